Background: an optimization exercise with open tools, aiming at small area. Do not read the settings as production practice.
Function was checked by simulation only, so behaviour that the tests miss may differ from the original.
Order is by start time. A run may have started before the one above it ended, and the first run may already hold edits.
Some runs may be left out. An edit can pass the tests and still lose a function that they never use.
No driver is modelled on the clock port, so clocking that relies on it looks cheaper here than on a real chip.
No activity file was given, so power comes from the tool's default toggle rates.

File: design.v
module lab4_branch_BranchGShareCtrl
#(
    parameter PHT_size  = 2048
)
(
    input  logic clk,
    input  logic reset,
    input  logic update_en,
    input  logic update_val,
    input logic entry_upper_reached,
    input logic entry_lower_reached,
    output logic update_ghr,
    output logic increment_entry,
    output logic decrement_entry
);
always_comb begin
    if (reset) begin
        update_ghr = 1'b0;
        increment_entry = 1'b0;
        decrement_entry = 1'b0;
    end else if (update_en) begin
        update_ghr = 1'b1;
        increment_entry = update_val && !entry_upper_reached;
        decrement_entry = !update_val && !entry_lower_reached;
    end else begin
        update_ghr = 1'b0;
        increment_entry = 1'b0;
        decrement_entry = 1'b0;
    end
end
endmodule
module lab4_branch_BranchGShareDpath
#(
  parameter PHT_size  = 2048
)
(
  input  logic clk,
  input  logic reset,
  input  logic update_val,
  input  logic[31:0] PC,
  output logic prediction,
  output logic entry_upper_reached,
  output logic entry_lower_reached,
  input logic update_ghr,
  input logic increment_entry,
  input logic decrement_entry
);
localparam ghr_length = $clog2(PHT_size);
logic [PHT_size-1:0][1:0] counts;  
logic [ghr_length-1:0] ghr;
logic [ghr_length-1:0] pc_index;
assign pc_index = PC[ghr_length+1:2];
logic [ghr_length-1:0] pht_index;
assign pht_index = pc_index ^ ghr;
always_ff @(posedge clk) begin
  if (reset) begin
    ghr <= {ghr_length{1'b0}};
    counts <= {PHT_size{2'b0}};
  end
  else if (increment_entry) counts[pht_index] <= counts[pht_index] + 1'b1;  
  else if (decrement_entry) counts[pht_index] <= counts[pht_index] - 1'b1;  
  if (!reset && update_ghr) ghr <= ((ghr << 1) | {{(ghr_length-1){1'b0}}, update_val});  
end
assign entry_upper_reached = counts[pht_index] == 2'b11;
assign entry_lower_reached = counts[pht_index] == 2'b00;
assign prediction = counts[pht_index][1];  
endmodule
module lab4_branch_BranchGShare
#(
  parameter PHT_size  = 2048
)
(
  input  logic clk,
  input  logic reset,
  input  logic update_en,
  input  logic update_val,
  input  logic [31:0] PC,
  output logic prediction
);
logic entry_upper_reached;
logic entry_lower_reached;
logic update_ghr;
logic increment_entry;
logic decrement_entry;
lab4_branch_BranchGShareCtrl
#(
  .PHT_size(PHT_size)
)
ctrl
(
  .*
);
lab4_branch_BranchGShareDpath
#(
  .PHT_size(PHT_size)
)
dpath
(
  .*
);
endmodule
File: run.sh
#!/bin/bash
# synth_recipe.tcl (not shown) runs the flow's synth.tcl, then flattens the netlist and writes it again
# the make line also repeats each setting of config.mk as NAME=value (left out here)
make -C /OpenROAD-flow-scripts/flow DESIGN_CONFIG=/design/flow/config.mk WORK_HOME=/design/flow/orfs CLKGATE_MAP_FILE= SYNTH_SCRIPT=/design/flow/synth_recipe.tcl finish
File: config.mk
export PLATFORM = sky130hd
export DESIGN_NAME = lab4_branch_BranchGShare
export DESIGN_NICKNAME = lab4_branch_BranchGShare
export VERILOG_FILES = /design/flow/design.v
export SDC_FILE = /design/flow/constraint.sdc
export NUM_CORES = 8
export LEC_CHECK = 0
export CAP_MARGIN = 20
export CORE_MARGIN = 2
export CORE_UTILIZATION = 40
export SLEW_MARGIN = 20
File: constraint.sdc
create_clock -name core_clock -period 12.0 [get_ports {clk}]
set_input_delay 2.4000 -clock core_clock [delete_from_list [all_inputs] [get_ports {clk}]]
set_output_delay 2.4000 -clock core_clock [all_outputs]
set_load 0.01 [all_outputs]
==> results.py, run 1 <==
metrics = {
    "run_status": {
        "status": "timing/DRC/antenna clean",
    },
    "critical_path": {
        "critPathKind": "in2out",
        "worstPathRequired_ps": 9600,
        "worst-path-max-fanout": 73,
        "crit_family": "buffers and inverters",
        "path_depth": 14,
        "critPathMostFrequentCell": "clkdlybuf4s50_1",
        "cp.buffers_inverters": 5,
        "crit_arrival_ps": 8760,
        "timing.rr.end": "dpath.counts[2106]",
        "cp_cell_sequence": "clkdlybuf4s50_1, xor2_4, buf_4, buf_12, mux4_2, a22oi_1, a21oi_1, nor4_1, a2111oi_0, a41oi_1, o2111ai_1, o32ai_4, inv_2, clkdlybuf4s50_1",
        "regToRegSetupSlack_ps": 3410,
        "endpoint_kind": "output port",
        "cp-endpoint": "prediction",
        "slowest_stage": "nor4_1",
        "crit_path_start": "PC[3]",
        "critPathMaxStageDelay_ps": 1210,
        "timing.rr.start": "dpath.ghr[2]",
        "start_kind": "input port",
        "ff2ff_path_depth": 16,
    },
    "sta": {
        "worst_slew_pin_slew_ps": 1390,
        "relSlewSlack_pct": 6.60,
        "fmax_mhz": 89.6,
        "final-hold-violation-count": 0,
        "rsz0062_at_grt": "false",
        "fin_ws_ps": 841,
        "setup_viol": 0,
        "drv_slew": 0,
        "period_share_pct": 93.0,
        "finClkSkew_ps": 79.1,
        "finalSetupTns_ps": 0,
        "fin_crit_ps": 11160,
    },
    "cells_and_area": {
        "drive_gt1_share_pct": 13.1,
        "final_util_pct": 44.3,
        "multi_input_area_um2": 94600,
        "area_growth_pct": 10.4,
        "seqCellArea_um2": 82300,
        "num-nets-final": 18600,
        "num-fill-cells": 45400,
    },
    "clocking": {
        "clk_latency_ps": 1100,
        "postCtsSetupRepairBufs": 0,
        "cts_tree": "yes",
        "clockBufferDepth": 4,
        "ctsHoldBuffers": 0,
        "numCtsBuffers": 437,
        "clockRootBuffer": "clkbuf_16",
        "clock-sinks": 4107,
        "clkTransAtPathRegs_ps": 60,
        "htree_levels": 5,
        "cts-resized-gates": 0,
    },
    "die": {
        "dieHeight_um": 699,
        "num_rows": 255,
        "top_level_ports": 37,
        "start_util_pct": 40.1,
        "core_um2": 481000,
        "die_w_um": 699,
        "dieArea_um2": 488000,
    },
    "synth": {
        "synth_nets": 19600,
        "synth.distinct_cells": 76,
        "ys.flop_type": "dfxtp_1",
        "netlist_area_um2": 193000,
        "synth_top_area_share_pct": 42.5,
        "synth_common_cells": "dfxtp_1 (4096), nand2_1 (3002), mux2i_1 (2127)",
        "synth_edf_count": 11,
        "synth_most_common_cell": "dfxtp_1",
        "yosys-top-cells-area": "dfxtp_1 (42%), mux4_2 (11%), mux2i_1 (11%), o32ai_1 (9.2%), nor4_1 (6.2%)",
        "syn_inst": 19600,
        "synth.avg_cell_area_um2": 9.86,
        "ys_ff_latch": 4107,
        "synthArstFlopShare_pct": 0,
        "yosys.area.top_type": "dfxtp_1",
        "ys_warn_count": 2,
        "yosysSeqAreaShare_pct": 42.6,
    },
    "power": {
        "p_leak_uw": 0.0603,
        "irDropWorstVdd_uv": 128,
        "powerDensity_nw_per_um2": 154,
    },
    "global_routing": {
        "grt_max_degree": 209,
        "grt.total_usage_pct": 30.1,
        "grt-ovfl-total": 0,
        "grt_pass1_wl_um": 1110000,
        "antenna_found_initial": 62,
        "grt_pass1_vias": 154000,
    },
    "run": {
        "drv_cap": 0,
    },
    "hold_path": {
        "hp-class": "reg2reg",
    },
    "route": {
        "vias_per_cell": 6.50,
        "drt_iter0_drc": 21600,
        "drtAntennaViolNets": 0,
        "wirelength_um": 769000,
        "vias": 165000,
        "drt_pass1_iterations": 8,
        "routedWlPerCell_um": 30.3,
        "drcViolationCount": 0,
    },
    "placement": {
        "gp_congestion": 1.02,
        "hpwl_um": 477000,
        "place.port_buffers": 15,
        "preCtsSetupSlack_ps": 1250,
    },
}
metal layers:
| metal | track usage [%] | routed length, um |
|---|---|---|
| met5 | 0 | 163 |
| met4 | 17.9 | 52900 |
| met3 | 9.15 | 89800 |
| met2 | 43.0 | 321000 |
| met1 | 39.9 | 305000 |
worst reg2reg max path, delay by kind of cell, from the launching register on:
| family | cells | cell delay, ps |
|---|---|---|
| AO/OA/AOI/OAI | 4 | 2330 |
| XOR/XNOR | 1 | 900 |
| buffers and inverters | 5 | 1880 |
| flip-flops | 1 | 540 |
| multiplexers | 3 | 1560 |
| AND/OR/NAND/NOR | 3 | 1280 |
metrics by stage:
stage	hold WS, ps	total power (uW)	cell area (um2)	instances
2_1_floorplan	431	16900	193000	19600
3_3_place_gp	438	19100	199000	24500
3_5_place_dp	443	19100	199000	24600
4_1_cts	454	32700	213000	25300
5_1_grt	463	33500	213000	25300
6_report	452	32900	213000	25400
worst min-delay path by stage:
stage | cells after the start | slack, ps | end | from
4_1_cts | 2 | 450 | dpath.counts[3640] | dpath.counts[3640]
6_report | 2 | 450 | dpath.counts[3640] | dpath.counts[3640]
3_3_place_gp | 2 | 440 | dpath.counts[3062] | dpath.counts[3062]
3_5_place_dp | 2 | 440 | dpath.counts[1794] | dpath.counts[1794]
2_1_floorplan | 2 | 430 | dpath.counts[2858] | dpath.counts[2858]
5_1_grt | 2 | 460 | dpath.counts[60] | dpath.counts[60]
power breakdown:
group          switching (uW)  internal, uW
registers                6.49         13600
logic                    4350          1040
clock network            5990          7850
total                   10300         22500
cell type report:
| cell class | instances | share of cell area (%) |
|---|---|---|
| antenna | 78 | 0.0915 |
| clock buffer | 662 | 6.01 |
| clock inverter | 114 | 0.722 |
| inverter | 2029 | 3.58 |
| multi-input combinational | 11400 | 44.4 |
| sequential | 4107 | 38.6 |
| tap | 6425 | 3.77 |
| timing repair buffer | 568 | 2.86 |
cells in the final DEF, fill, tap and decap left out, types with 112 or more instances in the layout:
cell	netlist	routed
buf_4	193	411
clkbuf_1	1086	124
dfxtp_1	4096	4096
clkbuf_16	0	439
o32ai_1	2028	2028
inv_1	2025	2025
nor4_1	1912	1906
nand2_1	3002	2987
o22ai_1	131	131
mux4_2	986	986
nand3_1	113	112
mux2i_1	2127	2126
nor4_2	132	138
buf_12	1	136
kinds of logic after synthesis:
kind of cell               after synthesis  share of synthesized area (%)
DFF                                   4107                           42.6
and+or+nand+nor                       5534                           14.1
adders and majority gates                2                         0.0130
AOI/OAI and AO/OA                     2744                           11.7
buffers and inverters                 4064                           8.86
muxes                                 3115                           22.5
xor gates and xnor gates                29                          0.139
state kept, by name, summed over array words and instances (netlist names):
name,count
dpath.ghr,11
dpath.counts,4096
==> run 2: changes to the inputs <==
==> design.v (replaced) <==
module lab4_branch_BranchGShareCtrl
(
    input  logic       update_en,
    input  logic       update_val,
    input  logic [1:0] cur_cnt,
    output logic [1:0] next_cnt
);
always_comb begin
    if (update_en && update_val && cur_cnt != 2'b11)
        next_cnt = cur_cnt + 2'b01;
    else if (update_en && !update_val && cur_cnt != 2'b00)
        next_cnt = cur_cnt - 2'b01;
    else
        next_cnt = cur_cnt;
end
endmodule
module lab4_branch_BranchGShareBit
(
  input  logic clk,
  input  logic sel,
  input  logic rowb,
  input  logic colc,
  output logic q
);
always_ff @(posedge clk)
  q <= ~((q | sel) & (rowb | colc));
endmodule
module lab4_branch_BranchGShareRead8
(
  input  logic [7:0] sel,
  input  logic [7:0] s,
  output logic       rd
);
assign rd = |(sel & s);
endmodule
module lab4_branch_BranchGShareRow
#(
  parameter COLS = 32
)
(
  input  logic            clk,
  input  logic            row_n,     
  input  logic            rowb,
  input  logic [COLS-1:0] col_n,     
  input  logic [COLS-1:0] colc0,
  input  logic [COLS-1:0] colc1,
  output logic            rd0,       
  output logic            rd1
);
logic [COLS-1:0] sel;
logic [COLS-1:0] s0;
logic [COLS-1:0] s1;
assign sel = ~(col_n | {COLS{row_n}});
genvar k;
generate
  for (k = 0; k < COLS; k++) begin : g_ent
    lab4_branch_BranchGShareBit b0
    (
      .clk  (clk),
      .sel  (sel[k]),
      .rowb (rowb),
      .colc (colc0[k]),
      .q    (s0[k])
    );
    lab4_branch_BranchGShareBit b1
    (
      .clk  (clk),
      .sel  (sel[k]),
      .rowb (rowb),
      .colc (colc1[k]),
      .q    (s1[k])
    );
  end
endgenerate
logic [COLS/8-1:0] rd0_p, rd1_p;
generate
  for (k = 0; k < COLS/8; k++) begin : g_rd
    lab4_branch_BranchGShareRead8 r0
    (
      .sel (sel[8*k+7:8*k]),
      .s   (s0[8*k+7:8*k]),
      .rd  (rd0_p[k])
    );
    lab4_branch_BranchGShareRead8 r1
    (
      .sel (sel[8*k+7:8*k]),
      .s   (s1[8*k+7:8*k]),
      .rd  (rd1_p[k])
    );
  end
endgenerate
assign rd0 = |rd0_p;
assign rd1 = |rd1_p;
endmodule
module lab4_branch_BranchGShareDpath
#(
  parameter PHT_size  = 2048
)
(
  input  logic       clk,
  input  logic       reset,
  input  logic       update_en,
  input  logic       update_val,
  input  logic[31:0] PC,
  input  logic [1:0] next_cnt,
  output logic [1:0] cur_cnt,
  output logic       prediction
);
localparam IW   = $clog2(PHT_size);
localparam CW   = 5;
localparam RW   = IW - CW;
localparam COLS = 1 << CW;
localparam ROWS = 1 << RW;
logic [IW-1:0] ghr;
logic          phase;
logic [IW-1:0] idx;
assign idx = PC[IW+1:2] ^ ghr;
logic [RW-1:0] ridx;
logic [CW-1:0] cidx;
assign ridx = idx[IW-1:CW];
assign cidx = idx[CW-1:0];
logic [ROWS-1:0] rsel;
logic [COLS-1:0] csel;
genvar j, k;
generate
  for (j = 0; j < ROWS; j++) begin : g_rsel
    assign rsel[j] = (ridx == j);
  end
  for (k = 0; k < COLS; k++) begin : g_csel
    assign csel[k] = (cidx == k);
  end
endgenerate
logic [ROWS-1:0] rowb;
logic [COLS-1:0] colc0, colc1;
logic            w0, w1;    
assign w0 = next_cnt[0] ^ phase;
assign w1 = next_cnt[1] ^ phase;
assign rowb  = reset ? {ROWS{1'b0}} : ~rsel;
assign colc0 = reset ? {COLS{1'b0}} : (~csel | {COLS{w0}});
assign colc1 = reset ? {COLS{1'b0}} : (~csel | {COLS{w1}});
logic [ROWS-1:0] rd0, rd1;
generate
  for (j = 0; j < ROWS; j++) begin : g_row
    lab4_branch_BranchGShareRow #(.COLS(COLS)) row
    (
      .clk   (clk),
      .row_n (~rsel[j]),
      .rowb  (rowb[j]),
      .col_n (~csel),
      .colc0 (colc0),
      .colc1 (colc1),
      .rd0   (rd0[j]),
      .rd1   (rd1[j])
    );
  end
endgenerate
logic s0, s1;    
assign s0 = |rd0;
assign s1 = |rd1;
assign cur_cnt    = {s1 ^ phase, s0 ^ phase};
assign prediction = s1 ^ phase;
always_ff @(posedge clk) begin
  phase <= reset | ~phase;
  if (reset)          ghr <= {IW{1'b0}};
  else if (update_en) ghr <= {ghr[IW-2:0], update_val};
end
endmodule
module lab4_branch_BranchGShare
#(
  parameter PHT_size  = 2048
)
(
  input  logic clk,
  input  logic reset,
  input  logic update_en,
  input  logic update_val,
  input  logic [31:0] PC,
  output logic prediction
);
logic [1:0] cur_cnt;
logic [1:0] next_cnt;
lab4_branch_BranchGShareCtrl ctrl
(
  .update_en  (update_en),
  .update_val (update_val),
  .cur_cnt    (cur_cnt),
  .next_cnt   (next_cnt)
);
lab4_branch_BranchGShareDpath
#(
  .PHT_size(PHT_size)
)
dpath
(
  .clk        (clk),
  .reset      (reset),
  .update_en  (update_en),
  .update_val (update_val),
  .PC         (PC),
  .next_cnt   (next_cnt),
  .cur_cnt    (cur_cnt),
  .prediction (prediction)
);
endmodule
--- a/config.mk
+++ b/config.mk
@@ -7,5 +7,6 @@
 export LEC_CHECK = 0
 export CAP_MARGIN = 20
 export CORE_MARGIN = 2
-export CORE_UTILIZATION = 40
+export CORE_UTILIZATION = 60
 export SLEW_MARGIN = 20
+export SYNTH_HIERARCHICAL = 1
==> run 2 against run 1 <==
  * Worst hold slack lost 9.1 ps
  * Die area is 52% lower
  * Combinational power fell by 37%
  * Sequential power rose by 23%
  * Still clean on timing, DRC and antenna
  * Non-clock buffer count decreased by 17
  * Utilization increased by 27 points
  * Maximum frequency down 4.4%
  * Clock skew down 5.5 ps
  * Final cell count down 30%
  * Total power is 1.4% higher
  * Flip-flop and latch count is 1 higher
  * Setup slack lost 520 ps
  * Critical endpoint unchanged
==> results.py, run 2 <==
metrics = {
    "clocking": {
        "clockRootBuffer": "clkbuf_16",
        "clockBufferDepth": 4,
        "clock-sinks": 4108,
        "htree_levels": 5,
        "numCtsBuffers": 408,
        "clkTransAtPathRegs_ps": 60,
        "ctsHoldBuffers": 0,
        "cts-resized-gates": 0,
        "postCtsSetupRepairBufs": 0,
        "clk_latency_ps": 1000,
        "cts_tree": "yes",
    },
    "route": {
        "wirelength_um": 592000,
        "drcViolationCount": 0,
        "drt_pass1_iterations": 9,
        "drtAntennaViolNets": 0,
        "vias": 136000,
        "drt_iter0_drc": 20100,
        "routedWlPerCell_um": 33.5,
        "vias_per_cell": 7.70,
    },
    "global_routing": {
        "grtUsageMet1_pct": 59.9,
        "grt_pass1_wl_um": 840000,
        "grtUsageMet2_pct": 68.3,
        "grt.total_usage_pct": 48.0,
        "antenna_found_initial": 34,
        "use_met3_pct": 16.4,
        "grt_max_degree": 65,
        "grt.busiest_layer": "met2",
        "grt_pass1_vias": 127000,
        "grt-ovfl-total": 0,
    },
    "critical_path": {
        "start_kind": "input port",
        "ff2ff_path_depth": 26,
        "critPathKind": "in2out",
        "timing.rr.start": "dpath.ghr[1]",
        "worst-path-max-fanout": 28,
        "regToRegSetupSlack_ps": 3090,
        "endpoint_kind": "output port",
        "timing.rr.end": "dpath.g_row[1].row.g_ent[28].b0.q",
        "worstPathRequired_ps": 9600,
        "crit_arrival_ps": 9280,
    },
    "synth": {
        "yosys.area.top_type": "dfxtp_1",
        "netlist_area_um2": 138000,
        "ys_ff_latch": 4108,
        "synth_top_area_share_pct": 59.5,
        "ys_warn_count": 9,
        "synth_common_cells": "dfxtp_1 (4108), o22ai_1 (4096), nor2_1 (2113)",
        "synth.distinct_cells": 23,
        "yosysSeqAreaShare_pct": 59.5,
        "synthArstFlopShare_pct": 0,
        "synth_nets": 13600,
        "yosys-top-cells-area": "dfxtp_1 (59%), o22ai_1 (19%), a22oi_1 (11%), nor2_1 (5.7%), nand4_1 (2.4%)",
        "syn_inst": 13600,
        "ys.flop_type": "dfxtp_1",
        "synth_most_common_cell": "dfxtp_1",
        "synth.avg_cell_area_um2": 10.2,
        "synth_edf_count": 0,
    },
    "sta": {
        "relSlewSlack_pct": 12.7,
        "setup_viol": 0,
        "final-hold-violation-count": 0,
        "period_share_pct": 97.3,
        "rsz0062_at_grt": "false",
        "finClkSkew_ps": 73.7,
        "finalSetupTns_ps": 0,
        "drv_slew": 0,
        "fmax_mhz": 85.6,
        "fin_crit_ps": 11680,
        "worst_slew_pin_slew_ps": 1300,
    },
    "power": {
        "powerDensity_nw_per_um2": 204,
        "p_leak_uw": 0.0565,
        "irDropWorstVdd_uv": 170,
    },
    "hold_path": {
        "hp-class": "reg2reg",
        "hold-path-cell-count": 1,
        "min_to": "dpath.g_row[45].row.g_ent[31].b0.q",
        "hp-start": "dpath.g_row[45].row.g_ent[31].b0.q",
    },
    "cells_and_area": {
        "drive_gt1_share_pct": 9.40,
        "design_area_um2": 163000,
        "num-nets-final": 14300,
        "layout_common_cells": "dfxtp_1 (4108), o22ai_1 (4096), nor2_1 (2101), a22oi_1 (2048), nand4_1 (520)",
        "final_util_pct": 71.1,
        "layout_commonest_cell": "dfxtp_1",
        "reg_top3": "dpath.g_row.row.g_ent.b0.q: 2048 flops, dpath.g_row.row.g_ent.b1.q: 2048 flops, dpath.ghr: 11 flops",
        "area_growth_pct": 18.0,
    },
    "die": {
        "top_level_ports": 37,
        "dieArea_um2": 234000,
        "core_um2": 229000,
        "num_rows": 176,
        "start_util_pct": 60.2,
        "die_w_um": 484,
        "dieHeight_um": 484,
    },
    "run_status": {
        "status": "timing/DRC/antenna clean",
    },
    "placement": {
        "place.port_buffers": 15,
        "gp_congestion": 0.916,
        "place_area_um2": 149000,
        "hpwl_um": 359000,
    },
    "run": {
        "drv_cap": 0,
    },
}
run 2: changes by cell type after synthesis, moves of 986 or more:
| cell | change |
|---|---|
| nor2_1 | +1912 |
| mux4_2 | -986 |
| inv_1 | -1992 |
| o32ai_1 | -2028 |
| clkbuf_1 | -1060 |
| nor4_1 | -1878 |
| nand2_1 | -2925 |
| o22ai_1 | +3965 |
| a22oi_1 | +1976 |
| mux2i_1 | -2115 |
run 2: cell type report:
cell class | count | area, um2
Clock buffer | 598 | 12100
Timing Repair Buffer | 551 | 6620
Antenna cell | 24 | 60.1
Fill cell | 16500 | 66400
Clock inverter | 120 | 1650
Inverter | 34 | 288
Sequential cell | 4108 | 82200
Multi-Input combinational cell | 9199 | 56400
Tap cell | 3026 | 3790
run 2: cell families (layout without fill, tap and decap cells):
kind of cell	after synthesis	in the layout	share of synthesized area, %
xor gates and xnor gates	27	27	0.171
and+or+nand+nor	2883	2883	9.19
DFF	4108	4108	59.5
buffers and inverters	263	1303	0.900
muxes	12	12	0.0869
other	0	24	0
adders and majority gates	2	2	0.0181
AOI/OAI and AO/OA	6275	6275	30.1
run 2: per-module statistics from Yosys (local to each module, per instance), excerpt:
module | area (um2) | cells | flip-flops and latches | copies in the design
lab4_branch_BranchGShareBit | 26.3 | 2 | 1 | 4096
lab4_branch_BranchGShareCtrl | 103 | 14 | 0 | 1
lab4_branch_BranchGShareRead8 | 36.3 | 5 | 0 | 512
run 2: worst max path at each step:
stage,start,endpoint
after floorplan,PC[3],dpath.g_row[0].row.g_ent[0].b1.q
after global placement,PC[12],prediction
after detailed placement,PC[11],prediction
after CTS,PC[11],prediction
after global routing,PC[12],prediction
final,PC[12],prediction
run 2: where the power goes:
group          internal [uW]  switching (uW)
Combinational           1260            2120
Sequential             15700            1140
Clock                   7750            5350
run 2: worst max-delay path, cell delays in order:
cell	delay, ps
clkdlybuf4s50_1	670
xnor2_1	530
nor2_4	240
buf_4	300
nand2_1	270
buf_4	410
nor2_1	170
a22oi_1	240
nand4_1	460
or4_1	650
nor4_1	550
buf_4	250
nand4_1	400
nor4_1	670
buf_4	210
xnor2_1	120
buf_4	180
clkdlybuf4s50_1	540
run 2: metal layers:
layer  part of all wire (%)  up-vias
met5                  0.050        -
met3                     15     3030
met2                     41    10600
met4                    9.2       26
met1                     35    65200
li1                       -    57100
run 2: through the flow:
stage                     instances  total power (uW)  hold WS (ps)  worst slack, ps
after floorplan               13600             18600           422             2210
after global placement        16900             20000           429              710
after detailed placement      16900             20300           437              709
after CTS                     17600             33100           445              689
after global routing          17600             34100           453              446
final                         17700             33300           443              322
==> run 3: changes to the inputs <==
--- a/config.mk
+++ b/config.mk
@@ -5,8 +5,11 @@
 export SDC_FILE = /design/flow/constraint.sdc
 export NUM_CORES = 8
 export LEC_CHECK = 0
-export CAP_MARGIN = 20
+export CAP_MARGIN = 0
 export CORE_MARGIN = 2
-export CORE_UTILIZATION = 60
-export SLEW_MARGIN = 20
+export CORE_UTILIZATION = 70
+export CTS_CLUSTER_DIAMETER = 80
+export CTS_CLUSTER_SIZE = 40
+export GPL_TIMING_DRIVEN = 0
+export SLEW_MARGIN = 0
 export SYNTH_HIERARCHICAL = 1
==> run 3 against run 2 <==
  * The run now fails in global routing (5_1_grt)
  * Synthesized cell count did not move
  * Area after synthesis did not move
==> results.py, run 3 <==
metrics = {
    "clocking": {
        "clock-sinks": 4108,
        "clockBufferDepth": 3,
        "numCtsBuffers": 144,
        "postCtsSetupRepairBufs": 0,
        "ctsHoldBuffers": 0,
        "clockRootBuffer": "clkbuf_16",
        "cts-resized-gates": 6,
        "htree_levels": 4,
    },
    "synth": {
        "synth_top_area_share_pct": 59.5,
        "yosysSeqAreaShare_pct": 59.5,
        "synth.distinct_cells": 23,
        "synth.avg_cell_area_um2": 10.2,
        "synth_most_common_cell": "dfxtp_1",
        "yosys.area.top_type": "dfxtp_1",
        "syn_inst": 13600,
        "yosys-top-cells-area": "dfxtp_1 (59%), o22ai_1 (19%), a22oi_1 (11%), nor2_1 (5.7%), nand4_1 (2.4%)",
        "ys.flop_type": "dfxtp_1",
        "netlist_area_um2": 138000,
        "synth_edf_count": 0,
        "synth_nets": 13600,
        "ys_warn_count": 9,
        "synth_common_cells": "dfxtp_1 (4108), o22ai_1 (4096), nor2_1 (2113)",
        "ys_ff_latch": 4108,
        "synthArstFlopShare_pct": 0,
    },
    "run_status": {
        "stop_error": "[ERROR GRT-0232] Routing congestion too high. Check the congestion heatmap in the GUI.",
        "failing_step": "global routing (5_1_grt)",
        "status": "aborted with a tool error",
    },
    "global_routing": {
        "grt_max_degree": 52,
        "grt-ovfl-total": 56,
        "grt.total_usage_pct": 70.0,
    },
    "placement": {
        "dp_cells": 16700,
        "place_area_um2": 153000,
        "hpwl_um": 417000,
        "gp_congestion": 0.890,
        "place.port_buffers": 14,
    },
    "die": {
        "num_rows": 163,
        "top_level_ports": 37,
        "start_util_pct": 70.2,
        "die_w_um": 448,
        "dieHeight_um": 448,
    },
}
==> run 3: kinds of logic after synthesis <==
logic type	Yosys count	share of synthesized area (%)
simple gates	2883	9.19
xor+xnor	27	0.171
buf+inv	263	0.900
mux	12	0.0869
fa+ha+maj	2	0.0181
flops	4108	59.5
compound gates	6275	30.1
==> run 3: how the worst max path moves through the flow <==
stage,startpoint,end,slack (ps),depth (start not counted)
after CTS,PC[12],prediction,130,15
after global placement,PC[3],dpath.g_row[6].row.g_ent[12].b0.q,-13740,22
after floorplan,PC[3],dpath.g_row[0].row.g_ent[0].b1.q,2210,22
after detailed placement,PC[12],dpath.g_row[32].row.g_ent[12].b0.q,-1340,28
==> run 3: per-module statistics from Yosys (local to each module, per instance), excerpt <==
module / area, um2 / times used
lab4_branch_BranchGShareCtrl: 103 / 1
lab4_branch_BranchGShareBit: 26.3 / 4096
lab4_branch_BranchGShareRead8: 36.3 / 512
==> run 3: power groups by stage <==
stage          registers (uW)  clock network, uW  logic, uW
3_5_place_dp            17100                  0       3510
2_1_floorplan           16800                  0       1770
4_1_cts                 16900               7000       3550
3_3_place_gp            17000                  0       2830
==> run 3: metal layers <==
metal,GRT overflow,GRT usage (%)
met2,32,86.0
met4,21,65.3
met5,0,32.8
met1,2,73.3
met3,1,51.9
==> run 3: metrics by stage <==
stage / utilization (%) / hold WS (ps) / power [uW] / TNS [ps] / worst slack, ps
after floorplan: - / 422 / 18600 / 0 / 2210
after global placement: 72.0 / 429 / 19800 / - / -13740
after detailed placement: 77.9 / 437 / 20600 / -2735870 / -1340
after CTS: 80.4 / 453 / 27400 / 0 / 128
==> run 4: changes to the inputs <==
==> design.v (replaced) <==
module lab4_branch_BranchGShareCtrl
(
    input  logic       update_en,
    input  logic       update_val,
    input  logic [1:0] cur_cnt,
    output logic [1:0] next_cnt
);
always_comb begin
    if (update_en && update_val && cur_cnt != 2'b11)
        next_cnt = cur_cnt + 2'b01;
    else if (update_en && !update_val && cur_cnt != 2'b00)
        next_cnt = cur_cnt - 2'b01;
    else
        next_cnt = cur_cnt;
end
endmodule
module lab4_branch_BranchGShareBit
(
  input  logic clk,
  input  logic wr,
  input  logic wr_n,
  input  logic c,
  output logic s
);
always_ff @(posedge clk)
  s <= ~((s | wr) & (wr_n | c));
endmodule
module lab4_branch_BranchGShareRead8
(
  input  logic [7:0] s,
  input  logic [7:0] wr_n,
  output logic       rd
);
assign rd = |(~s & ~wr_n);
endmodule
module lab4_branch_BranchGShareCol
#(
  parameter ROWS = 64
)
(
  input  logic            clk,
  input  logic [ROWS-1:0] wr,
  input  logic [ROWS-1:0] wr_n,
  input  logic            c0,
  input  logic            c1,
  output logic            rd0_n,     
  output logic            rd1_n      
);
logic [ROWS-1:0] s0;
logic [ROWS-1:0] s1;
genvar j;
generate
  for (j = 0; j < ROWS; j++) begin : g_ent
    lab4_branch_BranchGShareBit b0
    (
      .clk  (clk),
      .wr   (wr[j]),
      .wr_n (wr_n[j]),
      .c    (c0),
      .s    (s0[j])
    );
    lab4_branch_BranchGShareBit b1
    (
      .clk  (clk),
      .wr   (wr[j]),
      .wr_n (wr_n[j]),
      .c    (c1),
      .s    (s1[j])
    );
  end
endgenerate
logic [ROWS/8-1:0] rd0_p, rd1_p;
generate
  for (j = 0; j < ROWS/8; j++) begin : g_rd
    lab4_branch_BranchGShareRead8 r0
    (
      .s    (s0[8*j+7:8*j]),
      .wr_n (wr_n[8*j+7:8*j]),
      .rd   (rd0_p[j])
    );
    lab4_branch_BranchGShareRead8 r1
    (
      .s    (s1[8*j+7:8*j]),
      .wr_n (wr_n[8*j+7:8*j]),
      .rd   (rd1_p[j])
    );
  end
endgenerate
assign rd0_n = |rd0_p;
assign rd1_n = |rd1_p;
endmodule
module lab4_branch_BranchGShareDpath
#(
  parameter PHT_size  = 2048
)
(
  input  logic       clk,
  input  logic       reset,
  input  logic       update_en,
  input  logic       update_val,
  input  logic[31:0] PC,
  input  logic [1:0] next_cnt,
  output logic [1:0] cur_cnt,
  output logic       prediction
);
localparam IW   = $clog2(PHT_size);
localparam CW   = 5;
localparam RW   = IW - CW;
localparam COLS = 1 << CW;
localparam ROWS = 1 << RW;
logic [IW-1:0] ghr;
logic          phase;
logic [IW-1:0] idx;
assign idx = PC[IW+1:2] ^ ghr;
logic [RW-1:0] ridx;
logic [CW-1:0] cidx;
assign ridx = idx[IW-1:CW];
assign cidx = idx[CW-1:0];
logic [ROWS-1:0] rsel;
logic [ROWS-1:0] wr, wr_n;
genvar j, k;
generate
  for (j = 0; j < ROWS; j++) begin : g_rsel
    assign rsel[j] = (ridx == j);
  end
endgenerate
assign wr   = rsel | {ROWS{reset}};
assign wr_n = ~rsel;
logic [COLS-1:0] c0, c1;
logic [COLS-1:0] rd0_n, rd1_n;
generate
  for (k = 0; k < COLS; k++) begin : g_col
    lab4_branch_BranchGShareCol #(.ROWS(ROWS)) col
    (
      .clk   (clk),
      .wr    (wr),
      .wr_n  (wr_n),
      .c0    (c0[k]),
      .c1    (c1[k]),
      .rd0_n (rd0_n[k]),
      .rd1_n (rd1_n[k])
    );
  end
endgenerate
logic s0, s1;    
assign s0 = ~rd0_n[cidx];
assign s1 = ~rd1_n[cidx];
assign cur_cnt    = {s1 ^ phase, s0 ^ phase};
assign prediction = s1 ^ phase;
logic w0, w1;    
assign w0 = next_cnt[0] ^ phase;
assign w1 = next_cnt[1] ^ phase;
generate
  for (k = 0; k < COLS; k++) begin : g_cl
    assign c0[k] = reset | ((cidx == k) ? w0 : ~rd0_n[k]);
    assign c1[k] = reset | ((cidx == k) ? w1 : ~rd1_n[k]);
  end
endgenerate
always_ff @(posedge clk) begin
  phase <= ~reset & ~phase;
  if (reset)          ghr <= {IW{1'b0}};
  else if (update_en) ghr <= {ghr[IW-2:0], update_val};
end
endmodule
module lab4_branch_BranchGShare
#(
  parameter PHT_size  = 2048
)
(
  input  logic clk,
  input  logic reset,
  input  logic update_en,
  input  logic update_val,
  input  logic [31:0] PC,
  output logic prediction
);
logic [1:0] cur_cnt;
logic [1:0] next_cnt;
lab4_branch_BranchGShareCtrl ctrl
(
  .update_en  (update_en),
  .update_val (update_val),
  .cur_cnt    (cur_cnt),
  .next_cnt   (next_cnt)
);
lab4_branch_BranchGShareDpath
#(
  .PHT_size(PHT_size)
)
dpath
(
  .clk        (clk),
  .reset      (reset),
  .update_en  (update_en),
  .update_val (update_val),
  .PC         (PC),
  .next_cnt   (next_cnt),
  .cur_cnt    (cur_cnt),
  .prediction (prediction)
);
endmodule
--- a/config.mk
+++ b/config.mk
@@ -7,9 +7,9 @@
 export LEC_CHECK = 0
 export CAP_MARGIN = 0
 export CORE_MARGIN = 2
-export CORE_UTILIZATION = 70
-export CTS_CLUSTER_DIAMETER = 80
-export CTS_CLUSTER_SIZE = 40
-export GPL_TIMING_DRIVEN = 0
+export CORE_UTILIZATION = 62
+export CTS_BUF_LIST = sky130_fd_sc_hd__clkbuf_16
+export CTS_CLUSTER_DIAMETER = 60
+export CTS_CLUSTER_SIZE = 30
 export SLEW_MARGIN = 0
 export SYNTH_HIERARCHICAL = 1
==> run 4 against run 3 <==
  * The run now finishes clean
  * Synthesized cell count down 15%
  * Area after synthesis down 6.8%
==> results.py, run 4 <==
metrics = {
    "route": {
        "vias_per_cell": 7.90,
        "drt_pass1_iterations": 8,
        "drtAntennaViolNets": 0,
        "wirelength_um": 483000,
        "drt_iter0_drc": 16000,
        "vias": 119000,
        "routedWlPerCell_um": 32.2,
        "drcViolationCount": 0,
    },
    "die": {
        "die_w_um": 460,
        "num_rows": 167,
        "dieArea_um2": 211000,
        "core_um2": 207000,
        "dieHeight_um": 460,
        "start_util_pct": 62.3,
        "top_level_ports": 37,
    },
    "cells_and_area": {
        "final_cells": 15000,
        "layout_common_cells": "o22ai_1 (6151), dfxtp_1 (4108), or4_1 (512), buf_4 (362), clkbuf_16 (203)",
        "seqCellArea_um2": 82200,
        "drive_gt1_share_pct": 8.58,
        "design_area_um2": 145000,
        "multi_input_area_um2": 47600,
        "area_growth_pct": 12.9,
        "reg_top3": "dpath.g_col.col.g_ent.b0.s: 2048 flops, dpath.g_col.col.g_ent.b1.s: 2048 flops, dpath.ghr: 11 flops",
        "final_util_pct": 70.3,
        "num-fill-cells": 15300,
        "layout_commonest_cell": "o22ai_1",
        "num-nets-final": 12200,
    },
    "synth": {
        "ys_warn_count": 9,
        "synth.avg_cell_area_um2": 11.2,
        "synth_top_area_share_pct": 63.9,
        "yosysSeqAreaShare_pct": 63.9,
        "synthArstFlopShare_pct": 0,
        "synth_nets": 11500,
        "synth_common_cells": "o22ai_1 (6151), dfxtp_1 (4108), or4_1 (512)",
        "yosys-top-cells-area": "dfxtp_1 (64%), o22ai_1 (30%), or4_1 (3.0%), nand2_1 (0.63%), nor4_1 (0.62%)",
        "netlist_area_um2": 129000,
        "ys_ff_latch": 4108,
        "syn_inst": 11500,
        "synth_most_common_cell": "o22ai_1",
        "ys.flop_type": "dfxtp_1",
        "yosys.area.top_type": "dfxtp_1",
        "synth_edf_count": 0,
        "synth.distinct_cells": 37,
    },
    "sta": {
        "period_share_pct": 92.9,
        "final-hold-violation-count": 0,
        "fin_crit_ps": 11150,
        "relSlewSlack_pct": 10.6,
        "fmax_mhz": 89.7,
        "rsz0062_at_grt": "false",
        "drv_slew": 0,
        "finalSetupTns_ps": 0,
        "finClkSkew_ps": 43.8,
        "setup_viol": 0,
        "worst_slew_pin_slew_ps": 1340,
    },
    "critical_path": {
        "slowest_stage": "nor4_1",
        "worst-path-max-fanout": 30,
        "endpoint_kind": "output port",
        "ff2ff_path_depth": 23,
        "crit_arrival_ps": 8750,
        "start_kind": "input port",
        "worstPathRequired_ps": 9600,
        "crit_family": "simple AND/OR/NAND/NOR gates",
        "critPathMaxStageDelay_ps": 960,
        "cp.buffers_inverters": 3,
        "critPathKind": "in2out",
        "path_depth": 15,
        "cp_cell_sequence": "clkdlybuf4s50_1, xnor2_1, nor2_4, nand2_4, buf_4, o22ai_1, or4_1, nor4_1, nand2_1, mux2_2, o22ai_1, a32oi_1, a31oi_1, xor2_1, clkdlybuf4s50_1",
        "regToRegSetupSlack_ps": 3280,
    },
    "clocking": {
        "clock-sinks": 4108,
        "postCtsSetupRepairBufs": 0,
        "clkTransAtPathRegs_ps": 90,
        "ctsHoldBuffers": 0,
        "numCtsBuffers": 196,
        "cts-resized-gates": 0,
        "cts_tree": "yes",
        "clockRootBuffer": "clkbuf_16",
        "htree_levels": 4,
        "clk_latency_ps": 900,
        "clockBufferDepth": 3,
    },
    "global_routing": {
        "grt_pass1_wl_um": 700000,
        "antenna_found_initial": 18,
        "grt_max_degree": 125,
        "grt_pass1_vias": 109000,
        "grt.total_usage_pct": 43.7,
        "grt-ovfl-total": 0,
    },
    "placement": {
        "place_area_um2": 139000,
        "gp_congestion": 0.964,
        "hpwl_um": 284000,
        "place.port_buffers": 15,
        "dp_cells": 14700,
    },
    "hold_path": {
        "hold-path-cell-count": 1,
        "hp-class": "reg2reg",
    },
    "power": {
        "p_leak_uw": 0.0552,
        "irDropWorstVdd_uv": 176,
        "powerDensity_nw_per_um2": 186,
    },
    "run": {
        "drv_cap": 0,
    },
    "run_status": {
        "status": "timing/DRC/antenna clean",
    },
}
-- run 4: per-module statistics from Yosys (local to each module, per instance), excerpt --
module                         flops+latches  area, um2
lab4_branch_BranchGShareBit                1       26.3
lab4_branch_BranchGShareCtrl               0        103
lab4_branch_BranchGShareRead8              0       32.5
-- run 4: path summary, 6_finish.rpt --
kind | start | end
worst max-delay path | PC[11] | prediction
worst min-delay path | dpath.g_col[13].col.g_ent[41].b1.s | dpath.g_col[13].col.g_ent[41].b1.s
worst max register to register | dpath.ghr[9] | dpath.g_col[24].col.g_ent[6].b0.s
worst min register to register | dpath.g_col[13].col.g_ent[41].b1.s | dpath.g_col[13].col.g_ent[41].b1.s
-- run 4: metal layers --
layer / global-route usage [%] / up-vias / part of all wire (%)
met5: 0 / - / 0.064
li1: - / 50700 / -
met3: 11.9 / 1565 / 13
met2: 63.8 / 8009 / 42
met1: 59.2 / 58400 / 39
met4: 23.2 / 18 / 6.3
-- run 4: report_power, final --
group	switching [uW]	internal, uW
Combinational	2240	1160
Clock	4780	3460
Sequential	593	14800
Total	7610	19400
-- run 4: area by class of cell --
cell class              count  share of cell area [%]
flip-flops and latches   4108                    56.6
multi-input cells        7350                    32.7
repair buffers            501                    3.69
clock buffers             203                    3.49
well taps                2704                    2.33
clock inverters           143                    1.17
diodes                      7                  0.0121
inverters                   2                 0.00516
-- run 4: cells by family after synthesis --
logic type	count (synthesis)	synth area share (%)
fa+ha+maj	2	0.0194
mux	36	0.413
simple gates	1001	4.80
buf+inv	43	0.170
flops	4108	63.9
compound gates	6284	30.5
xor+xnor	27	0.198
-- run 4: stage by stage --
step | hold WS, ps | total power, uW | worst slack [ps]
finish | 447 | 27000 | 852
global route | 457 | 27700 | 941
CTS | 449 | 26800 | 1210
detailed placement | 437 | 18900 | 917
global placement | 429 | 18700 | 981
floorplan | 422 | 17400 | 2030
==> run 5: changes to the inputs <==
--- a/config.mk
+++ b/config.mk
@@ -8,8 +8,8 @@
 export CAP_MARGIN = 0
 export CORE_MARGIN = 2
 export CORE_UTILIZATION = 62
-export CTS_BUF_LIST = sky130_fd_sc_hd__clkbuf_16
-export CTS_CLUSTER_DIAMETER = 60
-export CTS_CLUSTER_SIZE = 30
+export CTS_BUF_LIST = sky130_fd_sc_hd__clkbuf_8
+export CTS_CLUSTER_DIAMETER = 40
+export CTS_CLUSTER_SIZE = 14
 export SLEW_MARGIN = 0
 export SYNTH_HIERARCHICAL = 1
==> run 5 against run 4 <==
  * Still clean on timing, DRC and antenna
  * Synthesized cell count is the same
  * Setup slack worse by 75 ps
  * Routed wire length rose by 1.2%
  * Register-to-register slack is essentially flat
  * Final cell count up 3.5%
  * Sequential power barely moved
  * Count of clock-buffer cells in the layout rose by 317
  * Maximum frequency is 0.67% lower
  * Sequential share of layout area fell by 1.7 points
==> results.py, run 5 <==
metrics = {
    "run_status": {
        "status": "timing/DRC/antenna clean",
    },
    "clocking": {
        "cts-resized-gates": 0,
        "ctsHoldBuffers": 0,
        "clock-sinks": 4108,
        "clockBufferDepth": 4,
        "clk_latency_ps": 1190,
        "postCtsSetupRepairBufs": 0,
        "clockRootBuffer": "clkbuf_8",
        "numCtsBuffers": 480,
        "clkTransAtPathRegs_ps": 70,
        "cts_tree": "yes",
        "htree_levels": 5,
    },
    "power": {
        "power_frac_clock_pct": 37.3,
        "p_leak_uw": 0.0575,
        "p_int_uw": 21600,
        "switching_power_uw": 8330,
        "comb_power_share_pct": 11.4,
        "irDropWorstVdd_uv": 159,
        "p_sw_share_pct": 27.9,
        "totalPowerFinal_uw": 29900,
        "powerDensity_nw_per_um2": 200,
        "p_seq_share_pct": 51.3,
    },
    "cells_and_area": {
        "final_util_pct": 72.4,
        "layout_commonest_cell": "o22ai_1",
        "layout_common_cells": "o22ai_1 (6151), dfxtp_1 (4108), clkbuf_8 (520), or4_1 (512), buf_4 (362)",
        "num-nets-final": 12500,
        "area_growth_pct": 16.4,
        "drive_gt1_share_pct": 12.2,
        "design_area_um2": 150000,
        "reg_top3": "dpath.g_col.col.g_ent.b0.s: 2048 flops, dpath.g_col.col.g_ent.b1.s: 2048 flops, dpath.ghr: 11 flops",
        "num-fill-cells": 14800,
    },
    "route": {
        "routedWlPerCell_um": 31.5,
        "drcViolationCount": 0,
        "drtAntennaViolNets": 0,
        "wirelength_um": 489000,
        "drt_iter0_drc": 16400,
        "vias": 121000,
        "drt_pass1_iterations": 8,
        "vias_per_cell": 7.77,
    },
    "critical_path": {
        "regToRegSetupSlack_ps": 3290,
        "crit_arrival_ps": 8820,
        "worstPathRequired_ps": 9600,
        "start_kind": "input port",
        "endpoint_kind": "output port",
        "critPathKind": "in2out",
        "timing.rr.end": "dpath.g_col[24].col.g_ent[40].b0.s",
        "worst-path-max-fanout": 68,
        "timing.rr.start": "dpath.ghr[9]",
        "ff2ff_path_depth": 23,
    },
    "global_routing": {
        "grt.total_usage_pct": 44.3,
        "grt_pass1_wl_um": 710000,
        "grt-ovfl-total": 0,
        "antenna_found_initial": 17,
        "grt_max_degree": 125,
        "grt_pass1_vias": 111000,
    },
    "sta": {
        "period_share_pct": 93.5,
        "fmax_mhz": 89.1,
        "drv_slew": 0,
        "finClkSkew_ps": 70.7,
        "final-hold-violation-count": 0,
        "setup_viol": 0,
        "finalSetupTns_ps": 0,
        "fin_crit_ps": 11220,
        "worst_slew_pin_slew_ps": 1380,
        "relSlewSlack_pct": 8.28,
        "rsz0062_at_grt": "false",
    },
    "die": {
        "dieArea_um2": 211000,
        "die_w_um": 460,
        "dieHeight_um": 460,
        "top_level_ports": 37,
        "num_rows": 167,
        "core_um2": 207000,
        "start_util_pct": 62.3,
    },
    "synth": {
        "synthArstFlopShare_pct": 0,
        "synth_nets": 11500,
        "ys_ff_latch": 4108,
        "synth_common_cells": "o22ai_1 (6151), dfxtp_1 (4108), or4_1 (512)",
        "ys_warn_count": 9,
        "yosysSeqAreaShare_pct": 63.9,
        "ys.flop_type": "dfxtp_1",
        "synth_top_area_share_pct": 63.9,
        "netlist_area_um2": 129000,
        "yosys.area.top_type": "dfxtp_1",
        "synth_edf_count": 0,
        "synth.distinct_cells": 37,
        "synth.avg_cell_area_um2": 11.2,
        "syn_inst": 11500,
        "yosys-top-cells-area": "dfxtp_1 (64%), o22ai_1 (30%), or4_1 (3.0%), nand2_1 (0.63%), nor4_1 (0.62%)",
        "synth_most_common_cell": "o22ai_1",
    },
    "placement": {
        "place.port_buffers": 15,
        "hpwl_um": 284000,
        "place_area_um2": 139000,
        "gp_congestion": 0.964,
    },
    "hold_path": {
        "hp-start": "dpath.g_col[17].col.g_ent[25].b0.s",
        "hold-path-cell-count": 1,
        "hp-class": "reg2reg",
        "min_to": "dpath.g_col[17].col.g_ent[25].b0.s",
    },
    "run": {
        "drv_cap": 0,
    },
}
run 5: changes by cell type in the layout (fill, tap and decap cells not counted), sizes merged:
cell      change
bufinv       +60
clkinvlp     +56
diode         +5
clkbuf      +317
clkinv       +69
inv          +19
run 5: worst max-delay path, cell delays in order:
cell and delay, ps:
clkdlybuf4s50_1 730, xnor2_1 590, nor2_4 290, nand2_4 270, buf_12 380, o22ai_1 150
or4_1 680, nor4_1 1020, nand2_1 240, mux2_2 330, o22ai_1 120, o21ai_0 170
a31oi_1 270, xor2_1 290, clkdlybuf4s50_1 850
run 5: how the worst max path moves through the flow:
stage | startpoint | endpoint | slack (ps) | cells past startpoint
finish | PC[11] | prediction | 780 | 15
global route | PC[11] | prediction | 870 | 15
CTS | PC[12] | prediction | 1240 | 16
detailed placement | PC[11] | dpath.g_col[24].col.g_ent[8].b1.s | 920 | 24
global placement | PC[12] | dpath.g_col[24].col.g_ent[44].b0.s | 980 | 24
floorplan | PC[12] | dpath.g_col[0].col.g_ent[23].b1.s | 2030 | 24
run 5: modules after synthesis (local to each module, per instance), excerpt:
module / flops+latches / copies in the design
lab4_branch_BranchGShareRead8: 0 / 512
lab4_branch_BranchGShareCtrl: 0 / 1
lab4_branch_BranchGShareBit: 1 / 4096
run 5: layout make-up:
class                   count  area [um2]  area share (%)
multi-input cells        7350       47600            31.7
inverters                   2        7.51         0.00501
flip-flops and latches   4108       82200            54.9
clock inverters           347        4130            2.75
well taps                2704        3380            2.26
diodes                     12        30.0          0.0200
repair buffers            501        5360            3.58
clock buffers             520        7160            4.78
run 5: layer usage:
layer  global-route usage [%]  routed length, um
met2                     64.2             204000
met3                     12.0              63400
met1                     59.5             190000
met4                     25.2              31500
met5                        0                327
run 5: cell families (layout without fill, tap and decap cells):
kind of cell,Yosys count,count (layout),synth area share (%)
compound gates,6284,6284,30.5
flops,4108,4108,63.9
simple gates,1001,1001,4.80
fa+ha+maj,2,2,0.0194
xor+xnor,27,27,0.198
buf+inv,43,1370,0.170
mux,36,36,0.413
other cells,0,12,0
run 5: through the flow:
step / cells / hold slack [ps] / setup slack [ps]
3_5_place_dp: 14700 / 437 / 917
4_1_cts: 15500 / 447 / 1240
5_1_grt: 15500 / 453 / 872
2_1_floorplan: 11500 / 422 / 2030
6_report: 15500 / 445 / 777
3_3_place_gp: 14700 / 429 / 981
run 5: power groups by stage:
stage | Sequential [uW] | Clock (uW) | Combinational (uW)
6_report | 15400 | 11200 | 3410
3_5_place_dp | 15600 | 0 | 3240
5_1_grt | 15500 | 11700 | 3480
4_1_cts | 15300 | 11100 | 3240
2_1_floorplan | 15500 | 0 | 1870
3_3_place_gp | 15600 | 0 | 3130
==> run 6: changes to the inputs <==
==> flow/run.sh (new file) <==
#!/bin/bash
# Own layout flow: the standard synthesis unchanged, then the standard ORFS
# steps with a few settings changed. Each step's output goes to its own log.
set -euo pipefail
bash standard.sh synth > synth.log 2>&1
bash standard.sh GPL_TIMING_DRIVEN=0 \
  "BUFFER_PORTS_ARGS=-buffer_cell sky130_fd_sc_hd__buf_2" \
  finish > layout.log 2>&1
==> standard.sh (new file) <==
#!/bin/bash
# synth_recipe.tcl (not shown) runs the flow's synth.tcl, then flattens the netlist and writes it again
# the make line also repeats each setting of config.mk as NAME=value (left out here)
make -C /OpenROAD-flow-scripts/flow DESIGN_CONFIG=/design/flow/config.mk WORK_HOME=/design/flow/orfs CLKGATE_MAP_FILE= SYNTH_SCRIPT=/design/flow/synth_recipe.tcl "${@:-finish}"
--- a/config.mk
+++ b/config.mk
@@ -8,8 +8,8 @@
 export CAP_MARGIN = 0
 export CORE_MARGIN = 2
 export CORE_UTILIZATION = 62
-export CTS_BUF_LIST = sky130_fd_sc_hd__clkbuf_8
-export CTS_CLUSTER_DIAMETER = 40
-export CTS_CLUSTER_SIZE = 14
+export CTS_BUF_LIST = sky130_fd_sc_hd__clkbuf_16
+export CTS_CLUSTER_DIAMETER = 60
+export CTS_CLUSTER_SIZE = 30
 export SLEW_MARGIN = 0
 export SYNTH_HIERARCHICAL = 1
removed: run.sh
==> run 6 against run 5 <==
  * Now fails the layout checks on max-capacitance violations, max-slew violations
  * First-iteration DRC count is 0.20% higher
  * Count of clock-buffer cells in the layout is 313 lower
  * Clock power fell by 25%
  * Utilization shrank 1.5 points
  * Clock skew shrank 19 ps
  * Via count fell by 1.1%
  * Critical path type is now in2reg
  * Largest power group unchanged
  * Highest routed layer unchanged
==> results.py, run 6 <==
metrics = {
    "critical_path": {
        "ff2ff_path_depth": 26,
        "slowest_stage": "nor4_1",
        "worst-path-max-fanout": 50,
        "start_kind": "input port",
        "critPathMaxStageDelay_ps": 1390,
        "critPathMostFrequentCell": "nand2_1",
        "endpoint_kind": "flop",
        "regToRegSetupSlack_ps": 1970,
        "timing.rr.start": "dpath.ghr[9]",
        "worstPathRequired_ps": 12780,
        "crit_path_start": "PC[12]",
        "cp-endpoint": "dpath.g_col[28].col.g_ent[54].b0.s",
        "timing.rr.end": "dpath.g_col[28].col.g_ent[54].b0.s",
        "crit_arrival_ps": 11990,
        "critPathKind": "in2reg",
    },
    "placement": {
        "place.port_buffers": 14,
        "hpwl_um": 287000,
        "gp_congestion": 0.931,
    },
    "synth": {
        "synth_most_common_cell": "o22ai_1",
        "syn_inst": 11500,
        "synth_nets": 11500,
        "synth_top_area_share_pct": 63.9,
        "ys.flop_type": "dfxtp_1",
        "synth_edf_count": 0,
        "netlist_area_um2": 129000,
        "yosys-top-cells-area": "dfxtp_1 (64%), o22ai_1 (30%), or4_1 (3.0%), nand2_1 (0.63%), nor4_1 (0.62%)",
        "synth_common_cells": "o22ai_1 (6151), dfxtp_1 (4108), or4_1 (512)",
        "synth.avg_cell_area_um2": 11.2,
        "yosysSeqAreaShare_pct": 63.9,
        "synthArstFlopShare_pct": 0,
        "ys_ff_latch": 4108,
        "ys_warn_count": 9,
        "synth.distinct_cells": 37,
        "yosys.area.top_type": "dfxtp_1",
    },
    "clocking": {
        "clkTransAtPathRegs_ps": 100,
        "clockRootBuffer": "clkbuf_16",
        "clockBufferDepth": 3,
        "cts-resized-gates": 0,
        "cts_tree": "yes",
        "postCtsSetupRepairBufs": 0,
        "clk_latency_ps": 910,
        "ctsHoldBuffers": 0,
        "numCtsBuffers": 197,
        "clock-sinks": 4108,
        "htree_levels": 4,
    },
    "sta": {
        "relSlewSlack_pct": -15.1,
        "final-hold-violation-count": 0,
        "setup_viol": 0,
        "worst_slew_pin_slew_ps": 1710,
        "period_share_pct": 93.4,
        "finalSetupTns_ps": 0,
        "whs_ps": 448,
        "finClkSkew_ps": 51.2,
        "drv_slew": 12,
        "rsz0062_at_grt": "false",
        "fin_crit_ps": 11210,
        "fmax_mhz": 89.2,
    },
    "hold_path": {
        "hp-start": "dpath.g_col[31].col.g_ent[58].b1.s",
        "hp-class": "reg2reg",
    },
    "die": {
        "dieHeight_um": 460,
        "die_w_um": 460,
        "num_rows": 167,
        "start_util_pct": 62.3,
        "dieArea_um2": 211000,
        "core_um2": 207000,
        "top_level_ports": 37,
    },
    "route": {
        "drtAntennaViolNets": 0,
        "routedWlPerCell_um": 32.9,
        "drt_pass1_iterations": 8,
        "drcViolationCount": 0,
        "wirelength_um": 488000,
        "vias": 119000,
        "drt_iter0_drc": 16400,
        "vias_per_cell": 8.05,
    },
    "power": {
        "powerDensity_nw_per_um2": 185,
        "totalPowerFinal_uw": 27100,
        "p_leak_uw": 0.0555,
        "irDropWorstVdd_uv": 169,
    },
    "global_routing": {
        "grt_pass1_wl_um": 709000,
        "grt_max_degree": 72,
        "grt.total_usage_pct": 44.1,
        "grt-ovfl-total": 0,
        "antenna_found_initial": 22,
        "grt_pass1_vias": 110000,
    },
    "run_status": {
        "failed_checks": "max-capacitance violations, max-slew violations",
        "status": "finished with violations",
    },
    "run": {
        "drv_cap": 8,
    },
    "cells_and_area": {
        "layout_common_cells": "o22ai_1 (6151), dfxtp_1 (4108), or4_1 (512), clkbuf_16 (207), buf_16 (177)",
        "num-nets-final": 12000,
        "layout_commonest_cell": "o22ai_1",
        "area_growth_pct": 13.9,
        "reg_top3": "dpath.g_col.col.g_ent.b0.s: 2048 flops, dpath.g_col.col.g_ent.b1.s: 2048 flops, dpath.ghr: 11 flops",
        "drive_gt1_share_pct": 7.03,
    },
}
[run 6: cell types whose count changed in the layout (fill, tap and decap cells not counted), sizes merged, moves of 14 or more]
cell / before / now
clkbuf: 520 / 247
buf: 487 / 268
clkinv: 117 / 52
bufinv: 67 / 6
clkinvlp: 66 / 11
inv: 99 / 77
clkdlybuf4s50: 14 / 0
[run 6: area by class of cell]
type | instances | area (um2)
repair buffers | 267 | 6300
well taps | 2704 | 3380
flip-flops and latches | 4108 | 82200
clock inverters | 144 | 1760
multi-input cells | 7350 | 47600
diodes | 11 | 27.5
plain buffers | 41 | 211
fillers | 14900 | 60200
inverters | 2 | 7.51
clock buffers | 207 | 5180
[run 6: logic make-up after synthesis]
logic type	after synthesis	share of synthesized area, %
AO/OA/AOI/OAI	6284	30.5
adder cells (fa/ha/maj)	2	0.0194
multiplexers	36	0.413
XOR/XNOR	27	0.198
buffers and inverters	43	0.170
flip-flops	4108	63.9
AND/OR/NAND/NOR	1001	4.80
[run 6: power breakdown]
group,switching (uW),total [uW],internal [uW]
Clock,4830,8350,3520
Combinational,2170,3350,1180
Sequential,594,15400,14800
[run 6: metal layers]
metal / GRT usage (%) / wire (um)
met1: 58.2 / 185000
met2: 65.8 / 206000
met3: 11.8 / 64600
met4: 24.4 / 31800
met5: 0 / 69
[run 6: critical path, delay by kind of cell]
kind | cells | cell delay, ps
AND/OR/NAND/NOR | 8 | 3670
adder cells (fa/ha/maj) | 1 | 220
buffers and inverters | 7 | 2230
multiplexers | 2 | 720
XOR/XNOR | 4 | 1290
AO/OA/AOI/OAI | 5 | 1220
[run 6: worst min-delay path by stage]
| stage | to | slack, ps | depth (start not counted) |
|---|---|---|---|
| after global routing | dpath.g_col[25].col.g_ent[30].b0.s | 460 | 1 |
| after global placement | dpath.g_col[31].col.g_ent[5].b0.s | 430 | 1 |
| after CTS | dpath.g_col[29].col.g_ent[49].b0.s | 450 | 1 |
| after detailed placement | dpath.g_col[1].col.g_ent[45].b1.s | 440 | 1 |
| after floorplan | dpath.g_col[0].col.g_ent[0].b0.s | 420 | 1 |
| final | dpath.g_col[31].col.g_ent[58].b1.s | 450 | 1 |
[run 6: stage by stage]
stage               utilization (%)  instances  instance area, um2  setup WS [ps]
finish                         70.9      14800              147000            794
global route                   70.9      14800              147000            953
CTS                            70.8      14800              146000           1310
detailed placement             67.5      14500              140000            443
global placement               63.9      14200              132000          -3410
floorplan                         -      11500              129000           2030
[run 6: Yosys stat by module, one instance, submodules excluded, excerpt]
module / area (um2) / flip-flops and latches / cells
lab4_branch_BranchGShareRead8: 32.5 / 0 / 5
lab4_branch_BranchGShareCtrl: 103 / 0 / 14
lab4_branch_BranchGShareBit: 26.3 / 1 / 2
==> run 7: changes to the inputs <==
==> flow/run.sh (replaced) <==
#!/bin/bash
# Own layout flow: the standard synthesis unchanged, then the standard ORFS
# steps with smaller buffers for the resizer, and a leaner clock tree.
# Each part's output goes to its own log in this folder.
set -euo pipefail
H=$(pwd)/flow/dont_use.tcl
bash standard.sh synth > synth.log 2>&1
export PRE_GLOBAL_PLACE_TCL=$H PRE_RESIZE_TCL=$H PRE_CTS_TCL=$H PRE_GLOBAL_ROUTE_TCL=$H
export BUFFER_PORTS_ARGS="-buffer_cell sky130_fd_sc_hd__buf_2"
export CTS_ARGS="-sink_clustering_enable -repair_clock_nets -buf_list sky130_fd_sc_hd__clkbuf_16 -sink_clustering_size 30 -sink_clustering_max_diameter 60 -dont_use_dummy_load"
bash standard.sh \
  PRE_GLOBAL_PLACE_TCL=$H PRE_RESIZE_TCL=$H PRE_CTS_TCL=$H PRE_GLOBAL_ROUTE_TCL=$H \
  "BUFFER_PORTS_ARGS=$BUFFER_PORTS_ARGS" "CTS_ARGS=$CTS_ARGS" \
  finish > layout.log 2>&1
==> flow/dont_use.tcl (new file) <==
# Keep the resizer to small buffers: it otherwise drives the long row and
# column lines of the PHT array with buf_12/buf_16 cells.
set_dont_use {sky130_fd_sc_hd__buf_6 sky130_fd_sc_hd__buf_8 sky130_fd_sc_hd__buf_12
  sky130_fd_sc_hd__buf_16 sky130_fd_sc_hd__bufinv_8 sky130_fd_sc_hd__bufinv_16
  sky130_fd_sc_hd__bufbuf_8 sky130_fd_sc_hd__bufbuf_16}
==> run 7 against run 6 <==
  * Still fails the layout checks on max-capacitance violations, max-slew violations
  * Via count shrank 0.97%
  * Count of clock-buffer cells in the layout down 10
  * Combinational power decreased by 2%
  * Utilization fell by 2.3 points
  * Synthesized cell count unchanged
  * Final cell count increased by 1.5%
  * First-iteration DRC count increased by 1.4%
  * Sequential share of layout area increased by 1.9 points
  * Total power down 5.0%
  * Flip-flop and latch count unchanged
  * Critical endpoint is now prediction
==> results.py, run 7 <==
metrics = {
    "sta": {
        "whs_ps": 445,
        "finalSetupTns_ps": 0,
        "final-hold-violation-count": 0,
        "relSlewSlack_pct": -5.54,
        "fin_ws_ps": 1120,
        "setup_viol": 0,
        "finClkSkew_ps": 94.2,
        "period_share_pct": 90.6,
        "fmax_mhz": 91.9,
        "drv_slew": 3,
        "fin_crit_ps": 10880,
        "worst_slew_pin_slew_ps": 1570,
        "rsz0062_at_grt": "false",
    },
    "clocking": {
        "cts-resized-gates": 0,
        "postCtsSetupRepairBufs": 0,
        "cts_tree": "yes",
        "clock-sinks": 4108,
        "clkTransAtPathRegs_ps": 70,
        "numCtsBuffers": 197,
        "clk_latency_ps": 910,
        "ctsHoldBuffers": 0,
    },
    "route": {
        "drtAntennaViolNets": 0,
        "drt_pass1_iterations": 8,
        "wirelength_um": 478000,
        "vias": 118000,
        "vias_per_cell": 7.85,
        "drcViolationCount": 0,
        "routedWlPerCell_um": 31.7,
        "drt_iter0_drc": 16600,
    },
    "die": {
        "dieHeight_um": 460,
        "start_util_pct": 62.3,
        "die_w_um": 460,
        "top_level_ports": 37,
        "num_rows": 167,
        "dieArea_um2": 211000,
        "core_um2": 207000,
    },
    "power": {
        "irDropWorstVdd_uv": 171,
        "p_leak_uw": 0.0532,
        "powerDensity_nw_per_um2": 181,
    },
    "global_routing": {
        "grt_pass1_wl_um": 695000,
        "grt.total_usage_pct": 43.3,
        "grt_max_degree": 67,
        "antenna_found_initial": 26,
        "grt-ovfl-total": 0,
        "grt_pass1_vias": 109000,
    },
    "placement": {
        "place.port_buffers": 15,
        "dp_cells": 14900,
        "preCtsSetupSlack_ps": 1220,
        "hpwl_um": 294000,
        "gp_congestion": 0.977,
    },
    "synth": {
        "synth_top_area_share_pct": 63.9,
        "synth_most_common_cell": "o22ai_1",
        "yosysSeqAreaShare_pct": 63.9,
        "synth_edf_count": 0,
        "netlist_area_um2": 129000,
        "synth_common_cells": "o22ai_1 (6151), dfxtp_1 (4108), or4_1 (512)",
        "synth.distinct_cells": 37,
        "ys_ff_latch": 4108,
        "yosys.area.top_type": "dfxtp_1",
        "syn_inst": 11500,
        "ys.flop_type": "dfxtp_1",
        "ys_warn_count": 9,
        "synthArstFlopShare_pct": 0,
        "synth_nets": 11500,
        "synth.avg_cell_area_um2": 11.2,
        "yosys-top-cells-area": "dfxtp_1 (64%), o22ai_1 (30%), or4_1 (3.0%), nand2_1 (0.63%), nor4_1 (0.62%)",
    },
    "cells_and_area": {
        "layout_commonest_cell": "o22ai_1",
        "drive_gt1_share_pct": 7.30,
        "reg_top3": "dpath.g_col.col.g_ent.b0.s: 2048 flops, dpath.g_col.col.g_ent.b1.s: 2048 flops, dpath.ghr: 11 flops",
        "layout_common_cells": "o22ai_1 (6151), dfxtp_1 (4108), or4_1 (512), buf_2 (242), buf_4 (232)",
        "num-fill-cells": 15800,
        "num-nets-final": 12400,
        "area_growth_pct": 10.2,
        "final_cells": 15100,
    },
    "critical_path": {
        "start_kind": "input port",
        "endpoint_kind": "output port",
        "cp_cell_sequence": "buf_2, xnor2_1, nor2_4, nand2_4, buf_4, o22ai_1, or4_1, nor4_2, nand2_1, mux4_1, o22ai_1, a211oi_2, a31oi_1, xor2_1, buf_2",
        "ff2ff_path_depth": 24,
        "crit_family": "simple AND/OR/NAND/NOR gates",
        "cp.buffers_inverters": 3,
        "critPathKind": "in2out",
        "critPathMaxStageDelay_ps": 1190,
        "crit_arrival_ps": 8480,
        "path_depth": 15,
        "worst-path-max-fanout": 35,
        "worstPathRequired_ps": 9600,
        "slowest_stage": "nor4_2",
    },
    "run": {
        "drv_cap": 3,
    },
    "hold_path": {
        "hp-class": "reg2reg",
        "hold-path-cell-count": 1,
    },
    "run_status": {
        "failed_checks": "max-capacitance violations, max-slew violations",
        "status": "finished with violations",
    },
}
[run 7: cell counts after synthesis]
No cell type changed its count.
[run 7: path summary, 6_finish.rpt]
check        slack [ps]                                end                         startpoint
max                1120                         prediction                             PC[12]
min                 440  dpath.g_col[5].col.g_ent[44].b0.s  dpath.g_col[5].col.g_ent[44].b0.s
min reg2reg         440  dpath.g_col[5].col.g_ent[44].b0.s  dpath.g_col[5].col.g_ent[44].b0.s
max reg2reg        2920  dpath.g_col[9].col.g_ent[26].b1.s                       dpath.ghr[9]
[run 7: cells by family after synthesis]
kind of cell | share of synthesized area, %
XOR/XNOR | 0.198
AND/OR/NAND/NOR | 4.80
buffers and inverters | 0.170
flip-flops | 63.9
adder cells (fa/ha/maj) | 0.0194
AO/OA/AOI/OAI | 30.5
multiplexers | 0.413
[run 7: cell type report]
type / instances / area (um2) / share of cell area, %
Inverter: 2 / 7.51 / 0.00529
Sequential cell: 4108 / 82200 / 58.0
Multi-Input combinational cell: 7350 / 47500 / 33.5
Clock buffer: 197 / 4930 / 3.47
Antenna cell: 10 / 25.0 / 0.0176
Timing Repair Buffer: 690 / 3760 / 2.65
Tap cell: 2704 / 3380 / 2.38
[run 7: stage by stage]
step / cell area (um2) / power [uW] / utilization [%]
after global routing: 142000 / 26400 / 68.6
after global placement: 137000 / 18600 / 66.2
final: 142000 / 25700 / 68.6
after floorplan: 129000 / 17400 / -
after CTS: 142000 / 25500 / 68.6
after detailed placement: 137000 / 18800 / 66.2
[run 7: routing by layer]
layer	part of all wire [%]	vias up	track usage, %
met5	0.012	-	0
met4	6.7	8	25.7
met3	12	1339	9.73
met2	42	7496	63.1
met1	39	58500	59.1
li1	-	50900	-
[run 7: Yosys stat by module (local to each module, per instance), excerpt]
module                         times used  cell area, um2  flops+latches  cells inside
lab4_branch_BranchGShareRead8         512            32.5              0             5
lab4_branch_BranchGShareBit          4096            26.3              1             2
lab4_branch_BranchGShareCtrl            1             103              0            14
[run 7: power by group]
group          total [uW]  internal (uW)  switching (uW)
clock                7070           2920            4150
combinational        3280           1040            2230
sequential          15400          14800             595
total               25700          18700            6980
==> run 8: changes to the inputs <==
==> flow/run.sh (replaced) <==
#!/bin/bash
# Own layout flow: the standard synthesis unchanged, then the standard ORFS
# steps with smaller buffers for the resizer, and a leaner clock tree.
# Each part's output goes to its own log in this folder.
set -euo pipefail
H=$(pwd)/flow/dont_use.tcl
G=$(pwd)/flow/grt_hook.tcl
bash standard.sh synth > synth.log 2>&1
export PRE_GLOBAL_PLACE_TCL=$H PRE_RESIZE_TCL=$H PRE_CTS_TCL=$H PRE_GLOBAL_ROUTE_TCL=$G
export BUFFER_PORTS_ARGS="-buffer_cell sky130_fd_sc_hd__buf_2"
export CTS_ARGS="-sink_clustering_enable -repair_clock_nets -buf_list sky130_fd_sc_hd__clkbuf_16 -sink_clustering_size 30 -sink_clustering_max_diameter 60 -dont_use_dummy_load"
bash standard.sh \
  PRE_GLOBAL_PLACE_TCL=$H PRE_RESIZE_TCL=$H PRE_CTS_TCL=$H PRE_GLOBAL_ROUTE_TCL=$G \
  "BUFFER_PORTS_ARGS=$BUFFER_PORTS_ARGS" "CTS_ARGS=$CTS_ARGS" \
  finish > layout.log 2>&1
==> flow/grt_hook.tcl (new file) <==
source [file join [file dirname [info script]] dont_use.tcl]
set ::env(CAP_MARGIN) 45
set ::env(SLEW_MARGIN) 45
==> config.mk (replaced) <==
export PLATFORM = sky130hd
export DESIGN_NAME = lab4_branch_BranchGShare
export DESIGN_NICKNAME = lab4_branch_BranchGShare
export VERILOG_FILES = /design/flow/design.v
export SDC_FILE = /design/flow/constraint.sdc
export NUM_CORES = 8
export LEC_CHECK = 0
export CAP_MARGIN = 20
export CORE_MARGIN = 2
export CORE_UTILIZATION = 66
export SLEW_MARGIN = 20
export SYNTH_HIERARCHICAL = 1
==> run 8 against run 7 <==
  * The run now finishes clean
  * Area after synthesis unchanged
  * Sequential share of layout area decreased by 0.80 points
  * First-iteration DRC count increased by 2.6%
  * Routed wire length decreased by 1.4%
  * Final cell count decreased by 0.72%
  * Utilization increased by 5.4 points
  * Global-route usage increased by 1.7 points
  * Worst hold slack got worse by 2.1 ps
  * Largest cell class unchanged
  * Clock skew decreased by 12 ps
  * Synthesized cell count unchanged
  * Critical endpoint unchanged
  * Combinational power about the same
  * Register-to-register slack improved by 150 ps
==> results.py, run 8 <==
metrics = {
    "route": {
        "drcViolationCount": 0,
        "vias": 119000,
        "routedWlPerCell_um": 31.5,
        "drt_iter0_drc": 17100,
        "vias_per_cell": 7.94,
        "drt_pass1_iterations": 9,
        "wirelength_um": 471000,
        "drtAntennaViolNets": 0,
    },
    "critical_path": {
        "critPathMaxStageDelay_ps": 720,
        "start_kind": "input port",
        "endpoint_kind": "output port",
        "cp_cell_sequence": "buf_2, xnor2_1, nor2_4, clkbuf_8, buf_4, nand2_4, buf_4, o22ai_1, or4_1, nor4_1, buf_1, nand2_1, mux4_1, o22ai_1, a211oi_2, a31oi_1, xor2_1, buf_2",
        "crit_arrival_ps": 8300,
        "worst-path-max-fanout": 39,
        "critPathKind": "in2out",
        "slowest_stage": "nor4_1",
        "worstPathRequired_ps": 9600,
    },
    "clocking": {
        "clkTransAtPathRegs_ps": 30,
        "postCtsSetupRepairBufs": 0,
        "clock-sinks": 4108,
        "clk_latency_ps": 910,
        "cts_tree": "yes",
        "cts-resized-gates": 0,
        "ctsHoldBuffers": 0,
        "numCtsBuffers": 194,
    },
    "sta": {
        "final-hold-violation-count": 0,
        "period_share_pct": 89.2,
        "fin_crit_ps": 10700,
        "fmax_mhz": 93.4,
        "drv_slew": 0,
        "relSlewSlack_pct": 35.8,
        "finalSetupTns_ps": 0,
        "worst_slew_pin_slew_ps": 955,
        "whs_ps": 443,
        "setup_viol": 0,
        "finClkSkew_ps": 82.4,
        "rsz0062_at_grt": "false",
    },
    "synth": {
        "yosysSeqAreaShare_pct": 63.9,
        "synth_top_family_by_area": "compound AO/OA/AOI/OAI gates",
        "synth_nets": 11500,
        "yosys.area.top_type": "dfxtp_1",
        "synth_most_common_cell": "o22ai_1",
        "syn_inst": 11500,
        "synth_simple_gate_area_share_pct": 4.80,
        "synth_mux_area_share_pct": 0.413,
        "synthArstFlopShare_pct": 0,
        "synth_top_area_share_pct": 63.9,
        "synth_common_cells": "o22ai_1 (6151), dfxtp_1 (4108), or4_1 (512)",
        "synth-xor-area-share_pct": 0.198,
        "synth_fa_ha_area_share_pct": 0.0194,
        "synth_edf_count": 0,
        "synth.distinct_cells": 37,
        "ys_ff_latch": 4108,
        "synth_compound_area_share_pct": 30.5,
        "ys.flop_type": "dfxtp_1",
        "synth.avg_cell_area_um2": 11.2,
        "netlist_area_um2": 129000,
        "ys_warn_count": 9,
        "yosys-top-cells-area": "dfxtp_1 (64%), o22ai_1 (30%), or4_1 (3.0%), nand2_1 (0.63%), nor4_1 (0.62%)",
    },
    "run": {
        "drv_cap": 0,
    },
    "power": {
        "p_leak_uw": 0.0540,
        "powerDensity_nw_per_um2": 179,
        "irDropWorstVdd_uv": 164,
        "totalPowerFinal_uw": 25700,
    },
    "global_routing": {
        "grt.total_usage_pct": 45.1,
        "grt-ovfl-total": 0,
        "antenna_found_initial": 27,
        "grt_max_degree": 75,
        "grt_pass1_vias": 110000,
        "grt_pass1_wl_um": 684000,
    },
    "die": {
        "num_rows": 162,
        "core_um2": 194000,
        "dieArea_um2": 199000,
        "dieHeight_um": 446,
        "die_w_um": 446,
        "top_level_ports": 37,
        "start_util_pct": 66.3,
    },
    "cells_and_area": {
        "layout_commonest_cell": "o22ai_1",
        "design_area_um2": 144000,
        "drive_gt1_share_pct": 8.22,
        "area_growth_pct": 11.7,
        "layout_common_cells": "o22ai_1 (6151), dfxtp_1 (4108), or4_1 (512), clkbuf_16 (266), buf_2 (228)",
        "reg_top3": "dpath.g_col.col.g_ent.b0.s: 2048 flops, dpath.g_col.col.g_ent.b1.s: 2048 flops, dpath.ghr: 11 flops",
        "final_util_pct": 74.0,
        "num-nets-final": 12400,
    },
    "placement": {
        "place_area_um2": 136000,
        "place.port_buffers": 15,
        "hpwl_um": 286000,
        "gp_congestion": 0.967,
    },
    "run_status": {
        "status": "timing/DRC/antenna clean",
    },
    "hold_path": {
        "hp-class": "reg2reg",
    },
}
==> run 8: changes by cell type in the layout (fill, tap and decap cells not counted), moves of 15 or more <==
cell and change:
nor2_2 +15, buf_4 -23, clkbuf_16 +69, clkbuf_8 +24
nor2_1 -16, clkbuf_2 +29, nand2_8 +17, buf_1 -42
nand2_4 -17, nor4_1 -15
==> run 8: cell type report <==
| type | instances | area, um2 |
|---|---|---|
| Sequential cell | 4108 | 82200 |
| Tap cell | 2542 | 3180 |
| Antenna cell | 19 | 47.5 |
| Inverter | 2 | 7.51 |
| Multi-Input combinational cell | 7350 | 47900 |
| Clock buffer | 194 | 4850 |
| Timing Repair Buffer | 737 | 5650 |
| Fill cell | 13600 | 50500 |
==> run 8: cell families (layout without fill, tap and decap cells) <==
family                     Yosys count  count (layout)
other                                0              19
adders and majority gates            2               2
muxes                               36              36
buffers and inverters               43             933
and+or+nand+nor                   1001            1001
xor gates and xnor gates            27              27
AOI/OAI and AO/OA                 6284            6284
DFF                               4108            4108
==> run 8: stage by stage <==
step	setup WS, ps	instances
after CTS	1730	14800
after detailed placement	1250	14700
after floorplan	2030	11500
final	1300	15000
after global routing	1350	14900
after global placement	1370	14700
==> run 8: path summary, 6_finish.rpt <==
check,start,to,slack [ps],cells after the start
max reg2reg,dpath.ghr[9],dpath.g_col[30].col.g_ent[14].b1.s,3070,27
max,PC[11],prediction,1300,18
min,dpath.g_col[27].col.g_ent[57].b0.s,dpath.g_col[27].col.g_ent[57].b0.s,440,1
min reg2reg,dpath.g_col[27].col.g_ent[57].b0.s,dpath.g_col[27].col.g_ent[57].b0.s,440,1
==> run 8: report_power, final <==
group	switching, uW	total (uW)	internal (uW)	leakage (uW)
combinational	2180	3300	1120	0.0172
sequential	605	15400	14800	0.0345
clock	4130	7010	2880	0.00239
==> run 8: worst max-delay path, delay by kind of cell <==
family | cells | cell delay (ps)
simple gates | 5 | 2180
buf+inv | 6 | 1600
xor+xnor | 2 | 890
compound gates | 4 | 620
mux | 1 | 600
==> run 8: routing by layer <==
metal	up-vias	global-route usage [%]	wire [um]
met4	8	26.7	28600
met2	8142	66.7	203000
li1	51000	-	-
met5	-	0	231
met3	1354	12.1	62000
met1	58300	59.3	178000
==> run 8: modules after synthesis, one instance, submodules excluded, excerpt <==
| module | cells inside | times used |
|---|---|---|
| lab4_branch_BranchGShareCtrl | 14 | 1 |
| lab4_branch_BranchGShareBit | 2 | 4096 |
| lab4_branch_BranchGShareRead8 | 5 | 512 |
==> run 9: changes to the inputs <==
--- a/config.mk
+++ b/config.mk
@@ -7,6 +7,6 @@
 export LEC_CHECK = 0
 export CAP_MARGIN = 20
 export CORE_MARGIN = 2
-export CORE_UTILIZATION = 66
+export CORE_UTILIZATION = 62
 export SLEW_MARGIN = 20
 export SYNTH_HIERARCHICAL = 1
==> run 9 against run 8 <==
  * Still clean on timing, DRC and antenna
  * Clock power grew 1%
  * Sequential share of layout area is 0.26 points lower
  * Register-to-register slack improved by 90 ps
  * Total power increased by 0.64%
  * Critical endpoint unchanged
  * Largest cell class unchanged
  * Largest power group unchanged
==> results.py, run 9 <==
metrics = {
    "synth": {
        "synth_mux_area_share_pct": 0.413,
        "synth_top_area_share_pct": 63.9,
        "synth.avg_cell_area_um2": 11.2,
        "synth_edf_count": 0,
        "synth-xor-area-share_pct": 0.198,
        "syn_inst": 11500,
        "ys.flop_type": "dfxtp_1",
        "yosysSeqAreaShare_pct": 63.9,
        "synth_fa_ha_area_share_pct": 0.0194,
        "synth_compound_area_share_pct": 30.5,
        "synth.distinct_cells": 37,
        "netlist_area_um2": 129000,
        "ys_ff_latch": 4108,
        "synth_top_family_by_area": "compound AO/OA/AOI/OAI gates",
        "yosys-top-cells-area": "dfxtp_1 (64%), o22ai_1 (30%), or4_1 (3.0%), nand2_1 (0.63%), nor4_1 (0.62%)",
        "synth_simple_gate_area_share_pct": 4.80,
        "synth_most_common_cell": "o22ai_1",
        "synthArstFlopShare_pct": 0,
        "ys_warn_count": 9,
        "yosys.area.top_type": "dfxtp_1",
        "synth_common_cells": "o22ai_1 (6151), dfxtp_1 (4108), or4_1 (512)",
        "synth_nets": 11500,
    },
    "global_routing": {
        "grt-ovfl-total": 0,
        "grt_pass1_wl_um": 695000,
        "grt_pass1_vias": 109000,
        "grt_max_degree": 67,
        "antenna_found_initial": 22,
        "grt.total_usage_pct": 43.3,
    },
    "route": {
        "drcViolationCount": 0,
        "routedWlPerCell_um": 31.6,
        "vias": 118000,
        "wirelength_um": 479000,
        "drtAntennaViolNets": 0,
        "drt_iter0_drc": 17200,
        "drt_pass1_iterations": 7,
        "vias_per_cell": 7.81,
    },
    "die": {
        "dieArea_um2": 211000,
        "core_um2": 207000,
        "die_w_um": 460,
        "top_level_ports": 37,
        "dieHeight_um": 460,
        "start_util_pct": 62.3,
        "num_rows": 167,
    },
    "cells_and_area": {
        "design_area_um2": 145000,
        "layout_commonest_cell": "o22ai_1",
        "reg_top3": "dpath.g_col.col.g_ent.b0.s: 2048 flops, dpath.g_col.col.g_ent.b1.s: 2048 flops, dpath.ghr: 11 flops",
        "layout_common_cells": "o22ai_1 (6151), dfxtp_1 (4108), or4_1 (512), clkbuf_16 (270), buf_2 (234)",
        "drive_gt1_share_pct": 8.61,
        "final_cells": 15200,
        "final_util_pct": 69.9,
        "area_growth_pct": 12.2,
        "num-nets-final": 12500,
    },
    "clocking": {
        "cts_tree": "yes",
        "cts-resized-gates": 0,
        "clkTransAtPathRegs_ps": 70,
        "ctsHoldBuffers": 0,
        "numCtsBuffers": 197,
        "clk_latency_ps": 910,
        "postCtsSetupRepairBufs": 0,
        "clock-sinks": 4108,
    },
    "critical_path": {
        "cp_cell_sequence": "buf_2, xnor2_1, nor2_4, clkbuf_8, clkbuf_4, nand2_4, buf_4, o22ai_1, or4_1, nor4_4, nand2_1, mux4_1, o22ai_1, a211oi_2, a31oi_1, xor2_1, buf_2",
        "ff2ff_path_depth": 26,
        "timing.rr.start": "dpath.ghr[10]",
        "crit_arrival_ps": 8350,
        "worst-path-max-fanout": 29,
        "endpoint_kind": "output port",
        "crit_family": "simple AND/OR/NAND/NOR gates",
        "critPathMaxStageDelay_ps": 740,
        "critPathKind": "in2out",
        "start_kind": "input port",
        "cp.buffers_inverters": 5,
        "worstPathRequired_ps": 9600,
        "timing.rr.end": "dpath.g_col[30].col.g_ent[27].b1.s",
        "regToRegSetupSlack_ps": 3160,
        "slowest_stage": "nor4_4",
    },
    "sta": {
        "relSlewSlack_pct": 38.0,
        "finalSetupTns_ps": 0,
        "finClkSkew_ps": 92.5,
        "rsz0062_at_grt": "false",
        "final-hold-violation-count": 0,
        "fmax_mhz": 93.0,
        "setup_viol": 0,
        "drv_slew": 0,
        "period_share_pct": 89.6,
        "worst_slew_pin_slew_ps": 923,
        "fin_crit_ps": 10750,
    },
    "placement": {
        "place.port_buffers": 15,
        "gp_congestion": 0.977,
        "hpwl_um": 294000,
        "place_area_um2": 137000,
        "dp_cells": 14900,
    },
    "power": {
        "powerDensity_nw_per_um2": 179,
        "p_leak_uw": 0.0543,
        "irDropWorstVdd_uv": 167,
        "totalPowerFinal_uw": 25900,
    },
    "run_status": {
        "status": "timing/DRC/antenna clean",
    },
    "hold_path": {
        "hp-start": "dpath.g_col[20].col.g_ent[36].b1.s",
        "hp-class": "reg2reg",
        "min_to": "dpath.g_col[20].col.g_ent[36].b1.s",
        "hold-path-cell-count": 1,
    },
    "run": {
        "drv_cap": 0,
    },
}
run 9: cell count changes in the layout (fill, tap and decap cells not counted), sizes merged:
cell    previous run  this run
buf              611       647
clkbuf           320       330
diode             19        10
run 9: per-module statistics from Yosys, one instance, submodules excluded, a selection:
module	times used	cells inside	area (um2)
lab4_branch_BranchGShareRead8	512	5	32.5
lab4_branch_BranchGShareBit	4096	2	26.3
lab4_branch_BranchGShareCtrl	1	14	103
run 9: per-layer routing:
layer,vias to the layer above,routed length (um),GRT usage [%]
li1,51100,-,-
met3,1245,59600,9.73
met5,-,48,0
met4,8,29000,25.7
met2,7491,204000,63.1
met1,58500,187000,59.1
run 9: final cells by class:
class	instances	area, um2
fill	15500	62300
sequential	4108	82200
tap	2704	3380
clock buffer	197	4930
inverter	2	7.51
multi-input combinational	7350	48000
timing repair buffer	780	5940
antenna	10	25.0
run 9: where the power goes:
group          leakage, uW  total (uW)  switching, uW  internal [uW]
logic               0.0174        3410           2260           1140
registers           0.0345       15400            596          14800
clock network      0.00243        7080           4160           2920
total               0.0543       25900           7020          18800
run 9: cell families (layout without fill, tap and decap cells):
family,Yosys count,in the layout
compound gates,6284,6284
flops,4108,4108
simple gates,1001,1001
buf+inv,43,979
mux,36,36
xor+xnor,27,27
fa+ha+maj,2,2
other cells,0,10
run 9: worst max path at each step:
stage           start                                 end  slack [ps]  depth (start not counted)
5_1_grt        PC[11]                          prediction        1280                         18
3_3_place_gp   PC[12]   dpath.g_col[9].col.g_ent[30].b1.s        1330                         26
4_1_cts        PC[12]                          prediction        1590                         16
3_5_place_dp   PC[12]  dpath.g_col[30].col.g_ent[27].b1.s        1220                         26
2_1_floorplan  PC[12]   dpath.g_col[0].col.g_ent[23].b1.s        2030                         24
6_report       PC[12]                          prediction        1250                         17
run 9: metrics by stage:
stage          hold WS [ps]  setup WS [ps]
2_1_floorplan           422           2030
3_3_place_gp            429           1330
3_5_place_dp            437           1220
4_1_cts                 446           1590
5_1_grt                 453           1280
6_report                444           1250
==> run 10: changes to the inputs <==
==> flow/grt_hook.tcl (replaced) <==
# Global routing step: small buffers only, and before the resizer's repair,
# upsize the drivers of lightly loaded nets whose slew is well up.
set hook_dir [file dirname [info script]]
source [file join $hook_dir dont_use.tcl]
source [file join $hook_dir weak.tcl]
if {[info procs orig_repair_design_helper] eq ""} {
  rename repair_design_helper orig_repair_design_helper
  proc repair_design_helper {} {
    weak_upsize 0.55 4
    orig_repair_design_helper
  }
}
==> flow/weak.tcl (new file) <==
proc weak_upsize {ratio maxfo} {
  set n 0
  set added 0.0
  foreach net [get_nets *] {
    set drv [get_pins -of_objects $net -filter "direction==output"]
    if {[llength $drv] != 1} continue
    set loads [get_pins -of_objects $net -filter "direction==input"]
    if {[llength $loads] > $maxfo || [llength $loads] == 0} continue
    set slew [get_property $drv slew_max]
    if {$slew <= $ratio * 1.5} continue
    set cell [get_cells -of_objects $drv]
    set ref [get_property $cell ref_name]
    if {![regexp {^(sky130_fd_sc_hd__[a-z0-9]+)_([0-9]+)$} $ref -> base size]} continue
    foreach s {2 4 8} {
      if {$s <= $size} continue
      set new [get_lib_cells -quiet */${base}_$s]
      if {[llength $new]} {
        replace_cell $cell $new
        incr n
        break
      }
    }
  }
  puts "weak_upsize: resized $n drivers"
}
==> run 10 against run 9 <==
  * The run now fails in global routing (5_1_grt)
  * Synthesized cell count is the same
  * Area after synthesis unchanged
==> results.py, run 10 <==
metrics = {
    "synth": {
        "netlist_area_um2": 129000,
        "yosys.area.top_type": "dfxtp_1",
        "synth_edf_count": 0,
        "ys_warn_count": 9,
        "synth_top_area_share_pct": 63.9,
        "synth_fa_ha_area_share_pct": 0.0194,
        "synth_most_common_cell": "o22ai_1",
        "ys_ff_latch": 4108,
        "synth_simple_gate_area_share_pct": 4.80,
        "synthArstFlopShare_pct": 0,
        "synth_mux_area_share_pct": 0.413,
        "yosys-top-cells-area": "dfxtp_1 (64%), o22ai_1 (30%), or4_1 (3.0%), nand2_1 (0.63%), nor4_1 (0.62%)",
        "synth_nets": 11500,
        "ys.flop_type": "dfxtp_1",
        "yosysSeqAreaShare_pct": 63.9,
        "synth.avg_cell_area_um2": 11.2,
        "syn_inst": 11500,
        "synth.distinct_cells": 37,
        "synth_compound_area_share_pct": 30.5,
        "synth_top_family_by_area": "compound AO/OA/AOI/OAI gates",
        "synth_common_cells": "o22ai_1 (6151), dfxtp_1 (4108), or4_1 (512)",
        "synth-xor-area-share_pct": 0.198,
    },
    "run_status": {
        "status": "aborted with a tool error",
        "failing_step": "global routing (5_1_grt)",
        "stop_error": "[ERROR EST-0104] inconsistent parasitics state",
    },
    "clocking": {
        "ctsHoldBuffers": 0,
        "postCtsSetupRepairBufs": 0,
        "cts-resized-gates": 0,
        "numCtsBuffers": 197,
        "clock-sinks": 4108,
    },
    "die": {
        "dieHeight_um": 460,
        "num_rows": 167,
        "die_w_um": 460,
        "start_util_pct": 62.3,
        "top_level_ports": 37,
    },
    "placement": {
        "gp_congestion": 0.977,
        "dp_cells": 14900,
        "hpwl_um": 294000,
        "place.port_buffers": 15,
        "preCtsSetupSlack_ps": 1220,
    },
    "global_routing": {
        "grt_max_degree": 67,
    },
}
## run 10: cell counts after synthesis
No cell type changed its count.
## run 10: how the worst max path moves through the flow
stage	start	endpoint	slack, ps	cells past startpoint
after detailed placement	PC[12]	dpath.g_col[30].col.g_ent[27].b1.s	1220	26
after global placement	PC[12]	dpath.g_col[9].col.g_ent[30].b1.s	1330	26
after floorplan	PC[12]	dpath.g_col[0].col.g_ent[23].b1.s	2030	24
after CTS	PC[12]	prediction	1590	16
## run 10: power groups by stage
stage               clock network, uW  logic (uW)  registers [uW]
floorplan                           0        1870           15500
global placement                    0        3020           15600
detailed placement                  0        3120           15600
CTS                              7070        3120           15300
## run 10: per-module statistics from Yosys, one instance, submodules excluded, excerpt
module / cells / times used / area [um2]
lab4_branch_BranchGShareRead8: 5 / 512 / 32.5
lab4_branch_BranchGShareBit: 2 / 4096 / 26.3
lab4_branch_BranchGShareCtrl: 14 / 1 / 103
## run 10: cells by family after synthesis
logic type / after synthesis
AOI/OAI and AO/OA: 6284
DFF: 4108
and+or+nand+nor: 1001
buffers and inverters: 43
muxes: 36
xor gates and xnor gates: 27
adders and majority gates: 2
## run 10: stage by stage
stage | total power (uW) | area, um2
4_1_cts | 25500 | 142000
2_1_floorplan | 17400 | 129000
3_5_place_dp | 18800 | 137000
3_3_place_gp | 18600 | 137000
==> run 11: changes to the inputs <==
--- a/flow/grt_hook.tcl
+++ b/flow/grt_hook.tcl
@@ -7,6 +7,7 @@
   rename repair_design_helper orig_repair_design_helper
   proc repair_design_helper {} {
     weak_upsize 0.55 4
+    estimate_parasitics -global_routing
     orig_repair_design_helper
   }
 }
==> run 11 against run 10 <==
  * The run again fails in global routing (5_1_grt)
  * Area after synthesis is the same
  * Synthesized cell count is the same
==> results.py, run 11 <==
metrics = {
    "synth": {
        "ys.flop_type": "dfxtp_1",
        "synth_most_common_cell": "o22ai_1",
        "ys_warn_count": 9,
        "yosysSeqAreaShare_pct": 63.9,
        "ys_ff_latch": 4108,
        "synth.avg_cell_area_um2": 11.2,
        "yosys-top-cells-area": "dfxtp_1 (64%), o22ai_1 (30%), or4_1 (3.0%), nand2_1 (0.63%), nor4_1 (0.62%)",
        "yosys.area.top_type": "dfxtp_1",
        "synth_nets": 11500,
        "netlist_area_um2": 129000,
        "syn_inst": 11500,
        "synth.distinct_cells": 37,
        "synthArstFlopShare_pct": 0,
        "synth_common_cells": "o22ai_1 (6151), dfxtp_1 (4108), or4_1 (512)",
        "synth_top_area_share_pct": 63.9,
        "synth_edf_count": 0,
    },
    "placement": {
        "gp_congestion": 0.977,
        "hpwl_um": 294000,
        "place.port_buffers": 15,
        "place_area_um2": 137000,
    },
    "global_routing": {
        "grt_max_degree": 67,
    },
    "die": {
        "top_level_ports": 37,
        "dieHeight_um": 460,
        "die_w_um": 460,
        "num_rows": 167,
        "start_util_pct": 62.3,
    },
    "clocking": {
        "cts-resized-gates": 0,
        "postCtsSetupRepairBufs": 0,
        "ctsHoldBuffers": 0,
        "numCtsBuffers": 197,
        "clock-sinks": 4108,
    },
    "run_status": {
        "stop_error": "[ERROR EST-0104] inconsistent parasitics state",
        "status": "aborted with a tool error",
        "failing_step": "global routing (5_1_grt)",
    },
}
[run 11: cell counts after synthesis]
Identical to the previous run, type by type.
[run 11: cell families after synthesis]
logic type	synth area share, %
buf+inv	0.170
mux	0.413
flops	63.9
compound gates	30.5
simple gates	4.80
xor+xnor	0.198
fa+ha+maj	0.0194
[run 11: through the flow]
step                      utilization, %  std cells  hold slack [ps]  power, uW  worst slack [ps]
after CTS                           68.6      15100              446      25500              1590
after detailed placement            66.2      14900              437      18800              1220
after global placement              66.2      14900              429      18600              1330
after floorplan                        -      11500              422      17400              2030
[run 11: how the worst min path moves through the flow]
stage,startpoint,endpoint,slack [ps],cells after the start
after CTS,dpath.g_col[28].col.g_ent[4].b1.s,dpath.g_col[28].col.g_ent[4].b1.s,450,1
after detailed placement,dpath.g_col[23].col.g_ent[53].b1.s,dpath.g_col[23].col.g_ent[53].b1.s,440,1
after global placement,dpath.g_col[6].col.g_ent[61].b1.s,dpath.g_col[6].col.g_ent[61].b1.s,430,1
after floorplan,dpath.g_col[0].col.g_ent[0].b0.s,dpath.g_col[0].col.g_ent[0].b0.s,420,1
[run 11: per-module statistics from Yosys (local to each module, per instance), excerpt]
| module | copies in the design | cells inside | cell area (um2) | flops+latches |
|---|---|---|---|---|
| lab4_branch_BranchGShareCtrl | 1 | 14 | 103 | 0 |
| lab4_branch_BranchGShareBit | 4096 | 2 | 26.3 | 1 |
| lab4_branch_BranchGShareRead8 | 512 | 5 | 32.5 | 0 |
[run 11: power by group through the flow]
stage / Clock [uW] / Sequential [uW] / Combinational (uW)
global placement: 0 / 15600 / 3020
CTS: 7070 / 15300 / 3120
detailed placement: 0 / 15600 / 3120
floorplan: 0 / 15500 / 1870
==> run 12: changes to the inputs <==
--- a/design.v
+++ b/design.v
@@ -89,6 +89,39 @@
 assign rd0_n = |rd0_p;
 assign rd1_n = |rd1_p;
 endmodule
+module lab4_branch_BranchGShareRowDrv
+(
+  input  logic hi,        
+  input  logic lo,        
+  input  logic hir_n,     
+  input  logic lor_n,     
+  output logic wr,
+  output logic wr_n
+);
+assign wr_n = ~(hi & lo);
+assign wr   = ~(hir_n | lor_n);
+endmodule
+module lab4_branch_BranchGShareColLine
+(
+  input  logic sel,
+  input  logic sel_n,
+  input  logic rd_n,      
+  input  logic wn,        
+  input  logic reset_n,
+  output logic c
+);
+assign c = ~((sel_n & rd_n & reset_n) | (sel & wn));
+endmodule
+module lab4_branch_BranchGShareColSel2
+(
+  input  logic sel_a_n,
+  input  logic rd_a_n,
+  input  logic sel_b_n,
+  input  logic rd_b_n,
+  output logic rd
+);
+assign rd = ~((sel_a_n | rd_a_n) & (sel_b_n | rd_b_n));
+endmodule
 module lab4_branch_BranchGShareDpath
 #(
   parameter PHT_size  = 2048
@@ -108,6 +141,8 @@
 localparam RW   = IW - CW;
 localparam COLS = 1 << CW;
 localparam ROWS = 1 << RW;
+localparam RH   = RW / 2;           
+localparam RL   = RW - RH;
 logic [IW-1:0] ghr;
 logic          phase;
 logic [IW-1:0] idx;
@@ -116,16 +151,33 @@
 logic [CW-1:0] cidx;
 assign ridx = idx[IW-1:CW];
 assign cidx = idx[CW-1:0];
-logic [ROWS-1:0] rsel;
+logic [(1<<RH)-1:0] hi, hir_n;
+logic [(1<<RL)-1:0] lo, lor_n;
+genvar j, k;
+generate
+  for (j = 0; j < (1 << RH); j++) begin : g_hi
+    assign hi[j]    = (ridx[RW-1:RL] == j);
+    assign hir_n[j] = ~(hi[j] | reset);
+  end
+  for (j = 0; j < (1 << RL); j++) begin : g_lo
+    assign lo[j]    = (ridx[RL-1:0] == j);
+    assign lor_n[j] = ~(lo[j] | reset);
+  end
+endgenerate
 logic [ROWS-1:0] wr, wr_n;
-genvar j, k;
-generate
-  for (j = 0; j < ROWS; j++) begin : g_rsel
-    assign rsel[j] = (ridx == j);
-  end
-endgenerate
-assign wr   = rsel | {ROWS{reset}};
-assign wr_n = ~rsel;
+generate
+  for (j = 0; j < ROWS; j++) begin : g_rdrv
+    lab4_branch_BranchGShareRowDrv rdrv
+    (
+      .hi    (hi[j >> RL]),
+      .lo    (lo[j % (1 << RL)]),
+      .hir_n (hir_n[j >> RL]),
+      .lor_n (lor_n[j % (1 << RL)]),
+      .wr    (wr[j]),
+      .wr_n  (wr_n[j])
+    );
+  end
+endgenerate
 logic [COLS-1:0] c0, c1;
 logic [COLS-1:0] rd0_n, rd1_n;
 generate
@@ -142,9 +194,51 @@
     );
   end
 endgenerate
+localparam CH = CW / 2;
+localparam CL = CW - CH;
+logic [(1<<CH)-1:0] chi, chi_n;
+logic [(1<<CL)-1:0] clo, clo_n;
+generate
+  for (k = 0; k < (1 << CH); k++) begin : g_chi
+    assign chi[k]   = (cidx[CW-1:CL] == k);
+    assign chi_n[k] = ~chi[k];
+  end
+  for (k = 0; k < (1 << CL); k++) begin : g_clo
+    assign clo[k]   = (cidx[CL-1:0] == k);
+    assign clo_n[k] = ~clo[k];
+  end
+endgenerate
+logic [COLS-1:0] csel, csel_n;
+generate
+  for (k = 0; k < COLS; k++) begin : g_csel
+    assign csel[k]   = ~(chi_n[k >> CL] | clo_n[k % (1 << CL)]);
+    assign csel_n[k] = ~(chi[k >> CL] & clo[k % (1 << CL)]);
+  end
+endgenerate
+logic [COLS/2-1:0] rs0, rs1;
+generate
+  for (k = 0; k < COLS/2; k++) begin : g_cmux
+    lab4_branch_BranchGShareColSel2 m0
+    (
+      .sel_a_n (csel_n[2*k]),
+      .rd_a_n  (rd0_n[2*k]),
+      .sel_b_n (csel_n[2*k+1]),
+      .rd_b_n  (rd0_n[2*k+1]),
+      .rd      (rs0[k])
+    );
+    lab4_branch_BranchGShareColSel2 m1
+    (
+      .sel_a_n (csel_n[2*k]),
+      .rd_a_n  (rd1_n[2*k]),
+      .sel_b_n (csel_n[2*k+1]),
+      .rd_b_n  (rd1_n[2*k+1]),
+      .rd      (rs1[k])
+    );
+  end
+endgenerate
 logic s0, s1;    
-assign s0 = ~rd0_n[cidx];
-assign s1 = ~rd1_n[cidx];
+assign s0 = |rs0;
+assign s1 = |rs1;
 assign cur_cnt    = {s1 ^ phase, s0 ^ phase};
 assign prediction = s1 ^ phase;
 logic w0, w1;    
@@ -152,8 +246,24 @@
 assign w1 = next_cnt[1] ^ phase;
 generate
   for (k = 0; k < COLS; k++) begin : g_cl
-    assign c0[k] = reset | ((cidx == k) ? w0 : ~rd0_n[k]);
-    assign c1[k] = reset | ((cidx == k) ? w1 : ~rd1_n[k]);
+    lab4_branch_BranchGShareColLine l0
+    (
+      .sel     (csel[k]),
+      .sel_n   (csel_n[k]),
+      .rd_n    (rd0_n[k]),
+      .wn      (~w0 & ~reset),
+      .reset_n (~reset),
+      .c       (c0[k])
+    );
+    lab4_branch_BranchGShareColLine l1
+    (
+      .sel     (csel[k]),
+      .sel_n   (csel_n[k]),
+      .rd_n    (rd1_n[k]),
+      .wn      (~w1 & ~reset),
+      .reset_n (~reset),
+      .c       (c1[k])
+    );
   end
 endgenerate
 always_ff @(posedge clk) begin
==> run 12 against run 11 <==
  * The flow again stops in global routing (5_1_grt)
  * Area after synthesis fell by 0.70%
  * Synthesized cell count fell by 1.0%
==> results.py, run 12 <==
metrics = {
    "clocking": {
        "postCtsSetupRepairBufs": 0,
        "numCtsBuffers": 194,
        "clock-sinks": 4108,
        "cts-resized-gates": 0,
        "ctsHoldBuffers": 0,
    },
    "run_status": {
        "failing_step": "global routing (5_1_grt)",
        "stop_error": "[ERROR EST-0104] inconsistent parasitics state",
        "status": "aborted with a tool error",
    },
    "die": {
        "die_w_um": 458,
        "start_util_pct": 62.4,
        "num_rows": 166,
        "top_level_ports": 37,
        "dieHeight_um": 458,
    },
    "synth": {
        "ys_ff_latch": 4108,
        "ys.flop_type": "dfxtp_1",
        "synth.avg_cell_area_um2": 11.2,
        "synth.distinct_cells": 25,
        "synthArstFlopShare_pct": 0,
        "netlist_area_um2": 128000,
        "yosysSeqAreaShare_pct": 64.3,
        "yosys.area.top_type": "dfxtp_1",
        "synth_top_area_share_pct": 64.3,
        "synth_most_common_cell": "o22ai_1",
        "syn_inst": 11400,
        "yosys-top-cells-area": "dfxtp_1 (64%), o22ai_1 (30%), or4_1 (3.0%), nor4_1 (0.67%), nand2_1 (0.48%)",
        "synth_edf_count": 0,
        "ys_warn_count": 9,
        "synth_common_cells": "o22ai_1 (6176), dfxtp_1 (4108), or4_1 (512)",
        "synth_nets": 11400,
    },
    "placement": {
        "place.port_buffers": 15,
        "hpwl_um": 303000,
        "dp_cells": 14900,
        "gp_congestion": 0.969,
    },
    "global_routing": {
        "grt_max_degree": 65,
    },
}
==> run 12: cell count changes after synthesis, moves of 10 or more <==
| cell | change |
|---|---|
| nand2b_1 | -65 |
| nand2_1 | -51 |
| clkbuf_1 | -29 |
| o21ai_0 | -62 |
| mux2_2 | -10 |
| a21o_1 | -60 |
| a32oi_1 | +63 |
| nor2_1 | +60 |
| nor3_1 | +22 |
| o22ai_1 | +25 |
==> run 12: Yosys stat by module (local to each module, per instance), excerpt <==
module	cell area, um2	flip-flops and latches	copies in the design
lab4_branch_BranchGShareRead8	32.5	0	512
lab4_branch_BranchGShareColSel2	6.26	0	32
lab4_branch_BranchGShareBit	26.3	1	4096
lab4_branch_BranchGShareRowDrv	7.51	0	64
lab4_branch_BranchGShareCtrl	98.8	0	1
lab4_branch_BranchGShareColLine	8.76	0	64
==> run 12: through the flow <==
stage	setup slack [ps]	area (um2)	utilization, %
after floorplan	1130	128000	-
after global placement	1080	138000	67.4
after detailed placement	1230	138000	67.4
after CTS	1880	143000	69.8
==> run 12: how the worst max path moves through the flow <==
stage | start | to | slack (ps)
2_1_floorplan | PC[9] | dpath.g_col[10].col.g_ent[0].b1.s | 1130
3_3_place_gp | PC[9] | dpath.g_col[30].col.g_ent[51].b1.s | 1080
3_5_place_dp | PC[9] | dpath.g_col[30].col.g_ent[63].b1.s | 1230
4_1_cts | PC[9] | prediction | 1880
==> run 12: power by group through the flow <==
stage	sequential, uW	combinational, uW	clock [uW]
after global placement	16900	3850	0
after CTS	16700	4020	6980
after detailed placement	17000	4020	0
after floorplan	16800	2480	0
==> run 12: cell families after synthesis <==
logic type	count (synthesis)	synth area share, %
AO/OA/AOI/OAI	6243	30.7
flip-flops	4108	64.3
AND/OR/NAND/NOR	979	4.69
XOR/XNOR	27	0.197
multiplexers	12	0.0939
buffers and inverters	10	0.0333
adder cells (fa/ha/maj)	2	0.0196
==> run 13: changes to the inputs <==
==> flow/run.sh (replaced) <==
#!/bin/bash
# Own layout flow: the standard synthesis unchanged, then the standard ORFS
# steps with small buffers for the resizer, a clock tree of clkbuf_16 only,
# and after the clock tree, stronger drivers for long lightly loaded nets.
# Each part's output goes to its own log in this folder.
set -euo pipefail
H=$(pwd)/flow/dont_use.tcl
C=$(pwd)/flow/cts_post.tcl
bash standard.sh synth > synth.log 2>&1
export PRE_GLOBAL_PLACE_TCL=$H PRE_RESIZE_TCL=$H PRE_CTS_TCL=$H POST_CTS_TCL=$C PRE_GLOBAL_ROUTE_TCL=$H
export BUFFER_PORTS_ARGS="-buffer_cell sky130_fd_sc_hd__buf_2"
export CTS_ARGS="-sink_clustering_enable -repair_clock_nets -buf_list sky130_fd_sc_hd__clkbuf_16 -sink_clustering_size 30 -sink_clustering_max_diameter 60 -dont_use_dummy_load"
bash standard.sh \
  PRE_GLOBAL_PLACE_TCL=$H PRE_RESIZE_TCL=$H PRE_CTS_TCL=$H POST_CTS_TCL=$C PRE_GLOBAL_ROUTE_TCL=$H \
  "BUFFER_PORTS_ARGS=$BUFFER_PORTS_ARGS" "CTS_ARGS=$CTS_ARGS" \
  finish > layout.log 2>&1
==> flow/cts_post.tcl (new file) <==
# After the clock tree: upsize the drivers of lightly loaded nets whose
# slew is already well up, then legalize.
source [file join [file dirname [info script]] weak.tcl]
estimate_parasitics -placement
weak_upsize 0.45 4
detailed_placement
check_placement
--- a/flow/weak.tcl
+++ b/flow/weak.tcl
@@ -1,6 +1,5 @@
 proc weak_upsize {ratio maxfo} {
   set n 0
-  set added 0.0
   foreach net [get_nets *] {
     set drv [get_pins -of_objects $net -filter "direction==output"]
     if {[llength $drv] != 1} continue
@@ -13,9 +12,9 @@
     if {![regexp {^(sky130_fd_sc_hd__[a-z0-9]+)_([0-9]+)$} $ref -> base size]} continue
     foreach s {2 4 8} {
       if {$s <= $size} continue
-      set new [get_lib_cells -quiet */${base}_$s]
-      if {[llength $new]} {
-        replace_cell $cell $new
+      set new [[ord::get_db] findMaster ${base}_$s]
+      if {$new ne "NULL"} {
+        [[ord::get_db_block] findInst [get_full_name $cell]] swapMaster $new
         incr n
         break
       }
removed: flow/grt_hook.tcl
==> run 13 against run 12 <==
  * Now clean on timing, DRC and antenna
  * Synthesized cell count stayed put
  * Area after synthesis stayed put
==> results.py, run 13 <==
metrics = {
    "global_routing": {
        "grt-ovfl-total": 0,
        "grt.total_usage_pct": 43.9,
        "grt_max_degree": 65,
        "grt_pass1_wl_um": 701000,
        "antenna_found_initial": 29,
        "grt_pass1_vias": 110000,
    },
    "synth": {
        "synth_edf_count": 0,
        "ys.flop_type": "dfxtp_1",
        "synth_most_common_cell": "o22ai_1",
        "yosys-top-cells-area": "dfxtp_1 (64%), o22ai_1 (30%), or4_1 (3.0%), nor4_1 (0.67%), nand2_1 (0.48%)",
        "yosys.area.top_type": "dfxtp_1",
        "synth.avg_cell_area_um2": 11.2,
        "synthArstFlopShare_pct": 0,
        "synth_common_cells": "o22ai_1 (6176), dfxtp_1 (4108), or4_1 (512)",
        "syn_inst": 11400,
        "ys_warn_count": 9,
        "ys_ff_latch": 4108,
        "synth_nets": 11400,
        "synth.distinct_cells": 25,
        "netlist_area_um2": 128000,
        "synth_top_area_share_pct": 64.3,
        "yosysSeqAreaShare_pct": 64.3,
    },
    "placement": {
        "hpwl_um": 303000,
        "dp_cells": 14900,
        "gp_congestion": 0.969,
        "place.port_buffers": 15,
    },
    "critical_path": {
        "worstPathRequired_ps": 9600,
        "endpoint_kind": "output port",
        "ff2ff_path_depth": 24,
        "cp_cell_sequence": "buf_2, xor2_1, nor3_2, buf_1, nand2_4, buf_2, o22ai_1, or4_1, nor4_1, nand2_1, o22ai_1, nor4_1, nand4_1, xor2_1, buf_2",
        "regToRegSetupSlack_ps": 3000,
        "cp.buffers_inverters": 4,
        "critPathMostFrequentCell": "buf_2",
        "crit_path_start": "PC[8]",
        "timing.rr.start": "dpath.ghr[6]",
        "critPathKind": "in2out",
        "critPathMaxStageDelay_ps": 840,
        "worst-path-max-fanout": 49,
        "timing.rr.end": "dpath.g_col[30].col.g_ent[55].b1.s",
        "crit_arrival_ps": 8150,
        "slowest_stage": "nand2_4",
        "start_kind": "input port",
        "crit_family": "simple AND/OR/NAND/NOR gates",
    },
    "route": {
        "vias_per_cell": 7.86,
        "vias": 118000,
        "drcViolationCount": 0,
        "drt_pass1_iterations": 8,
        "drt_iter0_drc": 16000,
        "wirelength_um": 482000,
        "drtAntennaViolNets": 0,
        "routedWlPerCell_um": 32.0,
    },
    "cells_and_area": {
        "area_growth_pct": 12.0,
        "reg_top3": "dpath.g_col.col.g_ent.b0.s: 2048 flops, dpath.g_col.col.g_ent.b1.s: 2048 flops, dpath.ghr: 11 flops",
        "drive_gt1_share_pct": 8.53,
        "final_util_pct": 70.0,
        "final_cells": 15100,
        "layout_common_cells": "o22ai_1 (6176), dfxtp_1 (4108), or4_1 (512), buf_4 (309), buf_2 (287)",
        "layout_commonest_cell": "o22ai_1",
        "num-nets-final": 12400,
    },
    "clocking": {
        "clock-sinks": 4108,
        "cts_tree": "yes",
        "clkTransAtPathRegs_ps": 80,
        "clk_latency_ps": 900,
    },
    "sta": {
        "setup_viol": 0,
        "rsz0062_at_grt": "false",
        "relSlewSlack_pct": 18.3,
        "worst_slew_pin_slew_ps": 1220,
        "fmax_mhz": 94.8,
        "period_share_pct": 87.9,
        "finalSetupTns_ps": 0,
        "whs_ps": 445,
        "finClkSkew_ps": 81.1,
        "fin_crit_ps": 10550,
        "final-hold-violation-count": 0,
        "drv_slew": 0,
    },
    "power": {
        "powerDensity_nw_per_um2": 195,
        "p_leak_uw": 0.0525,
        "irDropWorstVdd_uv": 170,
    },
    "run": {
        "drv_cap": 0,
    },
    "die": {
        "die_w_um": 458,
        "dieArea_um2": 210000,
        "top_level_ports": 37,
        "core_um2": 205000,
        "start_util_pct": 62.4,
        "dieHeight_um": 458,
        "num_rows": 166,
    },
    "hold_path": {
        "hp-class": "reg2reg",
        "hold-path-cell-count": 1,
        "hp-start": "dpath.g_col[1].col.g_ent[6].b1.s",
        "min_to": "dpath.g_col[1].col.g_ent[6].b1.s",
    },
    "run_status": {
        "status": "timing/DRC/antenna clean",
    },
}
run 13: cell counts after synthesis:
Identical to the previous run, type by type.
run 13: per-stage QoR:
| step | area, um2 | worst slack [ps] | total power [uW] |
|---|---|---|---|
| floorplan | 128000 | 1130 | 19300 |
| detailed placement | 138000 | 1230 | 21100 |
| global route | 143000 | 1400 | 28800 |
| global placement | 138000 | 1080 | 20800 |
| finish | 143000 | 1450 | 28000 |
run 13: kinds of logic (layout without fill, tap and decap cells):
family / after synthesis / after routing / synth area share (%)
xor+xnor: 27 / 27 / 0.197
simple gates: 979 / 979 / 4.69
buf+inv: 10 / 997 / 0.0333
fa+ha+maj: 2 / 2 / 0.0196
compound gates: 6243 / 6243 / 30.7
mux: 12 / 12 / 0.0939
other cells: 0 / 13 / 0
flops: 4108 / 4108 / 64.3
run 13: worst max path at each step:
stage / end / slack, ps / cells past startpoint
3_3_place_gp: dpath.g_col[30].col.g_ent[51].b1.s / 1080 / 26
5_1_grt: prediction / 1400 / 15
3_5_place_dp: dpath.g_col[30].col.g_ent[63].b1.s / 1230 / 26
6_report: prediction / 1450 / 15
2_1_floorplan: dpath.g_col[10].col.g_ent[0].b1.s / 1130 / 21
run 13: cell type report:
class / instances / area (um2)
antenna: 13 / 32.5
clock buffer: 194 / 4850
fill: 15300 / 61500
inverter: 4 / 20.0
multi-input combinational: 7263 / 48200
sequential: 4108 / 82200
tap: 2688 / 3360
timing repair buffer: 799 / 4520
run 13: power by group:
group / leakage [uW] / internal (uW) / switching [uW]
registers: 0.0346 / 15700 / 1080
logic: 0.0155 / 1500 / 2730
clock network: 0.00239 / 2880 / 4130
total: 0.0525 / 20100 / 7940
run 13: routing by layer:
layer	wire, um	vias up	track usage [%]
met5	142	-	0
met4	32000	22	25.2
met3	62200	1699	11.4
met2	205000	7727	65.4
met1	182000	58000	57.9
li1	-	51000	-
run 13: modules after synthesis (local to each module, per instance), excerpt:
module | cells inside | copies in the design | flip-flops and latches
lab4_branch_BranchGShareCtrl | 13 | 1 | 0
lab4_branch_BranchGShareRead8 | 5 | 512 | 0
lab4_branch_BranchGShareBit | 2 | 4096 | 1
lab4_branch_BranchGShareColLine | 1 | 64 | 0
lab4_branch_BranchGShareRowDrv | 2 | 64 | 0
lab4_branch_BranchGShareColSel2 | 1 | 32 | 0
==> run 14: changes to the inputs <==
--- a/config.mk
+++ b/config.mk
@@ -7,6 +7,6 @@
 export LEC_CHECK = 0
 export CAP_MARGIN = 20
 export CORE_MARGIN = 2
-export CORE_UTILIZATION = 62
+export CORE_UTILIZATION = 66
 export SLEW_MARGIN = 20
 export SYNTH_HIERARCHICAL = 1
==> run 14 against run 13 <==
  * Still clean
  * Setup slack better by 220 ps
  * Combinational power up 4%
  * Utilization up 4.1 points
  * Non-clock buffer count down 84
  * Critical path type unchanged
  * Largest cell class unchanged
  * Largest power group unchanged
==> results.py, run 14 <==
metrics = {
    "critical_path": {
        "cp_cell_sequence": "buf_2, xnor2_1, nor3_2, buf_2, nand2_4, buf_4, o22ai_1, or4_1, nor4_1, buf_1, nand2_1, o22ai_1, nor4_1, nand4_1, xor2_1, buf_2",
        "crit_arrival_ps": 7930,
        "worstPathRequired_ps": 9600,
        "cp-endpoint": "prediction",
        "critPathKind": "in2out",
        "ff2ff_path_depth": 26,
        "critPathMaxStageDelay_ps": 920,
        "critPathMostFrequentCell": "buf_2",
        "regToRegSetupSlack_ps": 3090,
        "endpoint_kind": "output port",
        "timing.rr.end": "dpath.g_col[31].col.g_ent[49].b1.s",
        "worst-path-max-fanout": 48,
        "start_kind": "input port",
        "timing.rr.start": "dpath.ghr[5]",
        "slowest_stage": "nor4_1",
        "crit_path_start": "PC[12]",
    },
    "synth": {
        "ys.flop_type": "dfxtp_1",
        "ys_ff_latch": 4108,
        "ys_warn_count": 9,
        "yosysSeqAreaShare_pct": 64.3,
        "synth_top_area_share_pct": 64.3,
        "syn_inst": 11400,
        "yosys.area.top_type": "dfxtp_1",
        "synth_nets": 11400,
        "netlist_area_um2": 128000,
        "synth_common_cells": "o22ai_1 (6176), dfxtp_1 (4108), or4_1 (512)",
        "synthArstFlopShare_pct": 0,
        "synth.avg_cell_area_um2": 11.2,
        "synth.distinct_cells": 25,
        "yosys-top-cells-area": "dfxtp_1 (64%), o22ai_1 (30%), or4_1 (3.0%), nor4_1 (0.67%), nand2_1 (0.48%)",
        "synth_most_common_cell": "o22ai_1",
        "synth_edf_count": 0,
    },
    "die": {
        "top_level_ports": 37,
        "dieArea_um2": 197000,
        "core_um2": 193000,
        "start_util_pct": 66.4,
        "die_w_um": 444,
        "num_rows": 161,
        "dieHeight_um": 444,
    },
    "clocking": {
        "clk_latency_ps": 900,
        "clock-sinks": 4108,
        "clkTransAtPathRegs_ps": 50,
        "cts_tree": "yes",
    },
    "route": {
        "drcViolationCount": 0,
        "vias_per_cell": 7.99,
        "routedWlPerCell_um": 32.3,
        "drt_pass1_iterations": 8,
        "wirelength_um": 480000,
        "drtAntennaViolNets": 0,
        "vias": 119000,
        "drt_iter0_drc": 16900,
    },
    "sta": {
        "relSlewSlack_pct": 18.9,
        "worst_slew_pin_slew_ps": 1210,
        "period_share_pct": 86.1,
        "finClkSkew_ps": 90.3,
        "final-hold-violation-count": 0,
        "fin_crit_ps": 10330,
        "finalSetupTns_ps": 0,
        "fmax_mhz": 96.8,
        "drv_slew": 0,
        "rsz0062_at_grt": "false",
        "setup_viol": 0,
    },
    "cells_and_area": {
        "design_area_um2": 143000,
        "final_util_pct": 74.0,
        "seqCellArea_um2": 82200,
        "layout_commonest_cell": "o22ai_1",
        "num-fill-cells": 13400,
        "multi_input_area_um2": 48400,
        "num-nets-final": 12300,
        "reg_top3": "dpath.g_col.col.g_ent.b0.s: 2048 flops, dpath.g_col.col.g_ent.b1.s: 2048 flops, dpath.ghr: 11 flops",
        "area_growth_pct": 11.5,
        "layout_common_cells": "o22ai_1 (6176), dfxtp_1 (4108), or4_1 (512), buf_2 (279), buf_4 (232)",
        "drive_gt1_share_pct": 8.00,
    },
    "run": {
        "drv_cap": 0,
    },
    "power": {
        "powerDensity_nw_per_um2": 197,
        "irDropWorstVdd_uv": 169,
        "p_leak_uw": 0.0523,
    },
    "run_status": {
        "status": "timing/DRC/antenna clean",
    },
    "placement": {
        "place_area_um2": 137000,
        "place.port_buffers": 15,
        "hpwl_um": 303000,
        "gp_congestion": 1.03,
    },
    "global_routing": {
        "antenna_found_initial": 33,
        "grt_pass1_vias": 111000,
        "grt.total_usage_pct": 46.5,
        "grt_max_degree": 87,
        "grt_pass1_wl_um": 696000,
        "grt-ovfl-total": 0,
    },
    "hold_path": {
        "hp-start": "dpath.g_col[31].col.g_ent[41].b0.s",
        "hp-class": "reg2reg",
        "hold-path-cell-count": 1,
    },
}
-- run 14: power breakdown --
group / switching [uW] / internal (uW)
registers: 1100 / 15700
logic: 2880 / 1510
clock network: 4080 / 2820
total: 8060 / 20000
-- run 14: worst min-delay path by stage --
stage / endpoint
after floorplan: dpath.g_col[0].col.g_ent[0].b0.s
after global placement: dpath.g_col[21].col.g_ent[51].b0.s
after detailed placement: dpath.g_col[17].col.g_ent[61].b1.s
after global routing: dpath.g_col[31].col.g_ent[5].b0.s
final: dpath.g_col[31].col.g_ent[41].b0.s
-- run 14: layer usage --
layer  routed length, um  track usage [%]  vias up
met5                 100                0        -
li1                    -                -    50800
met2              197000             65.9     8317
met1              174000             60.2    57800
met3               71200             15.6     1615
met4               37500             31.5       16
-- run 14: critical path, delay by kind of cell --
kind	cells	cell delay, ps
and+or+nand+nor	7	2660
buffers and inverters	5	1490
xor gates and xnor gates	2	880
AOI/OAI and AO/OA	2	400
-- run 14: modules after synthesis, one instance, submodules excluded, a selection --
module | copies in the design | cells inside | flip-flops and latches | area, um2
lab4_branch_BranchGShareBit | 4096 | 2 | 1 | 26.3
lab4_branch_BranchGShareColLine | 64 | 1 | 0 | 8.76
lab4_branch_BranchGShareColSel2 | 32 | 1 | 0 | 6.26
lab4_branch_BranchGShareCtrl | 1 | 13 | 0 | 98.8
lab4_branch_BranchGShareRead8 | 512 | 5 | 0 | 32.5
lab4_branch_BranchGShareRowDrv | 64 | 2 | 0 | 7.51
-- run 14: area by class of cell --
class                      count  share of cell area [%]
sequential                  4108                    57.7
multi-input combinational   7263                    33.9
clock buffer                 190                    3.33
timing repair buffer         715                    2.77
tap                         2526                    2.22
antenna                       24                  0.0421
inverter                       4                  0.0140
-- run 14: cells by family (layout without fill, tap and decap cells) --
family / count (synthesis) / count (layout) / synth area share [%]
and+or+nand+nor: 979 / 979 / 4.69
other: 0 / 24 / 0
buffers and inverters: 10 / 909 / 0.0333
adders and majority gates: 2 / 2 / 0.0196
muxes: 12 / 12 / 0.0939
DFF: 4108 / 4108 / 64.3
AOI/OAI and AO/OA: 6243 / 6243 / 30.7
xor gates and xnor gates: 27 / 27 / 0.197
-- run 14: metrics by stage --
| step | total power (uW) | hold WS [ps] | cells | setup slack (ps) |
|---|---|---|---|---|
| 3_5_place_dp | 21200 | 437 | 14600 | 999 |
| 2_1_floorplan | 19300 | 422 | 11400 | 1130 |
| 6_report | 28100 | 442 | 14800 | 1670 |
| 5_1_grt | 28800 | 451 | 14800 | 1660 |
| 3_3_place_gp | 20900 | 429 | 14600 | 1040 |

[re-timing with driven ports]
Ports are ideal in the flow. The routed layouts listed here were re-timed in OpenROAD. Step 1: set_driving_cell puts a clkbuf_16 on clk and a buf_2 on each other input, an assumption about the parent block. Step 2 adds t to the input delays and takes it off the output delays; t is the mean of the earliest and latest rising clock arrival at the registers after step 1. Input paths then give back, and output paths get back, about the clock's delay inside the block. Three values: ideal ports, drivers, drivers and shift; two values: the first two.
run	t, ns	setup slack, ns	clock arrival spread, ns	worst register clock-pin slew, ns	cell pins on the clock port's net
run 1	1.155	0.841 / 0.815 / 0.815	0.079 / 0.080	0.07 / 0.07	1
run 2	1.068	0.322 / 0.284 / 0.282	0.073 / 0.074	0.07 / 0.07	1
run 4	0.973	0.852 / 0.830 / 0.450	0.044 / 0.044	0.11 / 0.11	1
run 5	1.239	0.777 / 0.755 / 0.405	0.071 / 0.070	0.10 / 0.10	1
run 6	0.995	0.794 / 0.879 / -0.116	0.051 / 0.052	0.11 / 0.11	1
run 7	0.951	1.123 / 1.101 / 0.714	0.094 / 0.095	0.11 / 0.11	1
run 8	0.973	1.296 / 1.220 / 0.860	0.083 / 0.082	0.11 / 0.11	1
run 9	0.962	1.251 / 1.229 / 0.944	0.093 / 0.092	0.11 / 0.11	1
run 13	0.950	1.452 / 1.427 / 0.839	0.081 / 0.081	0.11 / 0.11	1
run 14	0.958	1.673 / 1.615 / 0.865	0.090 / 0.090	0.12 / 0.12	1
For run 6, which loses most, drivers alone change the setup slack by +0.085 ns; drivers and shift together by -0.910 ns.
